Source: an optimization exercise on an open RTL-to-GDS flow (aim: small area, a short achievable clock period and few clock cycles). Production flows keep margins and buffers that such runs may drop. At most, simulation tests tie the RTL to the original design; equivalence was not proved. Order is by start time. A run may have started before the one above it ended, and the first run may already hold edits. Not every run is shown, and edits may drop behaviour that the tests do not exercise. For runs 3 and 4, only the layout was checked, not whether the RTL still works.

## design/flow/run.sh

```bash
#!/bin/bash
# synth_recipe.tcl (not shown) runs the flow's synth.tcl, then flattens the netlist and writes it again
# the make line also repeats each setting of config.mk as NAME=value (left out here)
make -C /OpenROAD-flow-scripts/flow DESIGN_CONFIG=/design/flow/config.mk WORK_HOME=/design/flow/orfs CLKGATE_MAP_FILE= SYNTH_SCRIPT=/design/flow/synth_recipe.tcl finish
```

## design/flow/config.mk

```make
export PLATFORM = sky130hd
export DESIGN_NAME = mips_multi
export DESIGN_NICKNAME = mips_multi
export VERILOG_FILES = /design/flow/design.v
export SDC_FILE = /design/flow/constraint.sdc
export NUM_CORES = 4
export LEC_CHECK = 0
export CAP_MARGIN = 20
export CORE_MARGIN = 2
export CORE_UTILIZATION = 40
export SLEW_MARGIN = 20
```

## design/flow/constraint.sdc

```tcl
create_clock -name core_clock -period 8.5 [get_ports {clk}]
set_input_delay 1.7000 -clock core_clock [delete_from_list [all_inputs] [get_ports {clk}]]
set_output_delay 1.7000 -clock core_clock [all_outputs]
set_load 0.01 [all_outputs]
```

## design/flow/design.v

```verilog
`timescale 1ns / 1ps
module sign_exten(
	input [15:0] i_16,
	output [31:0] o_32
    );
	assign o_32 = {{16{i_16[15]}}, i_16[15:0]};
endmodule
`timescale 1ns / 1ps
module Regs(
    input clk,
    input rst,
    input [4:0] reg_R_addr_A,
    input [4:0] reg_R_addr_B,
    input [4:0] reg_W_addr,
    input [31:0] wdata,
    input reg_we,
    output [31:0] rdata_A,
    output [31:0] rdata_B
    );
	 reg [31:0] register [1:31];
	 integer i;
	 assign rdata_A = (reg_R_addr_A==0)?0:register[reg_R_addr_A];
	 assign rdata_B = (reg_R_addr_B==0)?0:register[reg_R_addr_B];
	 always @ (posedge clk or posedge rst) begin
		if (rst==1) begin
			for (i=1;i<32;i=i+1)
			register [i] <= {31{1'b0}};		 
		end else begin
			if ((reg_W_addr != 0) && (reg_we == 1))
				register[reg_W_addr] <= wdata;
		end
	end
endmodule
`timescale 1ns / 1ps
module CPU(
	input [5:0] Op,
	input [3:0] state,
	output reg [3:0] next,
	output wire PCWriteCond, PCWrite, IorD, MemRead, MemWrite, MemtoReg, IRWrite, ALUSrcA, RegWrite, RegDst,
	output wire [1:0] PCSource, ALUOp, ALUSrcB
    );
	wire R = (Op==6'h0);
	wire LW = (Op==6'h23);
	wire SW = (Op==6'h2B);
	wire BEQ = (Op==6'h4);
	wire J = (Op==6'h2);
	always @(*) begin 
		case (state)
			0: next <= 1;
			1: begin 
					if (J) next <= 9;
					else if (BEQ) next <= 8;
					else if (R) next <= 6;
					else next <= 2;
				end
			2: begin
					if (SW) next <= 5;
					else if (LW) next <= 3;
					else next <= 0;
				end
			3: next <= 4;
			6: next <= 7;
			default: next <= 0;
		endcase
	end
	assign MemRead = (state == 0) || (state == 3);
	assign IRWrite = (state == 0);
	assign PCWrite = (state == 0) || (state == 9);
	assign PCWriteCond = (state == 8);
	assign IorD = (state == 3) || (state == 5);
	assign MemWrite = (state == 5);
	assign MemtoReg = (state == 4);
	assign PCSource[0] = (state == 8);
	assign PCSource[1] = (state == 9);
	assign ALUOp[1] = (state == 6);
	assign ALUOp[0] = (state == 8);
	assign ALUSrcB[1] = (state == 1) || (state == 2);
	assign ALUSrcB[0] = (state == 0) || (state == 1);
	assign ALUSrcA = (state == 2) || (state == 6) || (state == 8);
	assign RegWrite = (state == 4) || (state == 7);
	assign RegDst = (state == 7);
endmodule
`timescale 1ns / 1ps
module ALUctrl(
    input wire [1:0] ALUop,
    input wire [5:0] Func,
    output reg [2:0] ALUoper
    );
	 always @(*) begin
		case (ALUop)  
			2'b10: case (Func)
				6'b100000: ALUoper <= 3'b010;  
				6'b100010: ALUoper <= 3'b110;  
				6'b100100: ALUoper <= 3'b000;  
				6'b100101: ALUoper <= 3'b001;  
				6'b101010: ALUoper <= 3'b111;  
				6'b100111: ALUoper <= 3'b100;  
				default: ALUoper <= 3'b010;
			endcase
			2'b01: ALUoper<=3'b110;  
			default: ALUoper<=3'b010;  
		endcase
	end
endmodule
`timescale 1ns / 1ps
module ALU(
    input [31:0] A, B, 
    input [2:0] O, 
    output reg [31:0] result, 
    output zero
);
    always @* case (O)
        3'b000: result <= A & B;	 
        3'b001: result <= A | B;	 
        3'b010: result <= A + B;	 
        3'b110: result <= A - B;	 
        3'b100: result <= ~ (A | B);  
        3'b111: result <= (A < B) ? 32'h1 : 32'h0;	 
        default: result <= 32'h0;
    endcase
    assign zero = (result==0);
endmodule
`timescale 1ns / 1ps
module mips_multi(
	input clk, rst,
	output [29:0] mem_addr,
	output mem_we,
	output [31:0] mem_wdata,
	input [31:0] mem_rdata
    );
	reg [31:0] PC;
	reg [31:0] IR;
	reg [31:0] ALUout;
	reg [31:0] MDR;
	reg [31:0] A, B;
	reg [3:0] state;
	wire [3:0] next;
	wire zero, PCW;
	wire PCWriteCond, PCWrite, IorD, MemRead, MemWrite, MemtoReg, IRWrite, ALUSrcA, RegWrite, RegDst;
	wire [1:0] PCSource, ALUOp, ALUSrcB;
	wire [31:0] jump, ALUresult, sign_extend, PC_in;
	wire [31:0] _A, _B;
	wire [27:0] tmp;
	assign tmp = IR[25:0] << 2;
	assign jump = {PC[31:28], tmp};
	CPU multi(IR[31:26], state, next, PCWriteCond, PCWrite, IorD, MemRead, MemWrite, MemtoReg, IRWrite, ALUSrcA, RegWrite, RegDst, PCSource, ALUOp, ALUSrcB);
	wire [31:0] byte_addr;
	assign byte_addr = IorD == 0 ? PC : ALUout;
	assign mem_addr = byte_addr[31:2];
	assign mem_we = MemWrite;
	assign mem_wdata = B;
	sign_exten a0(IR[15:0], sign_extend);
	wire [2:0] O;
	ALUctrl alu_ctr(ALUOp, IR[5:0], O);
	wire [31:0] alu_b;
	assign alu_b = ALUSrcB == 2'b00 ? B :
						ALUSrcB == 2'b01 ? 4 :
						ALUSrcB == 2'b10 ? sign_extend : sign_extend << 2;
	ALU alu(ALUSrcA == 0 ? PC : A, alu_b, O, ALUresult, zero);
	wire [4:0] W_addr;
	wire [31:0] W_data;
	assign W_addr = RegDst == 0 ? IR[20:16] : IR[15:11];
	assign W_data = MemtoReg == 1 ? MDR : ALUout;
	Regs r(clk, rst, IR[25:21], IR[20:16], W_addr, W_data, RegWrite, _A, _B);
	assign PCW = (zero & PCWriteCond) | PCWrite;
	assign PC_in = PCSource == 2'b00 ? ALUresult :
						PCSource == 2'b01 ? ALUout :
						PCSource == 2'b10 ? jump : 0;
	always @ (posedge clk or posedge rst) begin
		if (rst) begin
			state <= 0;
			PC <= 0;
		end else begin
			state <= next;
			if (PCW) PC <= PC_in;
		end
	end
	always @ (posedge clk) begin
		if (MemRead) MDR <= mem_rdata;
		if (MemRead & IRWrite) IR <= mem_rdata;
		ALUout <= ALUresult;
		A <= _A;
		B <= _B;
	end
endmodule
```

==> reports/results.ini, run 1 <==
[clock_tree]
cts_hold_buffers = 0
clock-sinks = 1188
root_buffer = clkbuf_16
cts_tree = done
clk_path_buf_depth = 3
htree_num_levels = 3
clk_pin_slew_ps = 60
post_cts_resized = 0
cts_made_buffers = 121
post-cts-setup-buffer-count = 0
clk_latency_ps = 780

[timing]
drv_slew = 0
layout_min_cycle_time_ps = 7421
rsz0062_at_grt = false
worstMarginPinSlew_ps = 1282
max_clock_freq_ghz = 0.1348
tns_ps = 0
setup_ws_ps = 1079
finalCritPeriodShare_pct = 87.31
setup_viol = 0
relSlewSlack_pct = 14.34
hold_viol = 0
finClkSkew_ps = 37.51

[setup_path]
critPathRequiredTime_ps = 9140
endpoint_kind = flip-flop
r2r_cells = 20
reg2reg_slack_ps = 1080
crit_type = reg -> reg
critPathArrivalTime_ps = 8060
cp-start-kind = flip-flop
reg2reg_from = state[1]
r2r_end = PC[22]
cp_max_fo = 27

[grt]
grt_pass1_wl_um = 424600
grt_start_max_net_pins = 161
antenna_found_initial = 21
gr-total-overflow = 0
track_usage_pct = 39.36
grt_pass1_vias = 54790

[synth]
synth_seq_area_share_pct = 49.94
synth_fp_nets = 6642
yosysUniqueCellTypes = 87
synth_area_per_cell_um2 = 9.099
synth_top_area_share_pct = 43.45
yosys_warnings = 6
synth_flop_cell = dfrtp_1
synth_area_leader_cell = dfrtp_1
ys_top_cells_by_area = dfrtp_1 43%, a21oi_1 6.0%, o21ai_0 5.1%, nor2_1 4.7%, a22oi_1 4.5%
synth-seq-cells = 1188
syn_area_um2 = 59210
synth-edff-count = 64
async_reset_ff_share_pct = 86.53
yosysMostFrequentCell = dfrtp_1
synthCells = 6507
ys_top_cells_by_count = 1028 x dfrtp_1, 749 x nor2_1, 715 x a21oi_1, 680 x nand2_1, 608 x o21ai_0

[detailed_routing]
detail-route-antenna-nets = 0
firstDrtPassIters = 12
routed_wl_um = 305900
viasPerCell = 7.067
wl_per_cell_um = 36.50
drc = 0
vias = 59230
drt_iter0_markers = 11620

[placed_design]
place_inst = 8136
hpwlAfterDp_um = 181100
globalplace.congestion = 0.9756
preCtsSetupSlack_ps = 1130
portBuffers = 96

[final_layout]
area_growth_pct = 13.59
drive_gt1_share_pct = 9.010
fillCellCount = 13940
finalNonFillerCells = 8381
nets = 6469

[floorplanning]
ios = 97
core-area_um2 = 147300
dieArea_um2 = 151100
fp-row-count = 141
start_util_pct = 40.19
die_y_um = 388.7
die_w_um = 388.7

[hold_path]
min_path_cells = 2
hp-class = reg -> reg
min_from = r.register[1][21]
min_to = r.register[1][21]

[run_status]
status = no timing/DRC/antenna violations

[job]
drv_cap = 0

-- how the worst max path moves through the flow --
| stage | start | end | slack (ps) | depth (start not counted) |
|---|---|---|---|---|
| finish | state[1] | PC[22] | 1080 | 20 |
| global route | state[1] | PC[25] | 700 | 20 |
| detailed placement | state[1] | PC[22] | 1130 | 20 |
| global placement | state[1] | PC[22] | 1210 | 20 |
| floorplan | rst | PC[0] | -7370 | 1 |
| CTS | state[1] | PC[25] | 1100 | 20 |
-- worst max-delay path, stage by stage (launching register included) --
cell and delay [ps]:
dfrtp_1 810, buf_4 360, nor2b_1 360, and2_1 570, a221o_1 330, inv_1 90
ha_1 250, nor2b_1 170, a2111oi_1 480, a21oi_1 140, buf_4 200, a211oi_1 640
nand2b_1 210, a32o_1 300, a311o_1 330, or4_1 500, or4_4 490, nor4_4 280
nor3_2 70, buf_4 320, mux2_1 370
-- area by class of cell --
| class | count | area [µm²] | share of cell area [%] |
|---|---|---|---|
| repair buffers | 295 | 2623 | 3.899 |
| inverters | 130 | 491.7 | 0.7311 |
| well taps | 1930 | 2415 | 3.591 |
| clock inverters | 55 | 729.5 | 1.085 |
| diodes | 14 | 35.03 | 0.05209 |
| multi-input cells | 4598 | 27850 | 41.40 |
| flip-flops and latches | 1188 | 29570 | 43.96 |
| clock buffers | 171 | 3548 | 5.276 |
-- cells in the final DEF (no fill, tap or decap), types with 19 or more instances in the layout --
cell and n:
a21oi_1 713, a221oi_1 261, a222oi_1 88, a22o_1 261, a22oi_1 353, buf_4 188
clkbuf_1 19, clkbuf_16 124, clkbuf_8 29, clkdlybuf4s50_1 96, clkinv_2 27, dfrtp_1 1028
dfxtp_1 96, edfxtp_1 64, ha_1 99, inv_1 129, mux2i_1 42, mux2i_2 25
nand2_1 665, nand2b_1 20, nand3_1 101, nand4_1 132, nor2_1 670, nor2_4 77
nor2b_1 20, nor3_1 86, nor4_1 21, o211ai_1 25, o21ai_0 608, o31ai_1 21
-- metal layers --
layer | global-route usage, % | wire [µm] | up-vias
met5 | 0 | 264 | -
met4 | 25.39 | 24580 | 30
met3 | 15.75 | 45350 | 1627
met2 | 56.45 | 125700 | 5435
met1 | 48.99 | 110000 | 28510
li1 | - | - | 23620
-- flip-flops by register name, indices dropped and copies added (netlist names) --
signal      cells
ALUout         32
IR             32
r.register    992
state           4
B              32
PC             32
A              32
MDR            32
-- stage by stage --
stage,util (%),hold slack (ps),cell area (µm²)
final,45.66,498.9,67260
after global routing,45.63,531.6,67220
after CTS,45.53,501.2,67070
after detailed placement,42.62,487.7,62790
after global placement,42.61,478.9,62770
after floorplan,-,466.0,59210
-- cells by family after synthesis --
kind of cell | Yosys count | share of synthesized area, %
mux | 89 | 1.536
flops | 1188 | 49.94
buf+inv | 721 | 4.643
compound gates | 2498 | 27.75
simple gates | 1892 | 13.70
xor+xnor | 18 | 0.2663
fa+ha+maj | 101 | 2.160
Testbench counts, summed over its fixed seeds: cycles 170,476.
Power of run 1 is not shown: the default activity estimate is doubtful for this run.
==> run 2, diff against run 1 <==
==> design/flow/design.v (replaced) <==
`timescale 1ns / 1ps
`timescale 1ns / 1ps
`timescale 1ns / 1ps
`timescale 1ns / 1ps
`timescale 1ns / 1ps
`timescale 1ns / 1ps
module mips_multi(
	input clk, rst,
	output [29:0] mem_addr,
	output mem_we,
	output [31:0] mem_wdata,
	input [31:0] mem_rdata
    );
	reg  [29:0] fpc;             
	reg         d_v;             
	reg  [31:0] d_ir;            
	reg         e_wr;            
	reg         e_lwwr;          
	reg         e_sw, e_beq;     
	reg         e_sub, e_add, e_and, e_or, e_nor, e_slt;
	reg         e_mem;           
	reg  [31:0] e_a, e_b;
	reg  [15:0] e_imm;
	reg  [4:0]  e_rd;
	reg  [29:0] e_bt;            
	reg         e_bi0, e_bi1;    
	reg         m_v, m_sw;       
	reg  [29:0] m_addr;
	reg         x_ld, x_we;      
	reg  [4:0]  x_rd;
	reg  [31:0] w_d;             
	reg  [31:0] rf [1:31];       
	reg  [31:1] rv;              
	wire [31:0] rvz = {rv, 1'b0};
	wire        wr_en = x_ld | x_we;
	wire [31:0] wr_d  = x_ld ? mem_rdata : w_d;
	always @(posedge clk)
		if (wr_en) rf[x_rd] <= wr_d;
	always @(posedge clk or posedge rst)
		if (rst) rv <= 31'b0;
		else if (wr_en) rv[x_rd] <= 1'b1;
	wire [5:0] op  = d_ir[31:26];
	wire [4:0] rs  = d_ir[25:21];
	wire [4:0] rt  = d_ir[20:16];
	wire [4:0] rd  = d_ir[15:11];
	wire [5:0] fn  = d_ir[5:0];
	wire d_r   = (op == 6'h00);
	wire d_lw  = (op == 6'h23);
	wire d_sw  = (op == 6'h2B);
	wire d_beq = (op == 6'h04);
	wire d_ub  = d_beq & (rs == rt);         
	wire f_sub = d_r & (fn == 6'h22);
	wire f_and = d_r & (fn == 6'h24);
	wire f_or  = d_r & (fn == 6'h25);
	wire f_nor = d_r & (fn == 6'h27);
	wire f_slt = d_r & (fn == 6'h2A);
	wire [4:0] d_dst = d_r ? rd : rt;
	wire d_use_rt = d_r | d_sw | d_beq;
	wire [29:0] d_bt = fpc + {{14{d_ir[15]}}, d_ir[15:0]};
	wire d_bi0 = (d_ir[15:0] == 16'd0);
	wire d_bi1 = (d_ir[15:0] == 16'd1);
	wire [31:0] opb = e_mem ? {{16{e_imm[15]}}, e_imm} : e_b;
	wire [32:0] sum = {1'b0, e_a} + {1'b0, opb ^ {32{e_sub}}} + {32'b0, e_sub};
	wire [31:0] alu = ({32{e_add}} & sum[31:0])
	                | ({32{e_and}} & (e_a & e_b))
	                | ({32{e_or}}  & (e_a | e_b))
	                | ({32{e_nor}} & ~(e_a | e_b))
	                | {31'b0, e_slt & ~sum[32]};
	wire taken  = e_beq & (e_a == e_b);
	wire kill_d = taken & ~e_bi0;             
	wire e_redir = kill_d & ~(e_bi1 & d_v);   
	wire stall = d_v & e_lwwr & ~d_ub &
	             ((e_rd == rs) | (d_use_rt & (e_rd == rt)));
	wire d_redir = d_v & d_ub & ~d_bi0 & ~kill_d;
	wire fetch   = ~m_v & ~(d_v & stall);
	wire squash  = e_redir | d_redir;
	wire [29:0] fpc1 = fpc + 30'd1;
	wire f_j = (mem_rdata[31:26] == 6'h02);
	wire d_go = d_v & ~stall & ~kill_d & ~d_ub;    
	wire [31:0] rf_a = rvz[rs] ? rf[rs] : 32'b0;
	wire [31:0] rf_b = rvz[rt] ? rf[rt] : 32'b0;
	wire [31:0] va = (e_wr & (e_rd == rs)) ? alu :
	                 (wr_en & (x_rd == rs)) ? wr_d : rf_a;
	wire [31:0] vb = (e_wr & (e_rd == rt)) ? alu :
	                 (wr_en & (x_rd == rt)) ? wr_d : rf_b;
	assign mem_addr  = m_v ? m_addr : fpc;
	assign mem_we    = m_sw;
	assign mem_wdata = w_d;
	always @(posedge clk or posedge rst) begin
		if (rst) begin
			fpc <= 30'b0;
			d_v <= 1'b0;
			e_wr <= 1'b0; e_lwwr <= 1'b0; e_sw <= 1'b0; e_beq <= 1'b0;
			m_v <= 1'b0; m_sw <= 1'b0;
			x_ld <= 1'b0; x_we <= 1'b0;
		end else begin
			if (e_redir)       fpc <= e_bt;
			else if (d_redir)  fpc <= d_bt;
			else if (fetch)    fpc <= f_j ? {fpc1[29:26], mem_rdata[25:0]} : fpc1;
			if (!(d_v & stall & ~kill_d))
				d_v <= fetch & ~squash & ~f_j;
			e_wr   <= d_go & d_r & (rd != 5'd0);
			e_lwwr <= d_go & d_lw & (rt != 5'd0);
			e_sw   <= d_go & d_sw;
			e_beq  <= d_go & d_beq;
			m_v  <= e_lwwr | e_sw;
			m_sw <= e_sw;
			x_ld <= e_lwwr;
			x_we <= e_wr;
		end
	end
	always @(posedge clk) begin
		if (!(d_v & stall)) d_ir <= mem_rdata;
		e_a   <= va;
		e_b   <= vb;
		e_imm <= d_ir[15:0];
		e_rd  <= d_dst;
		e_bt  <= d_bt;
		e_bi0 <= d_bi0;
		e_bi1 <= d_bi1;
		e_mem <= d_lw | d_sw;
		e_sub <= f_sub | f_slt;
		e_add <= ~(f_and | f_or | f_nor | f_slt);
		e_and <= f_and;
		e_or  <= f_or;
		e_nor <= f_nor;
		e_slt <= f_slt;
		m_addr <= alu[31:2];
		x_rd  <= e_rd;
		w_d   <= e_sw ? e_b : alu;
	end
endmodule
==> run 2 against run 1 <==
  * Still clean
  * Worst setup slack better by 2800 ps
  * Wire length down 38%
  * Area after synthesis rose by 7.5%
==> reports/results.ini, run 2 <==
[setup_path]
critPathArrivalTime_ps = 2890  ; -5170 ps
cp-start-kind = flip-flop
cp_max_fo = 21  ; -22%
endpoint_kind = output pin
critPathRequiredTime_ps = 6800  ; -2340 ps
crit_type = reg -> out

[timing]
worstMarginPinSlew_ps = 1077  ; -204.5 ps
finalCritPeriodShare_pct = 53.99  ; -33 points
finClkSkew_ps = 34.03  ; -3.489 ps
hold_viol = 0  ; unchanged
relSlewSlack_pct = 26.12  ; +12 points
setup_viol = 0  ; unchanged
drv_slew = 0  ; unchanged
rsz0062_at_grt = false
layout_min_cycle_time_ps = 4589  ; -2832 ps
whs_ps = 401.8  ; -97.04 ps
max_clock_freq_ghz = 0.2179  ; +62%
tns_ps = 0  ; unchanged

[synth]
synthCells = 4016  ; -38%
syn_area_um2 = 63650  ; +7.5%
synth_area_leader_cell = edfxtp_1
synth_fp_nets = 4189  ; -37%
synth-edff-count = 1024  ; +1500%
synth_flop_cell = edfxtp_1
ys_top_cells_by_count = 1024 x edfxtp_1, 591 x mux4_2, 271 x nor2_1, 251 x a21oi_1, 201 x dfxtp_1
yosys_warnings = 1  ; -5
ys_top_cells_by_area = edfxtp_1 48%, mux4_2 21%, dfxtp_1 6.3%, mux2i_1 3.0%, dfrtp_1 2.8%
synth_top_area_share_pct = 48.31  ; +4.9 points
yosysMostFrequentCell = edfxtp_1
synth_area_per_cell_um2 = 15.85  ; +74%
async_reset_ff_share_pct = 5.405  ; -81 points
synth-seq-cells = 1295  ; +9.0%
yosysUniqueCellTypes = 93  ; +6.9%
synth_seq_area_share_pct = 57.39  ; +7.4 points

[grt]
gr-total-overflow = 0  ; unchanged
grt_pass1_vias = 38520  ; -30%
grt_start_max_net_pins = 120  ; -25%
antenna_found_initial = 3  ; -86%
grt_pass1_wl_um = 273000  ; -36%
track_usage_pct = 23.23  ; -16 points

[floorplanning]
start_util_pct = 40.23  ; about the same
ios = 97  ; unchanged
core-area_um2 = 158200  ; +7.4%
dieArea_um2 = 162300  ; +7.4%
die_w_um = 402.9  ; +3.6%
fp-row-count = 146  ; +3.5%
die_y_um = 402.9  ; +3.6%

[clock_tree]
clk_pin_slew_ps = 60  ; about the same
root_buffer = clkbuf_16
cts_made_buffers = 141  ; +17%
cts_hold_buffers = 0  ; unchanged
clk_latency_ps = 790  ; about the same
post_cts_resized = 0  ; unchanged
cts_tree = done
htree_num_levels = 4  ; +1
clk_path_buf_depth = 3  ; unchanged
clock-sinks = 1295  ; +9.0%
post-cts-setup-buffer-count = 0  ; unchanged

[final_layout]
drive_gt1_share_pct = 24.82  ; +16 points
area_growth_pct = 12.35
finalNonFillerCells = 6251  ; -25%
largest-register = rf
nets = 4238  ; -34%
final_common_cell = edfxtp_1
mostFrequentLayoutCells = 1024 x edfxtp_1, 591 x mux4_2, 250 x a21oi_1
largest_reg_flops = 992  ; unchanged

[detailed_routing]
firstDrtPassIters = 6  ; -6
drt_iter0_markers = 4811  ; -59%
met3_length_um = 14760  ; -67%
dr.max_layer_used = met5
drc = 0  ; unchanged
met2_length_um = 89470  ; -29%
vias = 38460  ; -35%
wl_met1_um = 80460  ; -27%
detail-route-antenna-nets = 0  ; unchanged
viasPerCell = 6.152  ; -13%
wl_per_cell_um = 30.36  ; -17%
routed_wl_um = 189800  ; -38%

[run_status]
status = no timing/DRC/antenna violations

[placed_design]
globalplace.congestion = 0.9132  ; -6.4%
portBuffers = 96  ; unchanged
hpwlAfterDp_um = 110700  ; -39%
place_inst = 5994  ; -26%

[job]
drv_cap = 0  ; unchanged

[hold_path]
hp-class = reg -> reg

-- run 2: cell type report --
cell class,count,area [µm²]
antenna,1,2.502
clock buffer,188,3849
clock inverter,68,595.6
fill,13650,86690
inverter,149,559.3
multi-input combinational,2305,25740
sequential,1295,36570
tap,2072,2592
timing repair buffer,173,1602
-- run 2: per-layer routing --
layer	track usage (%)	up-vias
met5	0	-
met4	7.096	4
met3	3.573	291
met2	36.79	1654
met1	33.15	20310
li1	-	16190
-- run 2: kinds of logic (layout without fill, tap and decap cells) --
group                    after synthesis  in the layout  synth area share, %
multiplexers                         862            862                25.36
adder cells (fa/ha/maj)              139            139                2.756
buffers and inverters                416            578                2.624
AND/OR/NAND/NOR                      595            595                4.413
XOR/XNOR                             137            137                1.885
other                                  0              1                    0
AO/OA/AOI/OAI                        572            572                5.579
flip-flops                          1295           1295                57.39
-- run 2: stage by stage --
stage	setup WS (ps)	utilization [%]	instance area [µm²]
after floorplan	4873	-	63650
after global placement	4169	42.39	67060
after detailed placement	4097	42.39	67060
after CTS	3824	45.20	71500
after global routing	3635	45.20	71510
final	3911	45.20	71510
-- run 2: critical path, stage by stage, from the launching register on --
cell and delay [ps]:
dfrtp_1 790, buf_4 410, mux2_2 400, clkdlybuf4s50_1 490
-- run 2: final timing paths --
path / startpoint / end / slack [ps] / depth (start not counted)
worst max-delay path: m_v / mem_addr[24] / 3910 / 3
worst min-delay path: e_sw / m_sw / 400 / 0
worst max register to register: e_mem / e_b[31] / 3980 / 15
worst min register to register: e_sw / m_sw / 400 / 0
max in group asynchronous: rst / e_sw / 6050 / 3
min in group asynchronous: rst / rv[6] / 1360 / 2
Testbench counts for the RTL of run 2, summed over its fixed seeds: cycles 61,336.
Power of run 2 is not shown: the default activity estimate is doubtful for this run.
==> run 3, diff against run 2 <==
--- a/design/flow/design.v
+++ b/design/flow/design.v
@@ -33,3 +33,2 @@
 	reg  [31:1] rv;              
-	wire [31:0] rvz = {rv, 1'b0};
 	wire        wr_en = x_ld | x_we;
@@ -79,4 +78,12 @@
 	wire d_go = d_v & ~stall & ~kill_d & ~d_ub;    
-	wire [31:0] rf_a = rvz[rs] ? rf[rs] : 32'b0;
-	wire [31:0] rf_b = rvz[rt] ? rf[rt] : 32'b0;
+	reg  [31:0] rf_a, rf_b;
+	integer i;
+	always @* begin
+		rf_a = 32'b0;
+		rf_b = 32'b0;
+		for (i = 1; i < 32; i = i + 1) begin
+			rf_a = rf_a | ({32{rv[i] & (rs == i)}} & rf[i]);
+			rf_b = rf_b | ({32{rv[i] & (rt == i)}} & rf[i]);
+		end
+	end
 	wire [31:0] va = (e_wr & (e_rd == rs)) ? alu :
--- a/design/flow/config.mk
+++ b/design/flow/config.mk
@@ -7,2 +7,3 @@
 export LEC_CHECK = 0
+export ABC_CLOCK_PERIOD_IN_PS = 3500
 export CAP_MARGIN = 20
@@ -10,2 +11,4 @@
 export CORE_UTILIZATION = 40
+export SETUP_SLACK_MARGIN = 4.5
 export SLEW_MARGIN = 20
+export TNS_END_PERCENT = 100
==> run 3 against run 2 <==
  * Area after synthesis decreased by 8.6%
  * Sequential share of layout area increased by 3.4 points
  * Critical path depth increased by 7
  * Worst hold slack improved by 4.6 ps
  * Still clean
  * Highest routed layer unchanged
  * Fmax increased by 13%
  * Die area decreased by 8.5%
  * Clock-buffer cell count decreased by 25
  * Final area decreased by 6.9%
  * Global-route usage increased by 12 points
  * Via count increased by 26%
  * Clock skew increased by 12 ps
  * Synthesized cell count increased by 13%
==> reports/results.ini, run 3 <==
[grt]
track_usage_pct = 34.96  ; +12 points
grt_start_max_net_pins = 66  ; -45%
antenna_found_initial = 14  ; +11
gr-total-overflow = 0  ; unchanged
grt_pass1_vias = 45030  ; +17%
grt_pass1_wl_um = 361300  ; +32%

[setup_path]
reg2reg_from = d_ir[17]
cp_max_fo = 19  ; -9.5%
critPathArrivalTime_ps = 4700  ; +1810 ps
reg2reg_slack_ps = 4420  ; +440 ps
endpoint = e_b[20]
r2r_cells = 10  ; -5
crit_type = reg -> reg
r2r_end = e_b[20]
critPathRequiredTime_ps = 9130  ; +2330 ps
endpoint_kind = flip-flop
cp-start-kind = flip-flop
startpoint = d_ir[17]

[placed_design]
globalplace.congestion = 0.9422  ; +3.2%
hpwlAfterDp_um = 146900  ; +33%
portBuffers = 96  ; unchanged

[final_layout]
drive_gt1_share_pct = 11.79  ; -13 points
final_common_cell = edfxtp_1
largest-register = rf
mostFrequentLayoutCells = 1024 x edfxtp_1, 483 x a22oi_1, 230 x a221oi_1
largest_reg_flops = 992  ; unchanged
fillCellCount = 12730  ; -6.8%
area_growth_pct = 14.47
nets = 4745  ; +12%

[hold_path]
hp-class = reg -> reg

[clock_tree]
cts_made_buffers = 140  ; -0.71%
clock-sinks = 1285  ; -0.77%
clk_pin_slew_ps = 60  ; about the same
cts_tree = done
cts_hold_buffers = 0  ; unchanged
clk_path_buf_depth = 3  ; unchanged
root_buffer = clkbuf_16
htree_num_levels = 4  ; unchanged
clk_latency_ps = 790  ; about the same

[timing]
worstMarginPinSlew_ps = 1224  ; +146.9 ps
max_clock_freq_ghz = 0.2453  ; +13%
hold_viol = 0  ; unchanged
rsz0062_at_grt = true
setup_viol = 0  ; unchanged
tns_ps = 0  ; unchanged
finalCritPeriodShare_pct = 47.97  ; -6.0 points
relSlewSlack_pct = 17.76  ; -8.4 points
layout_min_cycle_time_ps = 4077  ; -512.2 ps
drv_slew = 0  ; unchanged
finClkSkew_ps = 46.12  ; +12.10 ps

[floorplanning]
die_y_um = 385.3  ; -4.4%
fp-row-count = 139  ; -4.8%
dieArea_um2 = 148500  ; -8.5%
core-area_um2 = 144000  ; -9.0%
die_w_um = 385.3  ; -4.4%
start_util_pct = 40.39  ; +0.15 points
ios = 97  ; unchanged

[synth]
synth_flop_cell = edfxtp_1
synth_area_leader_cell = edfxtp_1
yosysMostFrequentCell = edfxtp_1
synthCells = 4552  ; +13%
synth_fp_nets = 4725  ; +13%
synth-edff-count = 1024  ; unchanged
async_reset_ff_share_pct = 5.447  ; +0.042 points
ys_top_cells_by_count = 1024 x edfxtp_1, 483 x a22oi_1, 284 x clkbuf_1, 232 x a221oi_1, 209 x a22o_1
yosys_warnings = 1  ; unchanged
synth_seq_area_share_pct = 62.46  ; +5.1 points
synth-seq-cells = 1285  ; -0.77%
ys_top_cells_by_area = edfxtp_1 53%, dfxtp_1 6.6%, a22oi_1 6.2%, a221oi_1 3.5%, a22o_1 3.1%
synth_top_area_share_pct = 52.87  ; +4.6 points
syn_area_um2 = 58160  ; -8.6%
synth_area_per_cell_um2 = 12.78  ; -19%
yosysUniqueCellTypes = 80  ; -14%

[detailed_routing]
wl_per_cell_um = 40.48  ; +33%
viasPerCell = 7.329  ; +19%
detail-route-antenna-nets = 0  ; unchanged
drc = 0  ; unchanged
drt_iter0_markers = 10820  ; +120%
firstDrtPassIters = 14  ; +8
routed_wl_um = 267400  ; +41%
vias = 48430  ; +26%

[job]
drv_cap = 0  ; unchanged

[run_status]
status = no timing/DRC/antenna violations

[run 3: final cells by class]
class                   instances  area (µm²)  area share (%)
clock buffers                 163        3641           5.469
diodes                         14       35.03         0.05262
repair buffers                232        2047           3.075
inverters                     114       430.4          0.6465
flip-flops and latches       1285       36330           54.57
clock inverters                97        1154           1.733
well taps                    1903        2381           3.577
multi-input cells            2799       20550           30.87
[run 3: how the worst min path moves through the flow]
stage | end | start | cells after the start
after global placement | x_rd[4] | e_rd[4] | 0
after detailed placement | x_rd[1] | e_rd[1] | 0
after global routing | e_imm[9] | d_ir[9] | 0
after CTS | e_imm[9] | d_ir[9] | 0
after floorplan | m_sw | e_sw | 0
final | e_imm[9] | d_ir[9] | 0
[run 3: metal layers]
layer,global-route usage [%],share of wire [%]
met1,42.48,34
met5,1.722,0.22
met2,50.75,41
met3,15.80,17
met4,20.72,7.7
[run 3: stage by stage]
step | utilization (%) | worst slack, ps | hold WS, ps | instance area [µm²] | instances
after global placement | 42.67 | 3985 | 406.7 | 61450 | 6321
final | 46.23 | 4423 | 406.4 | 66570 | 6607
after detailed placement | 42.67 | 4011 | 400.1 | 61450 | 6321
after floorplan | - | 4774 | 351.9 | 58160 | 4552
after CTS | 46.06 | 4493 | 399.1 | 66330 | 6582
after global routing | 46.21 | 4465 | 406.3 | 66540 | 6593
[run 3: repair_timing]
item	CTS	global route
endpoints found under the setup margin	79	57
gates resized for setup	15	18
pin swaps	1	4
setup buffers	1	10
[run 3: critical path: stages (launching register included)]
cell,delay [ps]
edfxtp_1,610
and3_1,340
and3_2,510
buf_4,450
a22o_1,250
a221oi_1,240
nand3_1,110
nor3_1,990
nand2_1,140
o211ai_1,170
o21ai_0,120
[run 3: logic make-up after synthesis]
| group | share of synthesized area [%] |
|---|---|
| XOR/XNOR | 2.063 |
| buffers and inverters | 3.085 |
| adder cells (fa/ha/maj) | 3.016 |
| AO/OA/AOI/OAI | 19.34 |
| flip-flops | 62.46 |
| multiplexers | 1.889 |
| AND/OR/NAND/NOR | 8.147 |
Power of run 3 is not shown: the default activity estimate is doubtful for this run.
==> run 4, diff against run 3 <==
--- a/design/flow/config.mk
+++ b/design/flow/config.mk
@@ -7,3 +7,2 @@
 export LEC_CHECK = 0
-export ABC_CLOCK_PERIOD_IN_PS = 3500
 export CAP_MARGIN = 20
@@ -11,4 +10,2 @@
 export CORE_UTILIZATION = 40
-export SETUP_SLACK_MARGIN = 4.5
 export SLEW_MARGIN = 20
-export TNS_END_PERCENT = 100
==> run 4 against run 3 <==
  * Critical endpoint is now w_d[25]
  * Still clean on timing, DRC and antenna
  * Sequential share of layout area grew 0.22 points
  * Critical path depth grew 4
  * First-iteration DRC count shrank 1.8%
  * Die area is the same
  * Worst hold slack gained 3.3 ps
  * Register-to-register slack lost 490 ps
  * Via count is essentially flat
  * Global-route usage is essentially flat
==> reports/results.ini, run 4 <==
[run_status]
status = no timing/DRC/antenna violations

[synth]
ys_top_cells_by_count = 1024 x edfxtp_1, 483 x a22oi_1, 284 x clkbuf_1, 232 x a221oi_1, 209 x a22o_1
synth_seq_area_share_pct = 62.46  ; unchanged
async_reset_ff_share_pct = 5.447  ; unchanged
synth_area_leader_cell = edfxtp_1
synth_area_per_cell_um2 = 12.78  ; unchanged
ys_top_cells_by_area = edfxtp_1 53%, dfxtp_1 6.6%, a22oi_1 6.2%, a221oi_1 3.5%, a22o_1 3.1%
synth_flop_cell = edfxtp_1
yosysMostFrequentCell = edfxtp_1
synth_fp_nets = 4725  ; unchanged
synth-edff-count = 1024  ; unchanged
synth_top_area_share_pct = 52.87  ; unchanged
synth-seq-cells = 1285  ; unchanged
syn_area_um2 = 58160  ; unchanged
synthCells = 4552  ; unchanged
yosys_warnings = 1  ; unchanged
yosysUniqueCellTypes = 80  ; unchanged

[placed_design]
portBuffers = 96  ; unchanged
hpwlAfterDp_um = 146900  ; unchanged
globalplace.congestion = 0.9422  ; unchanged

[timing]
drv_slew = 0  ; unchanged
rsz0062_at_grt = false
max_clock_freq_ghz = 0.2189  ; -11%
layout_min_cycle_time_ps = 4569  ; +492.1 ps
hold_viol = 0  ; unchanged
finalCritPeriodShare_pct = 53.76  ; +5.8 points
finClkSkew_ps = 46.38  ; +0.2590 ps
relSlewSlack_pct = 8.277  ; -9.5 points
worstMarginPinSlew_ps = 1365  ; +141.1 ps
setup_viol = 0  ; unchanged
tns_ps = 0  ; unchanged

[setup_path]
cp_max_fo = 17  ; -2
slowest_delay_ps = 670  ; -320 ps
critPathRequiredTime_ps = 9120  ; about the same
reg2reg_slack_ps = 3930  ; -490 ps
cp_cell_sequence = buf_4, clkinv_1, a21oi_1, xnor2_1, ha_1, a2111oi_0, o221a_2, o31a_1, o31ai_4, a31oi_1, o31ai_2, xor2_1, a21oi_1, mux2i_1
crit_slowest_cell = a2111oi_0
cp_common_cell = a21oi_1
endpoint_kind = flip-flop
critPathArrivalTime_ps = 5190  ; +490 ps
reg2reg_from = e_mem
crit_type = reg -> reg
r2r_end = w_d[25]
cp-start-kind = flip-flop
r2r_cells = 14  ; +4

[hold_path]
min_to = e_imm[9]
min_path_cells = 0  ; unchanged
hp-class = reg -> reg
min_from = d_ir[9]

[grt]
grt_pass1_wl_um = 361200  ; about the same
grt_pass1_vias = 45040  ; +0.024%
antenna_found_initial = 16  ; +2
track_usage_pct = 34.94  ; about the same
grt_start_max_net_pins = 66  ; unchanged
gr-total-overflow = 0  ; unchanged

[clock_tree]
clk_path_buf_depth = 3  ; unchanged
clock-sinks = 1285  ; unchanged
cts_tree = done
htree_num_levels = 4  ; unchanged
root_buffer = clkbuf_16
cts_hold_buffers = 0  ; unchanged
post-cts-setup-buffer-count = 0  ; -1
cts_made_buffers = 140  ; unchanged
post_cts_resized = 0  ; -15
clk_pin_slew_ps = 60  ; about the same
clk_latency_ps = 800  ; about the same

[final_layout]
nets = 4734  ; -0.23%
final_common_cell = edfxtp_1
largest-register = rf
area_growth_pct = 14.01
drive_gt1_share_pct = 11.13  ; -0.66 points
largest_reg_flops = 992  ; unchanged
mostFrequentLayoutCells = 1024 x edfxtp_1, 483 x a22oi_1, 232 x a221oi_1

[floorplanning]
die_w_um = 385.3  ; unchanged
start_util_pct = 40.39  ; unchanged
die_y_um = 385.3  ; unchanged
ios = 97  ; unchanged
dieArea_um2 = 148500  ; unchanged
core-area_um2 = 144000  ; unchanged
fp-row-count = 139  ; unchanged

[detailed_routing]
routed_wl_um = 267100  ; -0.11%
wl_per_cell_um = 40.54  ; +0.15%
detail-route-antenna-nets = 0  ; unchanged
viasPerCell = 7.344  ; +0.20%
vias = 48400  ; -0.060%
firstDrtPassIters = 14  ; unchanged
drt_iter0_markers = 10620  ; -1.8%
drc = 0  ; unchanged

[job]
drv_cap = 0  ; unchanged

==> run 4: cell counts after synthesis <==
Identical to the previous run, type by type.
==> run 4: layout make-up <==
cell class,instances,area (µm²)
antenna,8,20.02
timing repair buffer,221,1919
tap,1903,2381
clock buffer,163,3641
inverter,114,429.2
sequential,1285,36330
fill,12740,77700
clock inverter,97,1154
multi-input combinational,2799,20430
==> run 4: layer usage <==
| metal | wire length (µm) | vias to the layer above | track usage (%) | share of wire (%) |
|---|---|---|---|---|
| li1 | - | 18360 | - | - |
| met1 | 90490 | 23460 | 42.49 | 34 |
| met2 | 109600 | 5044 | 50.71 | 41 |
| met3 | 45430 | 1499 | 15.74 | 17 |
| met4 | 21020 | 31 | 20.75 | 7.9 |
| met5 | 623 | - | 1.722 | 0.23 |
==> run 4: worst max-delay path: cells and delay by family (launching register included) <==
family / cells / cell delay, ps
adders and majority gates: 1 / 400
buffers and inverters: 2 / 820
xor gates and xnor gates: 2 / 250
DFF: 1 / 310
muxes: 1 / 140
AOI/OAI and AO/OA: 8 / 2520
==> run 4: how the worst max path moves through the flow <==
stage	to	startpoint	slack (ps)	depth (start not counted)
floorplan	fpc[28]	d_ir[18]	4770	12
global placement	w_d[27]	e_mem	3980	14
detailed placement	w_d[25]	e_mem	4010	14
CTS	e_a[27]	e_mem	4000	14
global route	e_a[0]	e_sub	3680	13
finish	w_d[25]	e_mem	3930	14
==> run 4: logic make-up (layout without fill, tap and decap cells) <==
family                   count (synthesis)  in the layout  share of synthesized area (%)
AO/OA/AOI/OAI                         1484           1484                          19.34
multiplexers                           102            102                          1.889
AND/OR/NAND/NOR                        937            937                          8.147
XOR/XNOR                               137            137                          2.063
buffers and inverters                  468            595                          3.085
other                                    0              8                              0
adder cells (fa/ha/maj)                139            139                          3.016
flip-flops                            1285           1285                          62.46
==> run 4: through the flow <==
step	worst slack, ps	util [%]	cells	area, µm²	hold WS [ps]
global placement	3985	42.67	6321	61450	406.7
finish	3931	46.04	6590	66300	409.7
floorplan	4774	-	4552	58160	351.9
detailed placement	4011	42.67	6321	61450	400.1
global route	3682	46.03	6582	66280	406.3
CTS	4003	46.00	6581	66240	399.1
Power of run 4 is not shown: the default activity estimate is doubtful for this run.
==> run 5, diff against run 4 <==
--- a/design/flow/design.v
+++ b/design/flow/design.v
@@ -27,3 +27,3 @@
 	reg         m_v, m_sw;       
-	reg  [29:0] m_addr;
+	reg  [29:0] ar;              
 	reg         x_ld, x_we;      
@@ -35,7 +35,13 @@
 	wire [31:0] wr_d  = x_ld ? mem_rdata : w_d;
-	always @(posedge clk)
-		if (wr_en) rf[x_rd] <= wr_d;
-	always @(posedge clk or posedge rst)
-		if (rst) rv <= 31'b0;
-		else if (wr_en) rv[x_rd] <= 1'b1;
+	genvar g;
+	generate
+		for (g = 1; g < 32; g = g + 1) begin : regs
+			wire we = wr_en & (x_rd == g);
+			always @(posedge clk)
+				if (we) rf[g] <= wr_d;
+			always @(posedge clk or posedge rst)
+				if (rst) rv[g] <= 1'b0;
+				else if (we) rv[g] <= 1'b1;
+		end
+	endgenerate
 	wire [5:0] op  = d_ir[31:26];
@@ -77,2 +83,6 @@
 	wire f_j = (mem_rdata[31:26] == 6'h02);
+	wire [29:0] fpc_n = e_redir ? e_bt :
+	                    d_redir ? d_bt :
+	                    ~fetch  ? fpc :
+	                    f_j     ? {fpc1[29:26], mem_rdata[25:0]} : fpc1;
 	wire d_go = d_v & ~stall & ~kill_d & ~d_ub;    
@@ -92,3 +102,3 @@
 	                 (wr_en & (x_rd == rt)) ? wr_d : rf_b;
-	assign mem_addr  = m_v ? m_addr : fpc;
+	assign mem_addr  = ar;
 	assign mem_we    = m_sw;
@@ -98,2 +108,3 @@
 			fpc <= 30'b0;
+			ar <= 30'b0;
 			d_v <= 1'b0;
@@ -103,5 +114,4 @@
 		end else begin
-			if (e_redir)       fpc <= e_bt;
-			else if (d_redir)  fpc <= d_bt;
-			else if (fetch)    fpc <= f_j ? {fpc1[29:26], mem_rdata[25:0]} : fpc1;
+			fpc <= fpc_n;
+			ar  <= (e_lwwr | e_sw) ? alu[31:2] : fpc_n;
 			if (!(d_v & stall & ~kill_d))
@@ -134,3 +144,2 @@
 		e_slt <= f_slt;
-		m_addr <= alu[31:2];
 		x_rd  <= e_rd;
--- a/design/flow/config.mk
+++ b/design/flow/config.mk
@@ -7,2 +7,3 @@
 export LEC_CHECK = 0
+export ABC_CLOCK_PERIOD_IN_PS = 3000
 export CAP_MARGIN = 20
@@ -10,2 +11,4 @@
 export CORE_UTILIZATION = 40
+export SETUP_SLACK_MARGIN = 5
 export SLEW_MARGIN = 20
+export TNS_END_PERCENT = 100
==> run 5 against run 4 <==
  * Still clean on timing, DRC and antenna
  * Worst hold slack gained 0.59 ps
  * Worst setup slack gained 950 ps
  * Clock skew grew 3.7 ps
  * Wire length grew 5.1%
==> reports/results.ini, run 5 <==
[grt]
antenna_found_initial = 14  ; -2
grt-busiest-layer = met2
grt_pass1_vias = 45050  ; +0.024%
grt_use_met2_pct = 51.06  ; +0.34 points
grt_start_max_net_pins = 65  ; -1.5%
gr-total-overflow = 0  ; unchanged
grt_util_met1_pct = 44.26  ; +1.8 points
grt_pass1_wl_um = 372600  ; +3.2%
grtUsageMet3_pct = 17.04  ; +1.3 points
track_usage_pct = 36.58  ; +1.6 points

[floorplanning]
fp-row-count = 139  ; unchanged
ios = 97  ; unchanged
core-area_um2 = 143500  ; -0.36%
die_w_um = 384.0  ; -0.33%
start_util_pct = 40.26  ; -0.12 points
die_y_um = 384.0  ; -0.33%
dieArea_um2 = 147500  ; -0.66%

[synth]
yosysUniqueCellTypes = 84  ; +5.0%
yosys_warnings = 2  ; +1
synthCells = 4500  ; -1.1%
synth_area_per_cell_um2 = 12.84  ; +0.48%
syn_area_um2 = 57770  ; -0.67%
yosysMostFrequentCell = edfxtp_1
ys_top_cells_by_count = 1024 x edfxtp_1, 551 x a22oi_1, 313 x clkbuf_1, 201 x a221oi_1, 193 x nand2_1
synth-seq-cells = 1285  ; unchanged
synth_seq_area_share_pct = 63.14  ; +0.68 points
synth_fp_nets = 4661  ; -1.4%
synth-edff-count = 1024  ; unchanged
synth_top_area_share_pct = 53.23  ; +0.35 points
synth_flop_cell = edfxtp_1
async_reset_ff_share_pct = 7.782  ; +2.3 points
ys_top_cells_by_area = edfxtp_1 53%, a22oi_1 7.2%, dfxtp_1 5.6%, dfrtp_1 4.3%, a221oi_1 3.0%
synth_area_leader_cell = edfxtp_1

[timing]
finalCritPeriodShare_pct = 42.57  ; -11 points
rsz0062_at_grt = true
tns_ps = 0  ; unchanged
layout_min_cycle_time_ps = 3618  ; -951.0 ps
max_clock_freq_ghz = 0.2764  ; +26%
drv_slew = 0  ; unchanged
hold_viol = 0  ; unchanged
setup_viol = 0  ; unchanged
finClkSkew_ps = 50.04  ; +3.660 ps
relSlewSlack_pct = 22.42  ; +14 points
worstMarginPinSlew_ps = 1164  ; -201.6 ps

[placed_design]
hpwlAfterDp_um = 154200  ; +4.9%
portBuffers = 96  ; unchanged
place_inst = 6271  ; -0.79%
globalplace.congestion = 0.9343  ; -0.84%

[clock_tree]
root_buffer = clkbuf_16
cts_made_buffers = 137  ; -2.1%
htree_num_levels = 4  ; unchanged
clk_pin_slew_ps = 60  ; about the same
cts_tree = done
cts_hold_buffers = 0  ; unchanged
clk_path_buf_depth = 3  ; unchanged
clk_latency_ps = 820  ; +20 ps
clock-sinks = 1285  ; unchanged

[final_layout]
largest_reg_flops = 992  ; unchanged
final_common_cell = edfxtp_1
drive_gt1_share_pct = 16.67  ; +5.5 points
area_growth_pct = 16.97
finalNonFillerCells = 6625  ; +0.53%
fillCellCount = 12520  ; -1.7%
mostFrequentLayoutCells = 1024 x edfxtp_1, 551 x a22oi_1, 190 x a221oi_1
nets = 4770  ; +0.76%
largest-register = rf

[hold_path]
hp-class = reg -> reg

[detailed_routing]
wl_per_cell_um = 42.38  ; +4.5%
firstDrtPassIters = 17  ; +3
routed_wl_um = 280800  ; +5.1%
detail-route-antenna-nets = 0  ; unchanged
drt_iter0_markers = 10730  ; +1.0%
drc = 0  ; unchanged
viasPerCell = 7.418  ; +1.0%
vias = 49140  ; +1.5%

[setup_path]
critPathRequiredTime_ps = 9140  ; +20 ps
cp_cell_sequence = buf_4, and3_1, and3_4, buf_4, a22o_1, a221oi_1, nand4_1, nor3_1, nand3_2, o211ai_1, o21ai_0
slowest_delay_ps = 530  ; -140 ps
cp-start-kind = flip-flop
critPathArrivalTime_ps = 4260  ; -930 ps
cp_common_cell = buf_4
crit_slowest_cell = edfxtp_1
crit_type = reg -> reg
cp_max_fo = 18  ; +1
endpoint_kind = flip-flop

[run_status]
status = no timing/DRC/antenna violations

[job]
drv_cap = 0  ; unchanged

## run 5: changes by cell type after synthesis, moves of 23 or more
| cell | before | now |
|---|---|---|
| a22o_1 | 209 | 186 |
| inv_1 | 113 | 89 |
| a21o_1 | 64 | 24 |
| nand3_1 | 153 | 181 |
| dfrtp_1 | 70 | 100 |
| xor2_1 | 52 | 17 |
| nor2_1 | 197 | 156 |
| dfxtp_1 | 191 | 161 |
| or2_2 | 6 | 37 |
| a221oi_1 | 232 | 201 |
| clkbuf_1 | 284 | 313 |
| a22oi_1 | 483 | 551 |
## run 5: cell families after synthesis
| logic type | Yosys count | synth area share [%] |
|---|---|---|
| DFF | 1285 | 63.14 |
| xor gates and xnor gates | 108 | 1.637 |
| AOI/OAI and AO/OA | 1489 | 19.34 |
| buffers and inverters | 443 | 2.902 |
| muxes | 93 | 1.733 |
| adders and majority gates | 127 | 2.777 |
| and+or+nand+nor | 955 | 8.471 |
## run 5: area by class of cell
cell class / instances / area, µm² / area share (%)
Clock buffer: 166 / 3654 / 5.407
Clock inverter: 74 / 759.5 / 1.124
Antenna cell: 12 / 30.03 / 0.04444
Timing Repair Buffer: 319 / 2815 / 4.166
Multi-Input combinational cell: 2775 / 21070 / 31.18
Inverter: 91 / 352.8 / 0.5222
Tap cell: 1903 / 2381 / 3.524
Sequential cell: 1285 / 36510 / 54.04
## run 5: worst paths after layout
path / to / start / slack [ps] / depth (start not counted)
worst max-delay path: e_b[0] / d_ir[19] / 4880 / 11
worst min-delay path: x_rd[2] / e_rd[2] / 410 / 0
worst max register to register: e_b[0] / d_ir[19] / 4880 / 11
worst min register to register: x_rd[2] / e_rd[2] / 410 / 0
max in group asynchronous: x_ld / rst / 5550 / 4
min in group asynchronous: fpc[14] / rst / 1500 / 3
## run 5: per-stage QoR
| stage | instance area, µm² | hold slack (ps) | utilization, % | setup slack (ps) |
|---|---|---|---|---|
| 2_1_floorplan | 57830 | 365.4 | - | 4966 |
| 3_3_place_gp | 61100 | 396.0 | 42.58 | 3314 |
| 3_5_place_dp | 61100 | 390.0 | 42.58 | 3266 |
| 4_1_cts | 66420 | 407.5 | 46.29 | 4968 |
| 5_1_grt | 67550 | 419.2 | 47.08 | 4779 |
| 6_report | 67570 | 410.3 | 47.10 | 4882 |
## run 5: worst max-delay path: cells and delay by family, from the launching register on
kind,cells,cell delay (ps)
and+or+nand+nor,5,1310
AOI/OAI and AO/OA,4,1040
buffers and inverters,2,570
DFF,1,530
## run 5: layer usage
metal / part of all wire [%] / vias up
li1: - / 18430
met1: 33 / 23830
met2: 40 / 5223
met3: 17 / 1622
met4: 9.7 / 32
met5: 0.18 / -
## run 5: timing repair
item                       4_1_cts  5_1_grt
buffers inserted                44       55
cloned                           1        2
pin swaps                       34       80
setup endpoints to repair      340      147
hold endpoints to repair         0        0
resized for setup              143      164
Testbench counts for the RTL of run 5, summed over its fixed seeds: cycles 61,336.
Power of run 5 is not shown: the default activity estimate is doubtful for this run.
==> run 6, diff against run 5 <==
--- a/design/flow/design.v
+++ b/design/flow/design.v
@@ -20,5 +20,4 @@
 	reg         e_sub, e_add, e_and, e_or, e_nor, e_slt;
-	reg         e_mem;           
 	reg  [31:0] e_a, e_b;
-	reg  [15:0] e_imm;
+	reg  [31:0] e_sd;            
 	reg  [4:0]  e_rd;
@@ -66,4 +65,23 @@
 	wire d_bi1 = (d_ir[15:0] == 16'd1);
-	wire [31:0] opb = e_mem ? {{16{e_imm[15]}}, e_imm} : e_b;
-	wire [32:0] sum = {1'b0, e_a} + {1'b0, opb ^ {32{e_sub}}} + {32'b0, e_sub};
+	wire [31:0] bx = e_b;
+	wire [31:0] p0 = e_a ^ bx;
+	wire [31:0] gk [0:5];
+	wire [31:0] pk [0:5];
+	assign gk[0] = (e_a & bx) | {31'b0, p0[0] & e_sub};
+	assign pk[0] = p0;
+	genvar l, k;
+	generate
+		for (l = 0; l < 5; l = l + 1) begin : pfx
+			for (k = 0; k < 32; k = k + 1) begin : bt
+				if (k >= (1 << l)) begin : m
+					assign gk[l+1][k] = gk[l][k] | (pk[l][k] & gk[l][k - (1 << l)]);
+					assign pk[l+1][k] = pk[l][k] & pk[l][k - (1 << l)];
+				end else begin : c
+					assign gk[l+1][k] = gk[l][k];
+					assign pk[l+1][k] = pk[l][k];
+				end
+			end
+		end
+	endgenerate
+	wire [32:0] sum = {gk[5][31], p0 ^ {gk[5][30:0], e_sub}};
 	wire [31:0] alu = ({32{e_add}} & sum[31:0])
@@ -115,3 +133,3 @@
 			fpc <= fpc_n;
-			ar  <= (e_lwwr | e_sw) ? alu[31:2] : fpc_n;
+			ar  <= (e_lwwr | e_sw) ? sum[31:2] : fpc_n;
 			if (!(d_v & stall & ~kill_d))
@@ -131,4 +149,4 @@
 		e_a   <= va;
-		e_b   <= vb;
-		e_imm <= d_ir[15:0];
+		e_b   <= ((d_lw | d_sw) ? {{16{d_ir[15]}}, d_ir[15:0]} : vb) ^ {32{f_sub | f_slt}};
+		e_sd  <= vb;
 		e_rd  <= d_dst;
@@ -137,3 +155,2 @@
 		e_bi1 <= d_bi1;
-		e_mem <= d_lw | d_sw;
 		e_sub <= f_sub | f_slt;
@@ -145,3 +162,3 @@
 		x_rd  <= e_rd;
-		w_d   <= e_sw ? e_b : alu;
+		w_d   <= e_sw ? e_sd : alu;
 	end
--- a/design/flow/config.mk
+++ b/design/flow/config.mk
@@ -7,3 +7,2 @@
 export LEC_CHECK = 0
-export ABC_CLOCK_PERIOD_IN_PS = 3000
 export CAP_MARGIN = 20
@@ -11,2 +10,4 @@
 export CORE_UTILIZATION = 40
+export CTS_CLUSTER_DIAMETER = 80
+export CTS_CLUSTER_SIZE = 24
 export SETUP_SLACK_MARGIN = 5
==> run 6 against run 5 <==
  * Register-to-register slack got worse by 40 ps
  * Still clean
  * Die area rose by 2.5%
  * First-iteration DRC count up 7.6%
  * Wire length rose by 1.7%
  * Fmax is 1.1% lower
  * Area after synthesis rose by 2.6%
  * Sequential share of layout area grew 1.9 points
  * Critical path depth unchanged
  * Highest routed layer unchanged
==> reports/results.ini, run 6 <==
[timing]
drv_slew = 0  ; unchanged
layout_min_cycle_time_ps = 3660  ; +41.38 ps
worstMarginPinSlew_ps = 1189  ; +25.69 ps
tns_ps = 0  ; unchanged
relSlewSlack_pct = 20.70  ; -1.7 points
finalCritPeriodShare_pct = 43.06  ; +0.49 points
hold_viol = 0  ; unchanged
finClkSkew_ps = 35.72  ; -14.32 ps
max_clock_freq_ghz = 0.2732  ; -1.1%
rsz0062_at_grt = true
setup_viol = 0  ; unchanged

[detailed_routing]
drt_iter0_markers = 11540  ; +7.6%
routed_wl_um = 285700  ; +1.7%
viasPerCell = 7.438  ; +0.28%
detail-route-antenna-nets = 0  ; unchanged
drc = 0  ; unchanged
firstDrtPassIters = 15  ; -2
vias = 49760  ; +1.3%
wl_per_cell_um = 42.71  ; +0.77%

[synth]
async_reset_ff_share_pct = 7.692  ; -0.090 points
synthCells = 4707  ; +4.6%
ys_top_cells_by_count = 1024 x edfxtp_1, 694 x a22oi_1, 234 x nand2_1, 232 x clkbuf_1, 193 x nor2_1
synth_top_area_share_pct = 51.89  ; -1.3 points
yosysUniqueCellTypes = 97  ; +15%
yosys_warnings = 2  ; unchanged
synth_flop_cell = edfxtp_1
synth-seq-cells = 1300  ; +1.2%
synth_area_leader_cell = edfxtp_1
synth_area_per_cell_um2 = 12.59  ; -1.9%
synth_seq_area_share_pct = 62.06  ; -1.1 points
synth_fp_nets = 4838  ; +3.8%
ys_top_cells_by_area = edfxtp_1 52%, a22oi_1 8.8%, dfxtp_1 5.9%, dfrtp_1 4.2%, ha_1 2.0%
synth-edff-count = 1024  ; unchanged
syn_area_um2 = 59260  ; +2.6%
yosysMostFrequentCell = edfxtp_1

[final_layout]
nets = 4849  ; +1.7%
multi_input_area_um2 = 21380  ; +1.5%
regArea_um2 = 36800  ; +0.77%
final_common_cell = edfxtp_1
fillCellCount = 13260  ; +5.9%
largest_reg_flops = 992  ; unchanged
drive_gt1_share_pct = 13.05  ; -3.6 points
largest-register = rf
area_growth_pct = 10.98
finalNonFillerCells = 6689  ; +0.97%
mostFrequentLayoutCells = 1024 x edfxtp_1, 694 x a22oi_1, 227 x nand2_1

[hold_path]
hp-class = reg -> reg

[placed_design]
hpwlAfterDp_um = 157300  ; +2.1%
place_inst = 6498  ; +3.6%
portBuffers = 96  ; unchanged
globalplace.congestion = 0.9603  ; +2.8%

[grt]
grt_pass1_wl_um = 380400  ; +2.1%
antenna_found_initial = 26  ; +12
track_usage_pct = 36.28  ; -0.29 points
grt_start_max_net_pins = 63  ; -3.1%
grt_pass1_vias = 45790  ; +1.6%
gr-total-overflow = 0  ; unchanged

[clock_tree]
clk_latency_ps = 710  ; -110 ps
cts_made_buffers = 67  ; -51%
clock-sinks = 1300  ; +1.2%
htree_num_levels = 3  ; -1
root_buffer = clkbuf_16
cts_tree = done
cts_hold_buffers = 0  ; unchanged
clk_path_buf_depth = 3  ; unchanged
clk_pin_slew_ps = 100  ; +40 ps

[floorplanning]
dieArea_um2 = 151200  ; +2.5%
fp-row-count = 141  ; +1.4%
die_w_um = 388.9  ; +1.3%
die_y_um = 388.9  ; +1.3%
core-area_um2 = 147500  ; +2.8%
start_util_pct = 40.18  ; -0.085 points
ios = 97  ; unchanged

[setup_path]
crit_type = reg -> reg
endpoint_kind = flip-flop
critPathArrivalTime_ps = 4210  ; -50 ps
critPathRequiredTime_ps = 9050  ; -90 ps
cp_max_fo = 19  ; +1
cp-start-kind = flip-flop

[job]
drv_cap = 0  ; unchanged

[run_status]
status = no timing/DRC/antenna violations

[run 6: changes by cell type in the layout (fill, tap and decap cells not counted), sizes merged, moves of 29 or more]
| cell | before | now |
|---|---|---|
| ha | 125 | 94 |
| a221oi | 206 | 102 |
| clkinv | 49 | 6 |
| nor2 | 156 | 194 |
| nor3 | 54 | 83 |
| a22oi | 551 | 694 |
| a22o | 186 | 101 |
| mux2 | 43 | 78 |
| nand2 | 193 | 236 |
| clkbuf | 166 | 90 |
[run 6: what timing repair did]
action	4_1_cts	5_1_grt
setup endpoints to repair	205	64
pin swaps	12	17
cloned	3	1
setup buffers	47	30
resized for setup	94	94
[run 6: worst max-delay path, cell delays in order, from the launching register on]
cell and delay, ps:
edfxtp_1 500, buf_4 190, and3_1 310, and3_2 290, buf_6 240, a2111oi_1 510
nand3_1 170, nor4_1 410, a31oi_1 290, a221o_1 370, nor3_1 160, a211oi_1 70
[run 6: stage by stage]
step	setup slack, ps	hold WS (ps)	instance area (µm²)	util (%)
floorplan	5104	351.9	59260	-
global placement	3820	390.4	62360	42.28
detailed placement	3844	386.9	62360	42.28
CTS	5001	404.8	65150	44.18
global route	4927	416.6	65750	44.58
finish	4840	410.5	65760	44.59
[run 6: final cells by class]
cell class	count	area share, %
clock buffers	90	2.745
clock inverters	12	0.2778
inverters	115	0.6754
diodes	8	0.03044
well taps	1930	3.672
flip-flops and latches	1300	55.95
multi-input cells	2939	32.52
repair buffers	295	4.132
[run 6: final timing paths]
kind,slack (ps),startpoint,to,cells after the start
max reg2reg,4840,d_ir[19],e_b[31],11
max,4840,d_ir[19],e_b[31],11
min reg2reg,410,e_rd[4],x_rd[4],0
min in group asynchronous,1550,rst,ar[21],3
min,410,e_rd[4],x_rd[4],0
max in group asynchronous,5690,rst,e_sw,4
[run 6: cell families (layout without fill, tap and decap cells)]
logic type / Yosys count / after routing / synth area share [%]
AOI/OAI and AO/OA: 1503 / 1503 / 19.05
and+or+nand+nor: 1120 / 1124 / 9.880
adders and majority gates: 97 / 97 / 2.086
other: 0 / 8 / 0
buffers and inverters: 472 / 512 / 3.345
DFF: 1300 / 1300 / 62.06
muxes: 112 / 112 / 2.057
xor gates and xnor gates: 103 / 103 / 1.522
[run 6: per-layer routing]
| metal | global-route usage, % | up-vias | routed length (µm) |
|---|---|---|---|
| met5 | 0 | - | 201 |
| met4 | 25.24 | 26 | 26510 |
| met3 | 14.89 | 1579 | 47560 |
| met2 | 52.97 | 5257 | 117400 |
| met1 | 43.56 | 24080 | 93970 |
| li1 | - | 18810 | - |
Testbench counts for the RTL of run 6, summed over its fixed seeds: cycles 61,336.
Power of run 6 is not shown: the default activity estimate is doubtful for this run.
==> run 7, diff against run 6 <==
--- a/design/flow/design.v
+++ b/design/flow/design.v
@@ -16,2 +16,3 @@
 	reg  [31:0] d_ir;            
+	reg  [31:1] d_sa, d_sb;      
 	reg         e_wr;            
@@ -112,4 +113,4 @@
 		for (i = 1; i < 32; i = i + 1) begin
-			rf_a = rf_a | ({32{rv[i] & (rs == i)}} & rf[i]);
-			rf_b = rf_b | ({32{rv[i] & (rt == i)}} & rf[i]);
+			rf_a = rf_a | ({32{rv[i] & d_sa[i]}} & rf[i]);
+			rf_b = rf_b | ({32{rv[i] & d_sb[i]}} & rf[i]);
 		end
@@ -147,3 +148,9 @@
 	always @(posedge clk) begin
-		if (!(d_v & stall)) d_ir <= mem_rdata;
+		if (!(d_v & stall)) begin
+			d_ir <= mem_rdata;
+			for (i = 1; i < 32; i = i + 1) begin
+				d_sa[i] <= (mem_rdata[25:21] == i);
+				d_sb[i] <= (mem_rdata[20:16] == i);
+			end
+		end
 		e_a   <= va;
==> design/flow/flow/run.sh (new file) <==
#!/bin/bash
set -euo pipefail
bash standard.sh SETUP_SLACK_MARGIN=5.5 finish > standard.log 2>&1
==> design/flow/standard.sh (new file) <==
#!/bin/bash
# synth_recipe.tcl (not shown) runs the flow's synth.tcl, then flattens the netlist and writes it again
# the make line also repeats each setting of config.mk as NAME=value (left out here)
make -C /OpenROAD-flow-scripts/flow DESIGN_CONFIG=/design/flow/config.mk WORK_HOME=/design/flow/orfs CLKGATE_MAP_FILE= SYNTH_SCRIPT=/design/flow/synth_recipe.tcl "${@:-finish}"
--- a/design/flow/config.mk
+++ b/design/flow/config.mk
@@ -12,3 +12,2 @@
 export CTS_CLUSTER_SIZE = 24
-export SETUP_SLACK_MARGIN = 5
 export SLEW_MARGIN = 20
removed: design/flow/run.sh
==> run 7 against run 6 <==
  * Non-clock buffer count is 111 higher
  * Wire length rose by 3.0%
  * Final area increased by 6.6%
  * Critical path type unchanged
  * Highest routed layer unchanged
==> reports/results.ini, run 7 <==
[grt]
gr-total-overflow = 0  ; unchanged
grt_pass1_vias = 47250  ; +3.2%
track_usage_pct = 35.72  ; -0.56 points
grt_start_max_net_pins = 64  ; +1.6%
antenna_found_initial = 27  ; +3.8%
grt_pass1_wl_um = 387200  ; +1.8%

[synth]
async_reset_ff_share_pct = 7.342  ; -0.35 points
syn_area_um2 = 60810  ; +2.6%
synth_fp_nets = 4834  ; -0.083%
synth_seq_area_share_pct = 63.54  ; +1.5 points
synthCells = 4703  ; -0.085%
ys_top_cells_by_count = 1086 x edfxtp_1, 440 x a22oi_1, 318 x clkbuf_1, 254 x a221oi_1, 232 x a22o_1
yosysUniqueCellTypes = 87  ; -10%
yosysMostFrequentCell = edfxtp_1
synth_top_area_share_pct = 53.63  ; +1.7 points
synth_flop_cell = edfxtp_1
synth_area_per_cell_um2 = 12.93  ; +2.7%
ys_top_cells_by_area = edfxtp_1 54%, dfxtp_1 5.8%, a22oi_1 5.4%, dfrtp_1 4.1%, a221oi_1 3.7%
yosys_warnings = 2  ; unchanged
synth_area_leader_cell = edfxtp_1
synth-edff-count = 1086  ; +6.1%
synth-seq-cells = 1362  ; +4.8%

[timing]
drv_slew = 0  ; unchanged
finClkSkew_ps = 60.66  ; +24.94 ps
layout_min_cycle_time_ps = 3146  ; -513.7 ps
finalCritPeriodShare_pct = 37.01  ; -6.0 points
relSlewSlack_pct = 18.56  ; -2.1 points
tns_ps = 0  ; unchanged
hold_viol = 0  ; unchanged
max_clock_freq_ghz = 0.3179  ; +16%
setup_viol = 0  ; unchanged
rsz0062_at_grt = true
worstMarginPinSlew_ps = 1219  ; +29.22 ps

[setup_path]
critPathArrivalTime_ps = 3500  ; -710 ps
reg2reg_slack_ps = 5350  ; +510 ps
r2r_cells = 5  ; -6
cp_max_fo = 19  ; unchanged
reg2reg_from = x_ld
critPathRequiredTime_ps = 8860  ; -190 ps
startpoint = x_ld
crit_type = reg -> reg
r2r_end = rf[11][22]
endpoint_kind = flip-flop
cp-start-kind = flip-flop

[floorplanning]
ios = 97  ; unchanged
dieArea_um2 = 155200  ; +2.6%
start_util_pct = 40.17  ; about the same
die_y_um = 393.9  ; +1.3%
die_w_um = 393.9  ; +1.3%
core-area_um2 = 151400  ; +2.6%
fp-row-count = 143  ; +1.4%

[clock_tree]
root_buffer = clkbuf_16
clk_path_buf_depth = 3  ; unchanged
clk_latency_ps = 740  ; +30 ps
clk_pin_slew_ps = 100  ; about the same
cts_tree = done
clock-sinks = 1362  ; +4.8%
cts_made_buffers = 72  ; +7.5%
htree_num_levels = 3  ; unchanged

[final_layout]
final_common_cell = edfxtp_1
nets = 4959  ; +2.3%
multi_input_area_um2 = 22430  ; +4.9%
fillCellCount = 13430  ; +1.2%
largest_reg_flops = 992  ; unchanged
mostFrequentLayoutCells = 1086 x edfxtp_1, 439 x a22oi_1, 235 x a221oi_1
largest-register = rf
area_growth_pct = 15.30
drive_gt1_share_pct = 20.10  ; +7.0 points
post-route-util_pct = 46.32  ; +1.7 points
regArea_um2 = 38740  ; +5.3%

[hold_path]
min_from = e_rd[1]
min_path_cells = 0  ; unchanged
min_to = x_rd[1]
hp-class = reg -> reg

[placed_design]
globalplace.congestion = 0.9634  ; +0.32%
hpwlAfterDp_um = 165000  ; +4.9%
portBuffers = 96  ; unchanged

[job]
drv_cap = 0  ; unchanged

[run_status]
status = no timing/DRC/antenna violations

[detailed_routing]
routed_wl_um = 294100  ; +3.0%
detail-route-antenna-nets = 0  ; unchanged
wl_per_cell_um = 42.49  ; -0.50%
vias = 51540  ; +3.6%
firstDrtPassIters = 11  ; -4
drt_iter0_markers = 10960  ; -5.0%
drc = 0  ; unchanged
viasPerCell = 7.446  ; +0.10%

## run 7: what timing repair did
| action | CTS | global route |
|---|---|---|
| buffers inserted | 66 | 89 |
| pin swaps | 38 | 92 |
| setup endpoints to repair | 310 | 180 |
| gates cloned | 9 | 12 |
| hold buffers | 0 | 0 |
| resized for setup | 560 | 273 |
## run 7: worst max path at each step
stage	endpoint	slack, ps	cells past startpoint
global route	e_b[20]	5330	14
detailed placement	ar[19]	4130	8
floorplan	ar[19]	5450	9
finish	rf[11][22]	5350	5
CTS	mem_addr[26]	5430	1
global placement	ar[19]	4100	8
## run 7: cell families (layout without fill, tap and decap cells)
kind of cell / count (synthesis) / after routing / share of synthesized area (%)
AOI/OAI and AO/OA: 1499 / 1499 / 18.83
DFF: 1362 / 1362 / 63.54
and+or+nand+nor: 1033 / 1038 / 8.870
buffers and inverters: 483 / 633 / 3.027
muxes: 122 / 130 / 2.162
xor gates and xnor gates: 107 / 107 / 1.541
adders and majority gates: 97 / 97 / 2.033
other: 0 / 26 / 0
## run 7: through the flow
stage	std cells	instance area (µm²)	worst slack [ps]	hold slack [ps]
2_1_floorplan	4703	60900	5451	351.9
3_3_place_gp	6607	64390	4095	389.4
3_5_place_dp	6607	64390	4133	389.3
4_1_cts	6794	68060	5430	407.9
5_1_grt	6896	70050	5325	418.7
6_report	6922	70120	5354	406.7
## run 7: final cells by class
type | count | share of cell area (%)
well taps | 2030 | 3.622
flip-flops and latches | 1362 | 55.26
inverters | 112 | 0.6424
clock buffers | 92 | 2.721
repair buffers | 406 | 5.289
repair inverters | 3 | 0.04104
multi-input cells | 2871 | 32.00
diodes | 26 | 0.09279
clock inverters | 20 | 0.3373
## run 7: critical path, stage by stage, from the launching register on
cell and delay, ps:
dfrtp_2 410, nor2_2 110, nor2_1 260, nand3_1 390, nor2_4 910, buf_4 670
## run 7: per-layer routing
layer  global-route usage, %  wire length, µm  up-vias
li1                        -                -    19200
met1                   42.64            96190    25060
met2                   52.57           121400     5579
met3                   15.32            49770     1679
met4                   23.38            26200       20
met5                  0.2155              573        -
Testbench counts for the RTL of run 7, summed over its fixed seeds: cycles 61,336.
Power of run 7 is not shown: the default activity estimate is doubtful for this run.
==> run 8, diff against run 7 <==
--- a/design/flow/config.mk
+++ b/design/flow/config.mk
@@ -9,3 +9,3 @@
 export CORE_MARGIN = 2
-export CORE_UTILIZATION = 40
+export CORE_UTILIZATION = 50
 export CTS_CLUSTER_DIAMETER = 80
==> run 8 against run 7 <==
  * Still clean on timing, DRC and antenna
  * Register-to-register slack hardly changed
  * Clock skew shrank 30 ps
  * Core utilization up 11 points
  * Critical path depth up 4
  * Clock-buffer cell count increased by 3
  * First-iteration DRC count rose by 9.9%
  * Sequential cell count unchanged
  * Global-route usage increased by 9.2 points
  * Wire length decreased by 0.26%
  * Worst hold slack improved by 2.9 ps
  * Critical endpoint is now e_a[22]
==> reports/results.ini, run 8 <==
[setup_path]
critPathRequiredTime_ps = 9100  ; +240 ps
crit_type = reg -> reg
critPathArrivalTime_ps = 3740  ; +240 ps
endpoint_kind = flip-flop
cp_max_fo = 32  ; +13
cp-start-kind = flip-flop

[detailed_routing]
viasPerCell = 7.940  ; +6.6%
routed_wl_um = 293400  ; -0.26%
drt_iter0_markers = 12040  ; +9.9%
vias = 51300  ; -0.46%
detail-route-antenna-nets = 0  ; unchanged
drc = 0  ; unchanged
wl_per_cell_um = 45.41  ; +6.9%
firstDrtPassIters = 17  ; +6

[floorplanning]
start_util_pct = 50.55  ; +10 points
ios = 97  ; unchanged
fp-row-count = 127  ; -11%
dieArea_um2 = 124400  ; -20%
die_w_um = 352.7  ; -10%
die_y_um = 352.7  ; -10%
core-area_um2 = 120300  ; -21%

[grt]
grt_start_max_net_pins = 68  ; +6.3%
antenna_found_initial = 12  ; -56%
gr-total-overflow = 0  ; unchanged
track_usage_pct = 44.94  ; +9.2 points
grt_pass1_wl_um = 386600  ; -0.14%
grt_pass1_vias = 46820  ; -0.91%

[timing]
setup_viol = 0  ; unchanged
tns_ps = 0  ; unchanged
relSlewSlack_pct = 20.43  ; +1.9 points
max_clock_freq_ghz = 0.3186  ; +0.24%
finClkSkew_ps = 31.11  ; -29.55 ps
layout_min_cycle_time_ps = 3139  ; -7.440 ps
rsz0062_at_grt = true
drv_slew = 0  ; unchanged
worstMarginPinSlew_ps = 1194  ; -25.12 ps
finalCritPeriodShare_pct = 36.92  ; -0.088 points
hold_viol = 0  ; unchanged
setup_ws_ps = 5361  ; +7.440 ps

[clock_tree]
cts_hold_buffers = 0  ; unchanged
cts_made_buffers = 73  ; +1.4%
clk_latency_ps = 720  ; -20 ps
clk_path_buf_depth = 3  ; unchanged
cts_tree = done
clock-sinks = 1362  ; unchanged
htree_num_levels = 3  ; unchanged
root_buffer = clkbuf_16
clk_pin_slew_ps = 100  ; about the same

[job]
drv_cap = 0  ; unchanged

[final_layout]
drive_gt1_share_pct = 19.48  ; -0.61 points
final_cell_area_um2 = 69460  ; -0.94%
final_common_cell = edfxtp_1
largest_reg_flops = 992  ; unchanged
largest-register = rf
nets = 4935  ; -0.48%
post-route-util_pct = 57.74  ; +11 points
fillCellCount = 9833  ; -27%
area_growth_pct = 14.22
mostFrequentLayoutCells = 1086 x edfxtp_1, 440 x a22oi_1, 233 x a221oi_1

[synth]
syn_area_um2 = 60810  ; unchanged
async_reset_ff_share_pct = 7.342  ; unchanged
synth_area_leader_cell = edfxtp_1
synth_seq_area_share_pct = 63.54  ; unchanged
yosys_warnings = 2  ; unchanged
ys_top_cells_by_count = 1086 x edfxtp_1, 440 x a22oi_1, 318 x clkbuf_1, 254 x a221oi_1, 232 x a22o_1
synthCells = 4703  ; unchanged
synth_fp_nets = 4834  ; unchanged
synth-edff-count = 1086  ; unchanged
yosysUniqueCellTypes = 87  ; unchanged
yosysMostFrequentCell = edfxtp_1
synth_flop_cell = edfxtp_1
ys_top_cells_by_area = edfxtp_1 54%, dfxtp_1 5.8%, a22oi_1 5.4%, dfrtp_1 4.1%, a221oi_1 3.7%
synth_top_area_share_pct = 53.63  ; unchanged
synth_area_per_cell_um2 = 12.93  ; unchanged
synth-seq-cells = 1362  ; unchanged

[placed_design]
preCtsSetupSlack_ps = 4266  ; +133.3 ps
postPlaceCellArea_um2 = 63730  ; -1.0%
globalplace.congestion = 0.9633  ; about the same
hpwlAfterDp_um = 156300  ; -5.2%
portBuffers = 96  ; unchanged

[run_status]
status = no timing/DRC/antenna violations

[hold_path]
hp-class = reg -> reg

[run 8: cell counts after synthesis]
No cell type changed its count.
[run 8: cells by family after synthesis]
group | Yosys count | synth area share (%)
DFF | 1362 | 63.54
and+or+nand+nor | 1033 | 8.870
xor gates and xnor gates | 107 | 1.541
buffers and inverters | 483 | 3.027
adders and majority gates | 97 | 2.033
muxes | 122 | 2.162
AOI/OAI and AO/OA | 1499 | 18.83
[run 8: what timing repair did]
item | in CTS | in global routing
pin swaps | 65 | 83
buffers inserted | 79 | 76
setup endpoints to repair | 307 | 135
cloned | 8 | 8
gates resized for setup | 583 | 252
[run 8: critical path, stage by stage (launching register included)]
cell	delay [ps]
dfrtp_1	410
and2_2	190
buf_6	260
a22o_1	320
a221oi_1	280
nand4_1	140
nor3_1	330
nand4_1	510
o211ai_1	330
o21ai_0	120
[run 8: final cells by class]
class | count | area (µm²) | area share (%)
Clock buffer | 95 | 2036 | 2.931
Antenna cell | 4 | 10.01 | 0.01441
Timing Repair Buffer | 384 | 3542 | 5.100
Inverter | 112 | 450.4 | 0.6485
Multi-Input combinational cell | 2868 | 22410 | 32.26
Tap cell | 1612 | 2017 | 2.904
Clock inverter | 21 | 244.0 | 0.3513
Timing Repair inverter | 3 | 26.28 | 0.03783
Sequential cell | 1362 | 38730 | 55.76
[run 8: routing by layer]
layer	global-route usage, %	wire length [µm]	up-vias
met5	0.5660	575	-
met4	28.96	26030	30
met3	19.72	51770	1485
met2	64.26	119000	5602
met1	55.41	95980	25070
li1	-	-	19110
[run 8: worst paths after layout]
path	from	to	slack, ps	cells past startpoint
setup / recovery	rv[1]	e_a[22]	5360	9
hold / removal	e_rd[2]	x_rd[2]	410	0
setup reg to reg	rv[1]	e_a[22]	5360	9
hold reg to reg	e_rd[2]	x_rd[2]	410	0
max in group asynchronous	rst	fpc[0]	5800	3
min in group asynchronous	rst	ar[20]	1500	2
[run 8: per-stage QoR]
step                      instances  hold WS (ps)
after floorplan                4703         351.9
after global placement         6170         399.2
after detailed placement       6170         398.1
after CTS                      6373         403.4
after global routing           6457         414.5
final                          6461         409.6
Power of run 8 is not shown: the default activity estimate is doubtful for this run.
==> run 9, diff against run 8 <==
==> design/flow/flow/run.sh (replaced) <==
#!/bin/bash
set -euo pipefail
bash standard.sh SETUP_SLACK_MARGIN=5.4 finish > standard.log 2>&1
==> run 9 against run 8 <==
  * Still clean on timing, DRC and antenna
  * Fmax shrank 1.5%
  * Synthesized cell count stayed put
  * Global-route usage about the same
  * Sequential cell count unchanged
  * Wire length down 0.82%
  * Core utilization shrank 0.86 points
  * First-iteration DRC count grew 0.42%
  * Register-to-register slack lost 50 ps
  * Sequential share of layout area increased by 0.77 points
  * Die area did not move
  * Critical path type unchanged
  * Critical endpoint is now e_a[8]
==> reports/results.ini, run 9 <==
[run_status]
status = no timing/DRC/antenna violations

[final_layout]
area_growth_pct = 12.53
largest-register = rf
mostFrequentLayoutCells = 1086 x edfxtp_1, 440 x a22oi_1, 243 x a221oi_1
final_common_cell = edfxtp_1
drive_gt1_share_pct = 16.00  ; -3.5 points
fillCellCount = 9798  ; -0.36%
largest_reg_flops = 992  ; unchanged
nets = 4873  ; -1.3%
regArea_um2 = 38680  ; -0.12%
multi_input_area_um2 = 21920  ; -2.2%

[synth]
synth-seq-cells = 1362  ; unchanged
synth-edff-count = 1086  ; unchanged
synth_top_area_share_pct = 53.63  ; unchanged
syn_area_um2 = 60810  ; unchanged
ys_top_cells_by_count = 1086 x edfxtp_1, 440 x a22oi_1, 318 x clkbuf_1, 254 x a221oi_1, 232 x a22o_1
synth_area_leader_cell = edfxtp_1
yosysMostFrequentCell = edfxtp_1
yosysUniqueCellTypes = 87  ; unchanged
synth_flop_cell = edfxtp_1
ys_top_cells_by_area = edfxtp_1 54%, dfxtp_1 5.8%, a22oi_1 5.4%, dfrtp_1 4.1%, a221oi_1 3.7%
async_reset_ff_share_pct = 7.342  ; unchanged
synth_fp_nets = 4834  ; unchanged
synth_seq_area_share_pct = 63.54  ; unchanged
yosys_warnings = 2  ; unchanged
synth_area_per_cell_um2 = 12.93  ; unchanged
synthCells = 4703  ; unchanged

[detailed_routing]
routed_wl_um = 291000  ; -0.82%
firstDrtPassIters = 10  ; -7
met2_length_um = 118700  ; -0.30%
detail-route-antenna-nets = 0  ; unchanged
wl_met1_um = 94700  ; -1.3%
vias = 50740  ; -1.1%
drc = 0  ; unchanged
viasPerCell = 7.930  ; -0.12%
met3_length_um = 50630  ; -2.2%
wl_per_cell_um = 45.48  ; +0.16%
drt_iter0_markers = 12090  ; +0.42%
dr.max_layer_used = met5

[setup_path]
crit_type = reg -> reg
endpoint_kind = flip-flop
reg2reg_slack_ps = 5310  ; -50 ps
cp-start-kind = flip-flop
r2r_end = e_a[8]
r2r_cells = 9  ; unchanged
critPathArrivalTime_ps = 3720  ; -20 ps
critPathRequiredTime_ps = 9030  ; -70 ps
cp_max_fo = 20  ; -38%
endpoint = e_a[8]
startpoint = rv[13]
reg2reg_from = rv[13]

[grt]
grt_pass1_vias = 46700  ; -0.25%
antenna_found_initial = 21  ; +9
grt_pass1_wl_um = 386800  ; about the same
grt_start_max_net_pins = 52  ; -24%
gr-total-overflow = 0  ; unchanged
track_usage_pct = 44.99  ; +0.046 points

[timing]
drv_slew = 0  ; unchanged
setup_viol = 0  ; unchanged
finalCritPeriodShare_pct = 37.49  ; +0.56 points
worstMarginPinSlew_ps = 1208  ; +14.09 ps
max_clock_freq_ghz = 0.3138  ; -1.5%
tns_ps = 0  ; unchanged
whs_ps = 388.2  ; -21.37 ps
hold_viol = 0  ; unchanged
rsz0062_at_grt = true
layout_min_cycle_time_ps = 3186  ; +47.73 ps
finClkSkew_ps = 44.33  ; +13.22 ps
relSlewSlack_pct = 19.49  ; -0.94 points

[placed_design]
portBuffers = 96  ; unchanged
hpwlAfterDp_um = 157400  ; +0.67%
globalplace.congestion = 0.9855  ; +2.3%

[floorplanning]
die_w_um = 352.7  ; unchanged
dieArea_um2 = 124400  ; unchanged
ios = 97  ; unchanged
die_y_um = 352.7  ; unchanged
core-area_um2 = 120300  ; unchanged
fp-row-count = 127  ; unchanged
start_util_pct = 50.55  ; unchanged

[clock_tree]
root_buffer = clkbuf_16
htree_num_levels = 3  ; unchanged
clock-sinks = 1362  ; unchanged
cts_made_buffers = 72  ; -1.4%
clk_latency_ps = 720  ; about the same
cts_tree = done
clk_pin_slew_ps = 100  ; about the same
cts_hold_buffers = 0  ; unchanged
clk_path_buf_depth = 3  ; unchanged

[job]
drv_cap = 0  ; unchanged

[hold_path]
hp-class = reg -> reg

run 9: kinds of logic after synthesis:
logic type / count (synthesis) / synth area share, %
flops: 1362 / 63.54
mux: 122 / 2.162
xor+xnor: 107 / 1.541
compound gates: 1499 / 18.83
fa+ha+maj: 97 / 2.033
buf+inv: 483 / 3.027
simple gates: 1033 / 8.870
run 9: layout make-up:
cell class | instances | share of cell area, %
Inverter | 112 | 0.6436
Tap cell | 1612 | 2.947
Timing Repair Buffer | 329 | 4.597
Clock buffer | 89 | 2.803
Antenna cell | 4 | 0.01463
Timing Repair inverter | 2 | 0.02560
Clock inverter | 25 | 0.4077
Sequential cell | 1362 | 56.53
Multi-Input combinational cell | 2863 | 32.03
run 9: metal layers:
layer / global-route usage, % / up-vias
li1: - / 18980
met1: 55.83 / 24740
met2: 64.02 / 5476
met3: 18.52 / 1520
met4: 30.87 / 24
met5: 0.1509 / -
run 9: timing repair:
| item | CTS | global route |
|---|---|---|
| endpoints found under the hold margin | 0 | 0 |
| cloned | 8 | 2 |
| buffers inserted | 40 | 53 |
| pin swaps | 33 | 64 |
| setup endpoints to repair | 224 | 106 |
| resized for setup | 306 | 220 |
run 9: stage by stage:
| step | utilization, % | cells | instance area (µm²) | worst slack, ps |
|---|---|---|---|---|
| final | 56.89 | 6398 | 68430 | 5314 |
| after global routing | 56.88 | 6394 | 68420 | 5349 |
| after CTS | 55.82 | 6339 | 67140 | 5371 |
| after detailed placement | 52.99 | 6177 | 63740 | 4324 |
| after global placement | 52.99 | 6177 | 63740 | 4282 |
| after floorplan | - | 4703 | 60840 | 5391 |
run 9: worst min-delay path by stage:
stage                     startpoint  endpoint  slack (ps)  cells past startpoint
final                        e_rd[4]   x_rd[4]         390                      0
after global routing         e_rd[2]   x_rd[2]         410                      0
after CTS                    e_rd[2]   x_rd[2]         390                      0
after detailed placement     e_rd[1]   x_rd[1]         390                      0
after floorplan                 e_sw      m_sw         350                      0
after global placement       e_rd[1]   x_rd[1]         390                      0
run 9: worst max-delay path, cell delays in order (launching register included):
cell and delay [ps]:
dfrtp_1 390, and2_2 180, buf_6 230, buf_12 240
a221oi_1 350, nand4_1 130, nor3_1 220, nand4_1 540
o211ai_1 490, o21ai_1 210
Power of run 9 is not shown: the default activity estimate is doubtful for this run.
==> run 10, diff against run 9 <==
--- a/design/flow/design.v
+++ b/design/flow/design.v
@@ -22,5 +22,4 @@
 	reg  [31:0] e_a, e_b;
-	reg  [31:0] e_sd;            
+	reg  [31:0] e_x;             
 	reg  [4:0]  e_rd;
-	reg  [29:0] e_bt;            
 	reg         e_bi0, e_bi1;    
@@ -102,3 +101,3 @@
 	wire f_j = (mem_rdata[31:26] == 6'h02);
-	wire [29:0] fpc_n = e_redir ? e_bt :
+	wire [29:0] fpc_n = e_redir ? e_x[29:0] :
 	                    d_redir ? d_bt :
@@ -157,5 +156,4 @@
 		e_b   <= ((d_lw | d_sw) ? {{16{d_ir[15]}}, d_ir[15:0]} : vb) ^ {32{f_sub | f_slt}};
-		e_sd  <= vb;
+		e_x   <= d_sw ? vb : {2'b0, d_bt};
 		e_rd  <= d_dst;
-		e_bt  <= d_bt;
 		e_bi0 <= d_bi0;
@@ -169,3 +167,3 @@
 		x_rd  <= e_rd;
-		w_d   <= e_sw ? e_sd : alu;
+		w_d   <= e_sw ? e_x : alu;
 	end
==> run 10 against run 9 <==
  * Worst setup slack got worse by 93 ps
  * Register-to-register slack got worse by 20 ps
  * Largest cell class unchanged
  * Worst hold slack improved by 16 ps
==> reports/results.ini, run 10 <==
[placed_design]
postPlaceCellArea_um2 = 62920  ; -1.3%
globalplace.congestion = 0.9815  ; -0.41%
place_inst = 6121  ; -0.91%
preCtsSetupSlack_ps = 4298  ; -25.89 ps
hpwlAfterDp_um = 159800  ; +1.6%
portBuffers = 96  ; unchanged

[detailed_routing]
wl_per_cell_um = 46.15  ; +1.5%
vias = 50650  ; -0.17%
firstDrtPassIters = 13  ; +3
detail-route-antenna-nets = 0  ; unchanged
viasPerCell = 7.891  ; -0.50%
drc = 0  ; unchanged
routed_wl_um = 296200  ; +1.8%
drt_iter0_markers = 11270  ; -6.8%

[setup_path]
crit_slowest_cell = clkdlybuf4s50_1
critPathRequiredTime_ps = 9120  ; +90 ps
cp_common_cell = a21oi_1
critPathArrivalTime_ps = 3900  ; +180 ps
slowest_delay_ps = 870  ; +330 ps
r2r_cells = 12  ; +3
cp-start-kind = input port
crit_type = in -> reg
cp_max_fo = 33  ; +65%
cp_cell_sequence = clkdlybuf4s50_1, mux2_4, nor2_1, a31oi_1, a21oi_1, a21oi_1, xor2_1
endpoint_kind = flip-flop

[synth]
syn_area_um2 = 59850  ; -1.6%
synth_flop_cell = edfxtp_1
synth_seq_area_share_pct = 63.55  ; about the same
async_reset_ff_share_pct = 7.508  ; +0.17 points
yosysUniqueCellTypes = 85  ; -2.3%
yosysMostFrequentCell = edfxtp_1
synth-edff-count = 1086  ; unchanged
ys_top_cells_by_area = edfxtp_1 54%, a22oi_1 6.6%, dfxtp_1 4.9%, dfrtp_1 4.2%, a221oi_1 3.1%
synth_area_leader_cell = edfxtp_1
synth_top_area_share_pct = 54.49  ; +0.86 points
synthCells = 4649  ; -1.1%
yosys_warnings = 2  ; unchanged
synth-seq-cells = 1332  ; -2.2%
synth_fp_nets = 4780  ; -1.1%
ys_top_cells_by_count = 1086 x edfxtp_1, 527 x a22oi_1, 311 x clkbuf_1, 229 x nor2_1, 211 x a221oi_1
synth_area_per_cell_um2 = 12.87  ; -0.43%

[grt]
grt_pass1_vias = 46860  ; +0.33%
track_usage_pct = 46.77  ; +1.8 points
gr-total-overflow = 0  ; unchanged
antenna_found_initial = 20  ; -4.8%
grt_pass1_wl_um = 390400  ; +0.92%
grt_start_max_net_pins = 63  ; +21%

[final_layout]
fillCellCount = 9444  ; -3.6%
nets = 4902  ; +0.60%
largest-register = rf
final_common_cell = edfxtp_1
mostFrequentLayoutCells = 1086 x edfxtp_1, 527 x a22oi_1, 226 x buf_4
drive_gt1_share_pct = 19.58  ; +3.6 points
area_growth_pct = 15.22
final_cell_area_um2 = 68960  ; +0.78%
finalNonFillerCells = 6419  ; +0.33%
largest_reg_flops = 992  ; unchanged

[clock_tree]
clk_path_buf_depth = 3  ; unchanged
clk_pin_slew_ps = 100  ; about the same
htree_num_levels = 3  ; unchanged
clk_latency_ps = 710  ; about the same
cts_made_buffers = 71  ; -1.4%
root_buffer = clkbuf_16
clock-sinks = 1332  ; -2.2%
cts_tree = done

[floorplanning]
start_util_pct = 50.55  ; about the same
die_w_um = 350.0  ; -0.78%
fp-row-count = 126  ; -0.79%
ios = 97  ; unchanged
core-area_um2 = 118400  ; -1.6%
dieArea_um2 = 122500  ; -1.6%
die_y_um = 350.0  ; -0.78%

[hold_path]
min_path_cells = 0  ; unchanged
hp-class = reg -> reg

[timing]
finClkSkew_ps = 47.02  ; +2.690 ps
drv_slew = 0  ; unchanged
setup_viol = 0  ; unchanged
tns_ps = 0  ; unchanged
max_clock_freq_ghz = 0.3049  ; -2.8%
layout_min_cycle_time_ps = 3279  ; +93.23 ps
rsz0062_at_grt = true
worstMarginPinSlew_ps = 1192  ; -16.01 ps
relSlewSlack_pct = 20.56  ; +1.1 points
hold_viol = 0  ; unchanged
finalCritPeriodShare_pct = 38.58  ; +1.1 points
setup_ws_ps = 5221  ; -93.23 ps

[job]
drv_cap = 0  ; unchanged

[run_status]
status = no timing/DRC/antenna violations

## run 10: worst paths after layout
path | endpoint | from | slack (ps)
worst max-delay path | e_b[6] | mem_rdata[6] | 5220
worst min-delay path | x_rd[3] | e_rd[3] | 400
worst max register to register | e_b[31] | rv[8] | 5290
worst min register to register | x_rd[3] | e_rd[3] | 400
max in group asynchronous | fpc[1] | rst | 5810
min in group asynchronous | m_sw | rst | 1510
## run 10: area by class of cell
class                   instances  area [µm²]  share of cell area (%)
well taps                    1600        2002                   2.903
repair buffers                412        4120                   5.975
multi-input cells            2837       22000                   31.90
diodes                          9       22.52                 0.03266
repair inverters                3       37.54                 0.05443
clock buffers                  91        1958                   2.839
clock inverters                21       282.8                  0.4100
inverters                     114       450.4                  0.6532
flip-flops and latches       1332       38090                   55.23
## run 10: stage by stage
stage	utilization, %	hold slack, ps
after CTS	56.61	406.5
after global placement	53.14	385.9
final	58.25	404.0
after floorplan	-	351.9
after detailed placement	53.14	386.9
after global routing	58.23	415.3
## run 10: logic make-up (layout without fill, tap and decap cells)
family | after synthesis | after routing | synth area share, %
flops | 1332 | 1332 | 63.55
compound gates | 1479 | 1479 | 18.68
buf+inv | 485 | 641 | 3.079
other cells | 0 | 9 | 0
simple gates | 1016 | 1019 | 8.646
xor+xnor | 111 | 111 | 1.624
mux | 129 | 131 | 2.354
fa+ha+maj | 97 | 97 | 2.065
## run 10: layer usage
metal | part of all wire (%) | vias to the layer above | track usage, %
met5 | 0.077 | - | 0.7064
li1 | - | 18900 | -
met2 | 40 | 5451 | 65.45
met4 | 9.5 | 20 | 33.20
met3 | 18 | 1601 | 21.12
met1 | 32 | 24680 | 57.19
## run 10: critical path: cells and delay by family
kind | cells | cell delay (ps)
compound gates | 3 | 570
buf+inv | 1 | 870
simple gates | 1 | 70
xor+xnor | 1 | 140
mux | 1 | 520
## run 10: timing repair
| item | in CTS | in global routing |
|---|---|---|
| pin swaps | 61 | 114 |
| hold buffers | 0 | 0 |
| resized for setup | 406 | 310 |
| gates cloned | 9 | 9 |
| buffers inserted | 76 | 83 |
| endpoints found under the setup margin | 447 | 370 |
Testbench counts for the RTL of run 10, summed over its fixed seeds: cycles 61,336.
Power of run 10 is not shown: the default activity estimate is doubtful for this run.
==> run 11, diff against run 10 <==
--- a/design/flow/design.v
+++ b/design/flow/design.v
@@ -22,4 +22,5 @@
 	reg  [31:0] e_a, e_b;
-	reg  [31:0] e_x;             
+	reg  [31:0] e_sd;            
 	reg  [4:0]  e_rd;
+	reg  [29:0] e_bt;            
 	reg         e_bi0, e_bi1;    
@@ -101,3 +102,3 @@
 	wire f_j = (mem_rdata[31:26] == 6'h02);
-	wire [29:0] fpc_n = e_redir ? e_x[29:0] :
+	wire [29:0] fpc_n = e_redir ? e_bt :
 	                    d_redir ? d_bt :
@@ -156,4 +157,5 @@
 		e_b   <= ((d_lw | d_sw) ? {{16{d_ir[15]}}, d_ir[15:0]} : vb) ^ {32{f_sub | f_slt}};
-		e_x   <= d_sw ? vb : {2'b0, d_bt};
+		e_sd  <= vb;
 		e_rd  <= d_dst;
+		e_bt  <= d_bt;
 		e_bi0 <= d_bi0;
@@ -167,3 +169,3 @@
 		x_rd  <= e_rd;
-		w_d   <= e_sw ? e_x : alu;
+		w_d   <= e_sw ? e_sd : alu;
 	end
--- a/design/flow/config.mk
+++ b/design/flow/config.mk
@@ -11,3 +11,3 @@
 export CTS_CLUSTER_DIAMETER = 80
-export CTS_CLUSTER_SIZE = 24
+export CTS_CLUSTER_SIZE = 20
 export SLEW_MARGIN = 20
==> run 11 against run 10 <==
  * Worst hold slack improved by 4.9 ps
  * Critical path type is now reg -> reg
  * First-iteration DRC count rose by 6.0%
  * Clock-buffer cell count increased by 16
  * Final cell count is 0.22% lower
  * Final area decreased by 0.85%
  * Fmax decreased by 0.17%
  * Sequential cell count is 30 higher
  * Worst setup slack lost 5.4 ps
==> reports/results.ini, run 11 <==
[clock_tree]
clk_latency_ps = 750  ; +40 ps
cts_made_buffers = 81  ; +14%
clk_path_buf_depth = 3  ; unchanged
cts_tree = done
clock-sinks = 1362  ; +2.3%
htree_num_levels = 3  ; unchanged
root_buffer = clkbuf_16
clk_pin_slew_ps = 90  ; about the same

[hold_path]
min_to = x_rd[1]
min_from = e_rd[1]
hp-class = reg -> reg
min_path_cells = 0  ; unchanged

[timing]
worstMarginPinSlew_ps = 1205  ; +13.77 ps
hold_viol = 0  ; unchanged
finClkSkew_ps = 45.03  ; -1.989 ps
layout_min_cycle_time_ps = 3285  ; +5.440 ps
max_clock_freq_ghz = 0.3044  ; -0.17%
setup_viol = 0  ; unchanged
rsz0062_at_grt = true
tns_ps = 0  ; unchanged
relSlewSlack_pct = 19.64  ; -0.92 points
finalCritPeriodShare_pct = 38.65  ; +0.064 points
drv_slew = 0  ; unchanged

[placed_design]
globalplace.congestion = 0.9855  ; +0.41%
portBuffers = 96  ; unchanged
hpwlAfterDp_um = 157400  ; -1.5%

[final_layout]
drive_gt1_share_pct = 15.87  ; -3.7 points
final_common_cell = edfxtp_1
fillCellCount = 9811  ; +3.9%
largest_reg_flops = 992  ; unchanged
largest-register = rf
mostFrequentLayoutCells = 1086 x edfxtp_1, 440 x a22oi_1, 243 x a221oi_1
area_growth_pct = 12.44
nets = 4871  ; -0.63%

[synth]
synth_top_area_share_pct = 53.63  ; -0.86 points
async_reset_ff_share_pct = 7.342  ; -0.17 points
synth-seq-cells = 1362  ; +2.3%
syn_area_um2 = 60810  ; +1.6%
synth-edff-count = 1086  ; unchanged
synth_flop_cell = edfxtp_1
synth_area_leader_cell = edfxtp_1
yosysUniqueCellTypes = 87  ; +2.4%
synth_seq_area_share_pct = 63.54  ; about the same
synthCells = 4703  ; +1.2%
synth_area_per_cell_um2 = 12.93  ; +0.44%
yosys_warnings = 2  ; unchanged
yosysMostFrequentCell = edfxtp_1
ys_top_cells_by_count = 1086 x edfxtp_1, 440 x a22oi_1, 318 x clkbuf_1, 254 x a221oi_1, 232 x a22o_1
synth_fp_nets = 4834  ; +1.1%
ys_top_cells_by_area = edfxtp_1 54%, dfxtp_1 5.8%, a22oi_1 5.4%, dfrtp_1 4.1%, a221oi_1 3.7%

[grt]
antenna_found_initial = 20  ; unchanged
track_usage_pct = 44.90  ; -1.9 points
grt_pass1_wl_um = 386200  ; -1.1%
grt_start_max_net_pins = 52  ; -17%
grt_pass1_vias = 46540  ; -0.68%
gr-total-overflow = 0  ; unchanged

[floorplanning]
die_w_um = 352.7  ; +0.79%
start_util_pct = 50.55  ; about the same
die_y_um = 352.7  ; +0.79%
ios = 97  ; unchanged
dieArea_um2 = 124400  ; +1.6%
fp-row-count = 127  ; +0.79%
core-area_um2 = 120300  ; +1.6%

[setup_path]
slowest_delay_ps = 560  ; -310 ps
r2r_cells = 9  ; -3
critPathBufInv = 2  ; +1
reg2reg_slack_ps = 5220  ; -70 ps
critPathArrivalTime_ps = 3850  ; -50 ps
cp_cell_sequence = and2_2, buf_4, buf_12, a221oi_1, nand4_1, nor3_1, nand4_1, o211ai_1, o21ai_1
reg2reg_from = d_sa[13]
r2r_end = e_a[8]
cp-start-kind = flip-flop
cp_common_cell = nand4_1
critPathRequiredTime_ps = 9070  ; -50 ps
cp_max_fo = 20  ; -39%
cp_top_family = simple AND/OR/NAND/NOR gates
endpoint_kind = flip-flop
crit_type = reg -> reg
crit_slowest_cell = nand4_1

[detailed_routing]
detail-route-antenna-nets = 0  ; unchanged
drc = 0  ; unchanged
firstDrtPassIters = 16  ; +3
routed_wl_um = 290400  ; -2.0%
vias = 50790  ; +0.27%
wl_per_cell_um = 45.34  ; -1.8%
viasPerCell = 7.930  ; +0.49%
drt_iter0_markers = 11940  ; +6.0%

[job]
drv_cap = 0  ; unchanged

[run_status]
status = no timing/DRC/antenna violations

run 11: worst reg2reg max path, delay by kind of cell, from the launching register on:
kind | cells | cell delay [ps]
AND/OR/NAND/NOR | 4 | 1130
flip-flops | 1 | 370
AO/OA/AOI/OAI | 3 | 1060
buffers and inverters | 2 | 580
run 11: through the flow:
stage	instance area, µm²	worst slack (ps)	hold slack (ps)	cells	utilization (%)
2_1_floorplan	60840	5391	351.9	4703	-
3_3_place_gp	63740	4282	390.6	6177	52.99
3_5_place_dp	63740	4324	392.9	6177	52.99
4_1_cts	67230	5345	407.7	6346	55.89
5_1_grt	68350	5283	417.3	6395	56.82
6_report	68370	5215	408.9	6405	56.84
run 11: repair_timing:
action	4_1_cts	5_1_grt
endpoints found under the setup margin	223	120
cloned	7	2
pin swaps	30	65
gates resized for setup	312	218
buffers inserted	36	47
hold buffers	0	0
run 11: how the worst max path moves through the flow:
stage	startpoint	depth (start not counted)	endpoint
after floorplan	mem_rdata[26]	8	ar[2]
after global placement	mem_rdata[26]	10	ar[13]
after detailed placement	mem_rdata[26]	10	ar[13]
after CTS	mem_rdata[22]	8	e_b[22]
after global routing	d_ir[31]	11	ar[13]
final	d_sa[13]	9	e_a[8]
run 11: area by class of cell:
class	count	area (µm²)	area share [%]
sequential	1362	38690	56.58
multi-input combinational	2863	21830	31.92
timing repair buffer	318	3019	4.416
clock buffer	107	2135	3.122
tap	1612	2017	2.950
inverter	112	440.4	0.6441
clock inverter	19	205.2	0.3001
antenna	10	25.02	0.03660
timing repair inverter	2	17.52	0.02562
run 11: per-layer routing:
layer	GRT usage, %	part of all wire, %	vias up
li1	-	-	19000
met1	55.62	33	24670
met2	64.33	41	5530
met3	18.35	17	1576
met4	30.35	9.2	18
met5	0	0.097	-
run 11: kinds of logic (layout without fill, tap and decap cells):
| logic type | Yosys count | count (layout) | share of synthesized area (%) |
|---|---|---|---|
| AO/OA/AOI/OAI | 1499 | 1499 | 18.83 |
| flip-flops | 1362 | 1362 | 63.54 |
| AND/OR/NAND/NOR | 1033 | 1036 | 8.870 |
| buffers and inverters | 483 | 558 | 3.027 |
| multiplexers | 122 | 124 | 2.162 |
| XOR/XNOR | 107 | 107 | 1.541 |
| adder cells (fa/ha/maj) | 97 | 97 | 2.033 |
| other | 0 | 10 | 0 |
Testbench counts for the RTL of run 11, summed over its fixed seeds: cycles 61,336.
Power of run 11 is not shown: the default activity estimate is doubtful for this run.

## static timing again, ports no longer ideal
The flow's constraints put no driver on any port. The routed layouts listed below were extracted and timed again, unchanged, in two steps. Step 1 (the two cells are an assumption about what drives the block):
set clk [get_ports {clk}]
set_driving_cell -lib_cell sky130_fd_sc_hd__clkbuf_16 $clk
set_driving_cell -lib_cell sky130_fd_sc_hd__buf_2 [delete_from_list [all_inputs] $clk]
Step 2 adds t to the input delays and takes it off the output delays; t is the mean of the earliest and latest rising clock arrival at the registers after step 1. Input paths then give back, and output paths get back, about the clock's delay inside the block. a / b / c = no drivers / after step 1 / after step 2; a / b = the first two.
| run | t, ns | setup slack, ns | hold WS [ns] | worst register clock-pin slew, ns |
|---|---|---|---|---|
| run 1 | 0.837 | 1.079 / 1.079 / 1.079 | 0.499 / 0.499 / 0.499 | 0.08 / 0.08 |
| run 2 | 0.857 | 3.911 / 3.826 / 3.977 | 0.402 / 0.402 / 0.402 | 0.07 / 0.07 |
| run 3 | 0.845 | 4.423 / 4.423 / 4.045 | 0.406 / 0.406 / 0.406 | 0.07 / 0.07 |
| run 4 | 0.849 | 3.931 / 3.931 / 3.931 | 0.410 / 0.410 / 0.410 | 0.07 / 0.07 |
| run 5 | 0.879 | 4.882 / 4.882 / 4.273 | 0.410 / 0.410 / 0.410 | 0.07 / 0.07 |
| run 6 | 0.773 | 4.840 / 4.840 / 4.252 | 0.410 / 0.410 / 0.410 | 0.11 / 0.11 |
| run 7 | 0.798 | 5.354 / 5.321 / 4.673 | 0.407 / 0.407 / 0.407 | 0.11 / 0.11 |
| run 8 | 0.782 | 5.361 / 5.361 / 4.777 | 0.410 / 0.410 / 0.410 | 0.11 / 0.11 |
| run 9 | 0.772 | 5.314 / 5.287 / 4.694 | 0.388 / 0.388 / 0.388 | 0.11 / 0.11 |
| run 10 | 0.768 | 5.220 / 5.238 / 4.507 | 0.404 / 0.404 / 0.404 | 0.10 / 0.10 |
| run 11 | 0.798 | 5.215 / 5.215 / 4.642 | 0.409 / 0.409 / 0.409 | 0.10 / 0.10 |
After both steps setup and hold are still met in every run listed. For run 10, which loses most, drivers alone change the setup slack by +0.018 ns; drivers and shift together by -0.713 ns.
